From an optimization exercise on the open Yosys and OpenROAD flow, aimed at small area and a short achievable clock period; shortcuts taken in it are not production practice. At most, simulation tests tie the RTL to the original design; equivalence was not proved. Runs are listed by start time; runs that overlapped did not see each other's results, and the first one shown may already differ from the original design. The series may have gaps, and a smaller design here may also do less where the tests do not look. The RTL of runs 1 to 4 was laid out without a check of its function.

--- flow/config.mk ---
export PLATFORM = sky130hd
export DESIGN_NAME = matrix_multiplication
export DESIGN_NICKNAME = matrix_multiplication
export VERILOG_FILES = /design/flow/design.v
export SDC_FILE = /design/flow/constraint.sdc
export NUM_CORES = 4
export LEC_CHECK = 0
export CAP_MARGIN = 20
export CORE_MARGIN = 2
export CORE_UTILIZATION = 40
export SLEW_MARGIN = 20
--- flow/constraint.sdc ---
create_clock -name core_clock -period 11.0 [get_ports {clk}]
set_input_delay 2.2000 -clock core_clock [delete_from_list [all_inputs] [get_ports {clk}]]
set_output_delay 2.2000 -clock core_clock [all_outputs]
set_load 0.01 [all_outputs]
--- flow/design.v ---
module matrix_multiplication #(
    parameter M = 2,  
    parameter N = 2,  
    parameter P = 2   
)(
    input clk,                    
    input reset,                  
    input start,                  
    input [M*N*32-1:0] A,         
    input [N*P*32-1:0] B,         
    output reg [M*P*32-1:0] C,    
    output reg done               
);
    reg [31:0] sum;
    integer i, j, k;
    always @(posedge clk or posedge reset) begin
        if (reset) begin
            done <= 0;
            for (i = 0; i < M; i = i + 1) begin
                for (j = 0; j < P; j = j + 1) begin
                    C[(i*P+j)*32 +: 32] <= 32'b0;
                end
            end
        end else if (start) begin
            done <= 0;   
            for (i = 0; i < M; i = i + 1) begin
                for (j = 0; j < P; j = j + 1) begin
                    sum = 32'b0;  
                    for (k = 0; k < N; k = k + 1) begin
                        sum = sum + A[(i*N+k)*32 +: 32] * B[(k*P+j)*32 +: 32];
                    end
                    C[(i*P+j)*32 +: 32] <= sum;   
                end
            end
            done <= 1;   
        end
    end
endmodule
--- flow/run.sh ---
#!/bin/bash
# synth_recipe.tcl (not shown) runs the flow's synth.tcl, then flattens the netlist and writes it again
# the make line also repeats each setting of config.mk as NAME=value (left out here)
make -C /OpenROAD-flow-scripts/flow DESIGN_CONFIG=/design/flow/config.mk WORK_HOME=/design/flow/orfs CLKGATE_MAP_FILE= SYNTH_SCRIPT=/design/flow/synth_recipe.tcl finish
==> results.cfg, run 1 <==
[logic_synthesis]
netlist_area_mm2 = 0.134
synthFlopType = dfrtp_1
synthesis.yosys.warnings = 1
yosysTopAreaCellShare_pct = 52.1
most_common_cell_in_the_netlist = inv_1
netlist_instances = 14700
synth_edf_count = 0
async_reset_ff_share_pct = 100
part_of_the_yosys_area_used_for_sequential_elements_pct = 2.41
synth_largest_area_cell = fa_1
cell_types_with_the_largest_area_share_after_synthesis = fa_1 (52%), inv_1 (11%), and2_1 (9.9%), ha_1 (9.5%), nand2_1 (6.1%)
synth_common_cells = inv_1 (3,789), fa_1 (3,480), nand2_1 (2,162), and2_1 (2,117), ha_1 (1,020)
synth.ff_latch_count = 129
syn_avg_cell_area_um2 = 9.07
synth.distinct_cells = 75

[clock_network]
cts_htree_levels = 4
cts_inserted_buffers = 17
worstSkewPairLatency_ns = 0.54
cts_tree = yes
cts_resized = 0
clockBufferDepth = 2
cts_hold_buffers_added = 0
tritoncts_num_sinks = 129
cts.clk_slew.worst_paths_ns = 0.08
postCtsSetupBuffers = 0
clock_root_buffer_master = clkbuf_16

[grt]
wire_length_of_the_first_global_routing_pass_um = 719000
first_global_vias = 107000
grt_start_max_net_pins = 52
gr-usage-all-layers_pct = 29.1
grt.overflow.total = 0
grt_antenna_before_repair = 78

[floorplan]
floorplan.die_area_mm2 = 0.339
floorplan.initialDensity_pct = 40.2
die_h_um = 582
fp.coreArea_mm2 = 0.333
num_io_pins = 388
rows = 212
die_w_um = 582

[setup_path]
critical-path-top-delay-family = adder cells
worstPathArrival_ns = 11.13
endpoint_required_time_on_the_critical_path_ns = 11.41
worst_path_most_repeated_cell = fa_1
startpoint_type = input pin
timing.setup.critical_path_class = input pin to flop
critical-path-slowest-cell = fa_1
endpoint_kind = flop
timing.critical_path.fanout_max = 12
critical-path-max-stage-delay_ns = 0.57
cp.buffers_inverters = 11

[detailed_routing]
viasPerCell = 5.11
top_signal_layer_used = met5
finalWirelength_um = 482000
wl_met2_um = 207000
avgRoutedWirePerCell_um = 24.8
drt-met1-wl_um = 200000
vias = 99400
number_of_drc_violations_after_detailed_routing_iteration_0 = 8201
drcViolationCount = 0
postRouteAntennaNets = 0
met3WireLength_um = 56300
drt_first_pass_iters = 9

[sta]
final_period_minus_worst_setup_slack_ns = 10.71
final.period_utilization_pct = 97.4
hold_violation_count_in_the_final_report = 0
relSlewSlack_pct = 23.0
final_max_slew_viol_count = 0
fmaxAchievable_ghz = 0.0934
finalSetupViolations = 0
whs_ns = 0.473
finalClockSkew_ns = 0
actual_slew_at_the_worst_max_slew_pin_ns = 1.15
setup_repair_after_global_routing_missed_its_margin = no
post-route-worst-setup-slack_ns = 0.289
tns_ns = 0

[min_path]
min-delay-path-class = flop to flop

[cells_and_area]
finish.net_count = 19800
fraction_of_layout_instances_using_a_drive_strength_above_1_pct = 6.73
stdcell_count = 19500
area.growth.synth_to_final_pct = 10.3

[placed_design]
gp_routability_congestion = 0.987
placement.io_buffers = 387
place_hpwl_um = 416000
dp.cells = 19400
dpl_worst_slack_ns = -0.412

[status]
run_status = no timing/DRC/antenna violations

[run]
maxCapViolations = 0
## per-stage QoR
| stage | util, % | area (um^2) |
|---|---|---|
| after floorplan | - | 134000 |
| after global placement | 44.1 | 147000 |
| after detailed placement | 44.1 | 147000 |
| after CTS | 44.3 | 148000 |
| after global routing | 44.3 | 148000 |
| final | 44.3 | 148000 |
## worst register-to-register path: stages, from the launching register on
cell and delay, ns:
dfrtp_1 0.49, nor2_1 0.15, a21oi_1 0.05, a211o_1 0.25
## cell usage in the layout, fill, tap and decap left out, drive strengths merged, types with 17 or more instances in the layout
cell type / netlist / layout
clkbuf: 857 / 17
nor2: 65 / 65
o21bai: 24 / 24
xnor2: 488 / 488
inv: 3789 / 3792
nand2: 2162 / 2162
nor3: 25 / 25
ha: 1020 / 1020
mux2: 92 / 92
a21o: 57 / 57
o21a: 19 / 19
a21oi: 104 / 104
buf: 10 / 867
fa: 3480 / 3480
xor2: 108 / 108
clkdlybuf4s50: 0 / 271
nand3: 17 / 17
dfrtp: 129 / 129
o21ai: 56 / 56
and2: 2117 / 2117
diode: 0 / 17
## path summary, 6_finish.rpt
kind,startpoint,to,slack (ns),cells past startpoint
min reg2reg,done,done,0.47,1
min in group asynchronous,reset,C[91],2.05,2
min,done,done,0.47,1
max in group asynchronous,reset,C[59],7.05,4
max,B[1],C[95],0.29,33
max reg2reg,C[62],C[62],9.94,3
## sequential cells by signal (all words and copies together), names as in the netlist
| signal | cells |
|---|---|
| C | 128 |
| done | 1 |
## per-layer routing
metal / global-route usage [%] / up-vias
met3: 8.91 / 747
met4: 9.33 / 56
met2: 43.8 / 4425
li1: - / 42000
met5: 0 / -
met1: 40.1 / 52200
## cell families (layout without fill, tap and decap cells)
| kind of cell | after synthesis | in the layout | share of synthesized area (%) |
|---|---|---|---|
| muxes | 94 | 94 | 0.792 |
| AOI/OAI and AO/OA | 335 | 335 | 1.66 |
| other | 0 | 17 | 0 |
| and+or+nand+nor | 4437 | 4437 | 16.6 |
| DFF | 129 | 129 | 2.41 |
| buffers and inverters | 4657 | 4959 | 13.1 |
| adders and majority gates | 4500 | 4500 | 61.6 |
| xor gates and xnor gates | 596 | 596 | 3.90 |
## layout make-up
| type | count | area [um^2] |
|---|---|---|
| Tap cell | 4387 | 5490 |
| Inverter | 3789 | 14200 |
| Timing Repair Buffer | 1138 | 10800 |
| Fill cell | 32800 | 186000 |
| Sequential cell | 129 | 3230 |
| Multi-Input combinational cell | 9962 | 113000 |
| Clock buffer | 17 | 425 |
| Clock inverter | 15 | 254 |
| Antenna cell | 17 | 42.5 |
Power of run 1 is left out: the tool's default activity adds up to more than one toggle a clock period on the data nets, which glitch-free logic cannot reach.
==> run 2: too many edits to list; what changed since run 1 <==
flow/design.v: 38 -> 8485 lines; modules unchanged: 0
  matrix_multiplication: edited, 38 -> 8475 lines, shown in part
  mm_fa: new, 4 lines
  mm_bpp: new, 3 lines
  mm_add32: new, 3 lines
==> module matrix_multiplication, changes in run 2, first 53 of 8507 lines <==
@@ -1,38 +1,8475 @@
-module matrix_multiplication #(
-    parameter M = 2,  
-    parameter N = 2,  
-    parameter P = 2   
-)(
-    input clk,                    
-    input reset,                  
-    input start,                  
-    input [M*N*32-1:0] A,         
-    input [N*P*32-1:0] B,         
-    output reg [M*P*32-1:0] C,    
-    output reg done               
+module matrix_multiplication (
+    input clk,
+    input reset,
+    input start,
+    input [127:0] A,
+    input [127:0] B,
+    output reg [127:0] C,
+    output reg done
 );
-    reg [31:0] sum;
-    integer i, j, k;
+    wire one1 = B[0];
+    wire two2 = B[1] & ~B[0];
+    wire one3 = B[2] ^ B[1];
+    wire two4 = (B[3] ^ B[2]) & ~(B[2] ^ B[1]);
+    wire one5 = B[4] ^ B[3];
+    wire two6 = (B[5] ^ B[4]) & ~(B[4] ^ B[3]);
+    wire one7 = B[6] ^ B[5];
+    wire two8 = (B[7] ^ B[6]) & ~(B[6] ^ B[5]);
+    wire one9 = B[8] ^ B[7];
+    wire two10 = (B[9] ^ B[8]) & ~(B[8] ^ B[7]);
+    wire one11 = B[10] ^ B[9];
+    wire two12 = (B[11] ^ B[10]) & ~(B[10] ^ B[9]);
+    wire one13 = B[12] ^ B[11];
+    wire two14 = (B[13] ^ B[12]) & ~(B[12] ^ B[11]);
+    wire one15 = B[14] ^ B[13];
+    wire two16 = (B[15] ^ B[14]) & ~(B[14] ^ B[13]);
+    wire one17 = B[16] ^ B[15];
+    wire two18 = (B[17] ^ B[16]) & ~(B[16] ^ B[15]);
+    wire one19 = B[18] ^ B[17];
+    wire two20 = (B[19] ^ B[18]) & ~(B[18] ^ B[17]);
+    wire one21 = B[20] ^ B[19];
+    wire two22 = (B[21] ^ B[20]) & ~(B[20] ^ B[19]);
+    wire one23 = B[22] ^ B[21];
+    wire two24 = (B[23] ^ B[22]) & ~(B[22] ^ B[21]);
+    wire one25 = B[24] ^ B[23];
+    wire two26 = (B[25] ^ B[24]) & ~(B[24] ^ B[23]);
+    wire one27 = B[26] ^ B[25];
+    wire two28 = (B[27] ^ B[26]) & ~(B[26] ^ B[25]);
+    wire one29 = B[28] ^ B[27];
==> module mm_fa as of run 2 <==
module mm_fa (input a, input b, input c, output s, output co);
    assign s = a ^ b ^ c;
    assign co = (a & b) | (a & c) | (b & c);
endmodule
==> module mm_bpp as of run 2 <==
module mm_bpp (input one, input two, input neg, input a1, input a0, output pp);
    assign pp = ((one & a1) | (two & a0)) ^ neg;
endmodule
==> module mm_add32 as of run 2 <==
module mm_add32 (input [31:0] x, input [31:0] y, output [31:0] s);
    assign s = x + y;
endmodule
--- a/flow/config.mk
+++ b/flow/config.mk
@@ -9,3 +9,4 @@
 export CORE_MARGIN = 2
 export CORE_UTILIZATION = 40
 export SLEW_MARGIN = 20
+export SYNTH_HIERARCHICAL = 1
==> run 2 against run 1 <==
Net effect:
- flip-flop and latch count is the same
- register-to-register slack improved by 0.22 ns
- worst setup slack better by 0.47 ns
- still clean
- cell count shrank 37%
- global-route usage rose by 9.5 points
- non-clock buffer count shrank 7
- largest cell class unchanged
- die area decreased by 26%
- core utilization grew 2.3 points
- clock-buffer cell count rose by 13
- clock skew stayed put
==> results.cfg, run 2 <==
[status]
run_status = no timing/DRC/antenna violations

[placed_design]
placement.io_buffers = 387
dp.cells = 12200
place_hpwl_um = 391000
gp_routability_congestion = 1.05

[setup_path]
worstSetupEndpoint = C[63]
worstPathArrival_ns = 10.69
r2r-end = C[31]
rrSetupSlack_ns = 10.16
timing.setup.critical_path_class = input pin to flop
worst_path_most_repeated_cell = fa_1
endpoint_required_time_on_the_critical_path_ns = 11.46
critical-path-max-stage-delay_ns = 0.91
cp_cell_sequence = clkdlybuf4s50_1 > nand2b_1 > o22ai_4 > buf_4 > a22oi_2 > xnor2_1 > fa_1 > fa_1 > fa_1 > fa_1 > fa_1 > fa_1 > fa_1 > fa_1 > fa_1 > fa_1 > ha_1 > a21oi_1 > inv_1 > o31ai_1 > o311ai_0 > mux2_2
rr_startpoint = C[31]
startpoint_type = input pin
cp-startpoint = B[102]
reg2regPathDepth = 1
timing.critical_path.fanout_max = 10
critical-path-slowest-cell = o22ai_4
endpoint_kind = flop

[logic_synthesis]
synth_common_cells = xnor2_1 (2,108), a22oi_2 (2,048), fa_1 (1,988), nand2_1 (155), a21oi_1 (136)
part_of_the_yosys_area_used_for_sequential_elements_pct = 3.28
syn_avg_cell_area_um2 = 12.5
cell_types_with_the_largest_area_share_after_synthesis = fa_1 (40%), a22oi_2 (26%), xnor2_1 (19%), dfrtp_1 (3.3%), ha_1 (1.6%)
synth_largest_area_cell = fa_1
synth.ff_latch_count = 129
synthFlopType = dfrtp_1
async_reset_ff_share_pct = 100
most_common_cell_in_the_netlist = xnor2_1
synth.distinct_cells = 57
synth_edf_count = 0
yosysTopAreaCellShare_pct = 40.4
netlist_instances = 7850
netlist_area_mm2 = 0.0985
synthesis.yosys.warnings = 7

[clock_network]
cts_tree = yes
clockBufferDepth = 3
tritoncts_num_sinks = 129
cts_htree_levels = 4
cts.clk_slew.worst_paths_ns = 0.06
cts_resized = 0
cts_hold_buffers_added = 0
postCtsSetupBuffers = 0
worstSkewPairLatency_ns = 0.56
cts_inserted_buffers = 25
clock_root_buffer_master = clkbuf_16

[cells_and_area]
multi_input_comb_area_mm2 = 0.0964
area.growth.synth_to_final_pct = 16.1
largest_register_ffs = 128
final_common_cell = xnor2_1
finish.net_count = 11400
commonest_cells_after_routing_fill_and_taps_aside = xnor2_1 (2,108), a22oi_2 (2,048), fa_1 (1,988), buf_4 (732), clkdlybuf4s50_1 (248)
top_register = C
stdcell_count = 12300
final.fill_count = 22300
utilization_pct = 46.6
fraction_of_layout_instances_using_a_drive_strength_above_1_pct = 35.9
biggestRegsByFlops = C x128, done x1
ff_latch_area_mm2 = 0.00323

[detailed_routing]
avgRoutedWirePerCell_um = 39.9
number_of_drc_violations_after_detailed_routing_iteration_0 = 9452
drcViolationCount = 0
drt_first_pass_iters = 6
postRouteAntennaNets = 0
viasPerCell = 6.63
finalWirelength_um = 489000
vias = 81300

[grt]
gr-usage-all-layers_pct = 38.7
grt_start_max_net_pins = 57
grt.overflow.total = 0
grt_antenna_before_repair = 39
first_global_vias = 85500
wire_length_of_the_first_global_routing_pass_um = 682000

[floorplan]
rows = 182
fp.coreArea_mm2 = 0.245
num_io_pins = 388
die_h_um = 500
die_w_um = 500
floorplan.initialDensity_pct = 40.1
floorplan.die_area_mm2 = 0.250

[sta]
finalClockSkew_ns = 0
final_max_slew_viol_count = 0
fmaxAchievable_ghz = 0.0977
final_period_minus_worst_setup_slack_ns = 10.24
relSlewSlack_pct = 19.9
whs_ns = 0.465
final.period_utilization_pct = 93.1
hold_violation_count_in_the_final_report = 0
finalSetupViolations = 0
actual_slew_at_the_worst_max_slew_pin_ns = 1.20
setup_repair_after_global_routing_missed_its_margin = no
tns_ns = 0

[min_path]
hold-path-cell-count = 1
min-delay-path-class = flop to flop

[run]
maxCapViolations = 0
==> run 2: cell count changes after synthesis, moves of 1492 or more <==
cell,before,now
nand2_1,2162,155
fa_1,3480,1988
inv_1,3789,21
a22oi_2,0,2048
xnor2_1,488,2108
and2_1,2117,128
==> run 2: layout make-up <==
type	count	share of cell area (%)
multi-input combinational	7697	84.3
timing repair buffer	1131	8.60
tap	3220	3.52
sequential	129	2.82
clock buffer	30	0.590
inverter	21	0.0733
antenna	21	0.0460
clock inverter	3	0.0131
==> run 2: kinds of logic (layout without fill, tap and decap cells) <==
kind of cell / count (synthesis) / count (layout) / share of synthesized area [%]
other: 1 / 81 / 0.00381
xor gates and xnor gates: 2220 / 2220 / 19.7
and+or+nand+nor: 545 / 545 / 2.88
DFF: 129 / 129 / 3.28
buffers and inverters: 83 / 1185 / 0.468
muxes: 128 / 128 / 1.46
adders and majority gates: 2112 / 2112 / 42.0
AOI/OAI and AO/OA: 2632 / 2632 / 30.2
==> run 2: layer usage <==
layer / share of wire (%) / up-vias / global-route usage, %
li1: - / 31000 / -
met1: 39 / 43400 / 50.5
met2: 42 / 5625 / 56.0
met3: 11 / 1291 / 9.78
met4: 8.4 / 12 / 26.8
met5: 0.016 / - / 0
==> run 2: per-stage QoR <==
stage,instance area (um^2),setup slack [ns]
after floorplan,99000,0.0355
after global routing,114000,0.604
final,114000,0.764
after global placement,114000,0.311
after detailed placement,114000,0.371
after CTS,114000,0.969
==> run 2: per-module statistics from Yosys (local to each module, per instance) <==
module	area, um^2	flip-flops and latches	copies in the design
matrix_multiplication	8210	129	1
mm_add32	1750	0	4
mm_bpp	21.3	0	2048
mm_fa	20.0	0	1984
==> run 2: how the worst min path moves through the flow <==
stage	from	endpoint	slack, ns
floorplan	done	done	0.51
global placement	done	done	0.45
detailed placement	done	done	0.45
CTS	done	done	0.47
global route	done	done	0.48
finish	done	done	0.47
==> run 2: worst max-delay path: cells and delay by family <==
kind                       cells  cell delay [ns]
adders and majority gates     11             5.14
AOI/OAI and AO/OA              5             1.62
buffers and inverters          3             0.97
muxes                          1             0.29
and+or+nand+nor                1             0.27
xor gates and xnor gates       1             0.17
Power of run 2 is left out for the same reason.
--- run 3: outline of the changes from run 2 ---
flow/design.v: 8485 -> 8485 lines; modules unchanged: 3
  matrix_multiplication: edited, 8475 -> 8475 lines, shown in part
==> module matrix_multiplication, changes in run 3, first 39 of 2468 lines <==
@@ -1252,7 +1252,7 @@
     wire s731, c732;
     mm_fa us731 (.a(c720), .b(s725), .c(s727), .s(s731), .co(c732));
     wire s733, c734;
-    mm_fa us733 (.a(c722), .b(s729), .c(s731), .s(s733), .co(c734));
+    mm_fa us733 (.a(s729), .b(c722), .c(s731), .s(s733), .co(c734));
     wire s735, c736;
     mm_fa us735 (.a(pp222), .b(pp510), .c(pp136), .s(s735), .co(c736));
     wire s737, c738;
@@ -1262,7 +1262,7 @@
     wire s741, c742;
     mm_fa us741 (.a(c728), .b(s735), .c(s737), .s(s741), .co(c742));
     wire s743, c744;
-    mm_fa us743 (.a(c730), .b(c732), .c(s739), .s(s743), .co(c744));
+    mm_fa us743 (.a(c730), .b(s739), .c(c732), .s(s743), .co(c744));
     wire s745, c746;
     mm_fa us745 (.a(s741), .b(c734), .c(s743), .s(s745), .co(c746));
     wire s747, c748;
@@ -1290,11 +1290,11 @@
     wire s769, c770;
     mm_fa us769 (.a(c752), .b(s761), .c(s763), .s(s769), .co(c770));
     wire s771, c772;
-    mm_fa us771 (.a(s765), .b(c754), .c(c756), .s(s771), .co(c772));
+    mm_fa us771 (.a(s765), .b(c754), .c(s767), .s(s771), .co(c772));
     wire s773, c774;
-    mm_fa us773 (.a(s767), .b(s769), .c(c758), .s(s773), .co(c774));
+    mm_fa us773 (.a(c756), .b(s769), .c(c758), .s(s773), .co(c774));
     wire s775, c776;
-    mm_fa us775 (.a(s771), .b(c760), .c(s773), .s(s775), .co(c776));
+    mm_fa us775 (.a(s771), .b(s773), .c(c760), .s(s775), .co(c776));
     wire s777, c778;
     mm_fa us777 (.a(pp139), .b(pp170), .c(pp199), .s(s777), .co(c778));
     wire s779, c780;
@@ -1330,9 +1330,9 @@
     wire s809, c810;
     mm_fa us809 (.a(c788), .b(s803), .c(s805), .s(s809), .co(c810));
     wire s811, c812;
-    mm_fa us811 (.a(c790), .b(s807), .c(c792), .s(s811), .co(c812));
+    mm_fa us811 (.a(c790), .b(s807), .c(s809), .s(s811), .co(c812));
removed: flow/run.sh
==> flow/flow/run.sh (new file) <==
#!/bin/bash
# Standard synthesis, then a drive-strength pass on the netlist, then the
# standard layout steps with small port buffers.
set -euo pipefail
HERE=$(pwd)
R=$HERE/orfs/results/sky130hd/matrix_multiplication/base
EXTRA=()
if [[ -f flow/extra.args ]]; then
  while read -r line; do [[ -n "$line" ]] && EXTRA+=("$line"); done < flow/extra.args
fi
bash standard.sh synth > "$HERE/log_1_synth.txt" 2>&1
cp "$R/1_2_yosys.v" "$HERE/synth_standard.v"
python3 flow/resize.py "$R/1_2_yosys.v" > "$HERE/log_1_resize.txt" 2>&1
rm -f "$R/1_synth.odb" "$R/1_synth.sdc"
bash standard.sh "${EXTRA[@]}" finish > "$HERE/log_2_layout.txt" 2>&1
==> flow/flow/extra.args (new file) <==
BUFFER_PORTS_ARGS=-buffer_cell sky130_fd_sc_hd__buf_2
==> flow/flow/resize.py (new file) <==
#!/usr/bin/env python3
"""Drive-strength pass on the synthesized netlist: cells that synthesis
picked at a larger drive than their loads need are set to the _1 size.
Only the cell's size changes; its function and pins stay the same."""
import re
import sys

SWAP = {
    'sky130_fd_sc_hd__a22oi_2': 'sky130_fd_sc_hd__a22oi_1',
    'sky130_fd_sc_hd__mux2_2': 'sky130_fd_sc_hd__mux2_1',
}
path = sys.argv[1]
text = open(path).read()
counts = {}


def sub(m):
    counts[m.group(1)] = counts.get(m.group(1), 0) + 1
    return SWAP[m.group(1)] + m.group(2)


pat = re.compile(r'\b(' + '|'.join(re.escape(k) for k in SWAP) + r')(\s+[^\s(]+\s*\()')
text = pat.sub(sub, text)
open(path, 'w').write(text)
for k, v in sorted(counts.items()):
    print(f'{k} -> {SWAP[k]}: {v}')
==> flow/standard.sh (new file) <==
#!/bin/bash
# synth_recipe.tcl (not shown) runs the flow's synth.tcl, then flattens the netlist and writes it again
# the make line also repeats each setting of config.mk as NAME=value (left out here)
make -C /OpenROAD-flow-scripts/flow DESIGN_CONFIG=/design/flow/config.mk WORK_HOME=/design/flow/orfs CLKGATE_MAP_FILE= SYNTH_SCRIPT=/design/flow/synth_recipe.tcl "${@:-finish}"
==> run 3 against run 2 <==
Net effect:
- worst hold slack improved by 0.010 ns
- core utilization is 0.78 points lower
- synthesized cell count is the same
- maximum frequency increased by 5.3%
- largest cell class unchanged
==> results.cfg, run 3 <==
[clock_network]
cts_tree = yes
cts.clk_slew.worst_paths_ns = 0.06
cts_htree_levels = 4
clock_root_buffer_master = clkbuf_16
cts_inserted_buffers = 17
postCtsSetupBuffers = 0
tritoncts_num_sinks = 129
clockBufferDepth = 2
worstSkewPairLatency_ns = 0.57
cts_hold_buffers_added = 0
cts_resized = 0

[setup_path]
timing.setup.critical_path_class = input pin to flop
r2r-end = C[127]
startpoint_type = input pin
endpoint_required_time_on_the_critical_path_ns = 11.44
reg2regPathDepth = 1
worst_path_most_repeated_cell = fa_1
rrSetupSlack_ns = 10.16
timing.critical_path.fanout_max = 17
critical-path-slowest-cell = buf_2
rr_startpoint = C[127]
worstPathArrival_ns = 10.16
endpoint_kind = flop
cp_cell_sequence = buf_2 > nand2_1 > o22ai_1 > buf_4 > a22oi_1 > xnor2_1 > fa_1 > fa_1 > fa_1 > fa_1 > fa_1 > fa_1 > fa_1 > fa_1 > ha_1 > a21o_1 > a21o_1 > a21oi_1 > inv_1 > o31ai_1 > o311ai_0 > mux2_1
critical-path-max-stage-delay_ns = 0.65

[cells_and_area]
top_register = C
final.fill_count = 20600
commonest_cells_after_routing_fill_and_taps_aside = xnor2_1 (2,108), a22oi_1 (2,048), fa_1 (1,988), buf_4 (545), buf_2 (358)
largest_register_ffs = 128
fraction_of_layout_instances_using_a_drive_strength_above_1_pct = 12.8
area.growth.synth_to_final_pct = 14.1
ff_latch_area_mm2 = 0.00323
finish.net_count = 11200
biggestRegsByFlops = C x128, done x1
final_common_cell = xnor2_1
multi_input_comb_area_mm2 = 0.0859

[floorplan]
floorplan.initialDensity_pct = 40.2
fp.coreArea_mm2 = 0.220
num_io_pins = 388
die_w_um = 474
rows = 172
floorplan.die_area_mm2 = 0.224
die_h_um = 474

[min_path]
min-delay-path-class = flop to flop
timing.hold.worst_endpoint = C[35]
hp-start = C[35]
hold-path-cell-count = 1

[grt]
grt.overflow.total = 0
grt_start_max_net_pins = 65
gr-usage-all-layers_pct = 40.8
wire_length_of_the_first_global_routing_pass_um = 651000
grt_antenna_before_repair = 61
first_global_vias = 85400

[sta]
final_period_minus_worst_setup_slack_ns = 9.72
actual_slew_at_the_worst_max_slew_pin_ns = 1.29
tns_ns = 0
hold_violation_count_in_the_final_report = 0
final.period_utilization_pct = 88.4
final_max_slew_viol_count = 0
setup_repair_after_global_routing_missed_its_margin = no
fmaxAchievable_ghz = 0.103
relSlewSlack_pct = 13.7
finalClockSkew_ns = 0
finalSetupViolations = 0

[detailed_routing]
drcViolationCount = 0
number_of_drc_violations_after_detailed_routing_iteration_0 = 12900
drt_first_pass_iters = 12
finalWirelength_um = 463000
viasPerCell = 7.01
vias = 82500
postRouteAntennaNets = 0
avgRoutedWirePerCell_um = 39.4

[placed_design]
gp_routability_congestion = 1.05
place_hpwl_um = 346000
placement.io_buffers = 387

[run]
maxCapViolations = 0

[status]
run_status = no timing/DRC/antenna violations

[logic_synthesis]
syn_avg_cell_area_um2 = 11.2
synthesis.yosys.warnings = 7
netlist_instances = 7850
netlist_area_mm2 = 0.0882
-- run 3: stage by stage --
step	hold slack [ns]	cells	utilization, %	instance area, um^2	setup WS [ns]
6_report	0.476	11800	45.8	101000	1.28
5_1_grt	0.487	11700	45.8	101000	1.04
4_1_cts	0.481	11700	45.8	101000	1.40
3_5_place_dp	0.455	11700	45.5	99900	0.810
3_3_place_gp	0.446	11700	45.5	99900	0.856
2_1_floorplan	0.509	7909	-	88400	0.512
-- run 3: worst max-delay path by stage --
stage                      from      to  slack [ns]
after global placement     B[5]   C[95]        0.86
after detailed placement   B[5]   C[91]        0.81
final                     B[55]   C[63]        1.28
after CTS                  B[5]   C[91]        1.40
after floorplan           B[34]  C[127]        0.51
after global routing       B[5]   C[91]        1.04
-- run 3: cell type report --
class                   instances  share of cell area [%]
flip-flops and latches        129                    3.21
clock inverters                11                   0.138
multi-input cells            7697                    85.4
repair buffers                966                    7.09
clock buffers                  20                   0.444
well taps                    2871                    3.57
diodes                         45                   0.112
inverters                      21                  0.0833
-- run 3: critical path: cells and delay by family --
| kind | cells | cell delay (ns) |
|---|---|---|
| multiplexers | 1 | 0.33 |
| AND/OR/NAND/NOR | 1 | 0.16 |
| adder cells (fa/ha/maj) | 9 | 4.50 |
| XOR/XNOR | 1 | 0.44 |
| buffers and inverters | 3 | 1.07 |
| AO/OA/AOI/OAI | 7 | 1.38 |
-- run 3: routing by layer --
metal	share of wire (%)	track usage, %	up-vias
met5	0.084	0.844	-
met4	8.8	29.5	27
met3	14	14.9	2029
met2	42	58.3	7655
met1	36	50.6	42100
li1	-	-	30700
Power of run 3 is left out for the same reason.
==> run 4: changes to the inputs <==
==> flow/flow/extra.args (replaced) <==
BUFFER_PORTS_ARGS=-buffer_cell sky130_fd_sc_hd__buf_2
SETUP_SLACK_MARGIN=2
==> run 4 against run 3 <==
Net effect:
- still clean
- die area did not move
- first-iteration DRC count grew 9.9%
- register-to-register slack lost 0.06 ns
- sequential share of layout area decreased by 0.068 points
- critical path depth is 1 lower
- wire length about the same
- cell count rose by 0.75%
- clock-buffer cell count unchanged
- core utilization is 0.99 points higher
- via count up 0.93%
- critical endpoint unchanged
==> results.cfg, run 4 <==
[sta]
relSlewSlack_pct = 28.1
setup_repair_after_global_routing_missed_its_margin = yes
finalClockSkew_ns = 0
actual_slew_at_the_worst_max_slew_pin_ns = 1.08
final.period_utilization_pct = 81.6
final_period_minus_worst_setup_slack_ns = 8.97
fmaxAchievable_ghz = 0.111
tns_ns = 0
final_max_slew_viol_count = 0
hold_violation_count_in_the_final_report = 0
finalSetupViolations = 0
whs_ns = 0.475

[placed_design]
placement.io_buffers = 387
place_hpwl_um = 332000
gp_routability_congestion = 1.04

[floorplan]
floorplan.initialDensity_pct = 40.2
num_io_pins = 388
rows = 172
fp.coreArea_mm2 = 0.220
die_h_um = 474
die_w_um = 474
floorplan.die_area_mm2 = 0.224

[grt]
wire_length_of_the_first_global_routing_pass_um = 641000
grt_start_max_net_pins = 73
first_global_vias = 85400
gr-usage-all-layers_pct = 40.0
grt.overflow.total = 0
grt_antenna_before_repair = 77

[setup_path]
reg2regPathDepth = 1
startpoint_type = input pin
cp-startpoint = A[45]
timing.setup.critical_path_class = input pin to flop
worstPathArrival_ns = 9.43
endpoint_required_time_on_the_critical_path_ns = 11.46
rr_startpoint = C[0]
timing.critical_path.fanout_max = 21
rrSetupSlack_ns = 10.10
endpoint_kind = flop
r2r-end = C[0]

[detailed_routing]
avgRoutedWirePerCell_um = 39.2
drcViolationCount = 0
postRouteAntennaNets = 0
vias = 83200
finalWirelength_um = 464000
drt_first_pass_iters = 9
number_of_drc_violations_after_detailed_routing_iteration_0 = 14200
viasPerCell = 7.02

[cells_and_area]
commonest_cells_after_routing_fill_and_taps_aside = xnor2_1 (2,103), a22oi_1 (2,047), fa_1 (1,982), buf_4 (537), buf_2 (307)
utilization_pct = 46.8
largest_register_ffs = 128
multi_input_comb_area_mm2 = 0.0862
biggestRegsByFlops = C x128, done x1
final_common_cell = xnor2_1
fraction_of_layout_instances_using_a_drive_strength_above_1_pct = 14.1
top_register = C
finish.net_count = 11300
final.fill_count = 20400
ff_latch_area_mm2 = 0.00323
area.growth.synth_to_final_pct = 16.5

[min_path]
hold-path-cell-count = 1
min-delay-path-class = flop to flop
hp-start = C[20]
timing.hold.worst_endpoint = C[20]

[clock_network]
cts_inserted_buffers = 17
cts_tree = yes
clock_root_buffer_master = clkbuf_16
cts_hold_buffers_added = 0
worstSkewPairLatency_ns = 0.57
cts_htree_levels = 4
clockBufferDepth = 2
cts.clk_slew.worst_paths_ns = 0.06
tritoncts_num_sinks = 129

[run]
maxCapViolations = 0

[status]
run_status = no timing/DRC/antenna violations

[logic_synthesis]
netlist_area_mm2 = 0.0882
synthesis.yosys.warnings = 7
syn_avg_cell_area_um2 = 11.2
netlist_instances = 7850
## run 4: cell count changes in the layout (fill, tap and decap cells not counted), sizes merged
cell	previous run	this run
buf	966	1008
bufbuf	0	1
clkbuf	20	62
clkinv	6	5
clkinvlp	2	3
diode	45	47
xor2	112	113
## run 4: through the flow
stage | cell area (um^2) | worst slack [ns] | std cells
final | 103000 | 2.03 | 11800
after global routing | 103000 | 1.94 | 11800
after CTS | 101000 | 1.98 | 11700
after detailed placement | 99400 | 0.285 | 11600
after global placement | 99400 | 0.355 | 11600
after floorplan | 89400 | 2.01 | 7909
## run 4: worst max-delay path, cell delays in order
cell and delay, ns:
buf_2 0.75, buf_12 0.32, a22oi_1 0.12, xnor2_1 0.22, fa_1 0.48, fa_1 0.46
fa_1 0.41, fa_1 0.45, fa_1 0.40, fa_1 0.46, fa_1 0.40, fa_1 0.39
fa_1 0.57, ha_1 0.40, a21o_1 0.19, a21o_1 0.20, a21oi_2 0.23, inv_1 0.06
o31ai_1 0.20, o311ai_0 0.16, mux2_1 0.31
## run 4: worst max path at each step
stage | to | cells past startpoint | slack, ns
5_1_grt | C[95] | 23 | 1.94
6_report | C[63] | 21 | 2.03
4_1_cts | C[95] | 24 | 1.98
2_1_floorplan | C[127] | 21 | 2.01
3_3_place_gp | C[91] | 22 | 0.36
3_5_place_dp | C[95] | 21 | 0.28
## run 4: area by class of cell
type	instances	area share, %
flip-flops and latches	129	3.14
multi-input cells	7698	83.9
clock buffers	20	0.444
repair buffers	1051	8.71
inverters	21	0.0816
well taps	2871	3.49
clock inverters	11	0.134
diodes	47	0.114
## run 4: layer usage
metal	wire length [um]	global-route usage [%]
met4	40700	29.0
met2	191000	56.6
met5	712	0.108
met1	163000	49.6
met3	68300	15.3
## run 4: timing repair
action                                  in CTS  in global routing
gates resized for setup                     79                156
endpoints found under the setup margin      28                 23
setup buffers                               83                 49
pin swaps                                   39                 42
cloned                                       4                 13
Power of run 4 is left out for the same reason.
==> run 5: too many edits to list; what changed since run 4 <==
flow/design.v: 8485 -> 11928 lines; modules unchanged: 2
  matrix_multiplication: edited, 8475 -> 11891 lines, shown in part
  mm_sel3: new, 3 lines
  mm_and2: new, 3 lines
  mm_or2: new, 3 lines
  mm_inv: new, 3 lines
  mm_nand2: new, 3 lines
  mm_nor2: new, 3 lines
  mm_xor2: new, 3 lines
  mm_xnor2: new, 3 lines
  mm_aoi21: new, 3 lines
  mm_oai21: new, 3 lines
  removed: mm_add32
==> module matrix_multiplication, changes in run 5, first 31 of 19593 lines <==
@@ -138,8331 +138,11747 @@
     wire pp129 = one1 & A[0];
     wire pp130 = B[1] & ~pp129;
     wire pp131;
-    mm_bpp upp131 (.one(one1), .two(two2), .neg(B[1]), .a1(A[1]), .a0(A[0]), .pp(pp131));
-    wire pp132;
-    mm_bpp upp132 (.one(one1), .two(two2), .neg(B[1]), .a1(A[2]), .a0(A[1]), .pp(pp132));
+    mm_bpp ui132 (.one(one1), .two(two2), .neg(B[1]), .a1(A[1]), .a0(A[0]), .pp(pp131));
     wire pp133;
-    mm_bpp upp133 (.one(one1), .two(two2), .neg(B[1]), .a1(A[3]), .a0(A[2]), .pp(pp133));
-    wire pp134;
-    mm_bpp upp134 (.one(one1), .two(two2), .neg(B[1]), .a1(A[4]), .a0(A[3]), .pp(pp134));
+    mm_bpp ui134 (.one(one1), .two(two2), .neg(B[1]), .a1(A[2]), .a0(A[1]), .pp(pp133));
     wire pp135;
-    mm_bpp upp135 (.one(one1), .two(two2), .neg(B[1]), .a1(A[5]), .a0(A[4]), .pp(pp135));
-    wire pp136;
-    mm_bpp upp136 (.one(one1), .two(two2), .neg(B[1]), .a1(A[6]), .a0(A[5]), .pp(pp136));
+    mm_bpp ui136 (.one(one1), .two(two2), .neg(B[1]), .a1(A[3]), .a0(A[2]), .pp(pp135));
     wire pp137;
-    mm_bpp upp137 (.one(one1), .two(two2), .neg(B[1]), .a1(A[7]), .a0(A[6]), .pp(pp137));
-    wire pp138;
-    mm_bpp upp138 (.one(one1), .two(two2), .neg(B[1]), .a1(A[8]), .a0(A[7]), .pp(pp138));
+    mm_bpp ui138 (.one(one1), .two(two2), .neg(B[1]), .a1(A[4]), .a0(A[3]), .pp(pp137));
     wire pp139;
-    mm_bpp upp139 (.one(one1), .two(two2), .neg(B[1]), .a1(A[9]), .a0(A[8]), .pp(pp139));
-    wire pp140;
-    mm_bpp upp140 (.one(one1), .two(two2), .neg(B[1]), .a1(A[10]), .a0(A[9]), .pp(pp140));
+    mm_bpp ui140 (.one(one1), .two(two2), .neg(B[1]), .a1(A[5]), .a0(A[4]), .pp(pp139));
     wire pp141;
-    mm_bpp upp141 (.one(one1), .two(two2), .neg(B[1]), .a1(A[11]), .a0(A[10]), .pp(pp141));
-    wire pp142;
==> module mm_sel3 as of run 5 <==
module mm_sel3 (input s1, input s2, input s3, input a1, input a0, input t, output y);
    assign y = ~((s1 & a1) | (s2 & a0) | (s3 & t));
endmodule
==> module mm_and2 as of run 5 <==
module mm_and2 (input a, input b, output y);
    assign y = a & b;
endmodule
==> module mm_or2 as of run 5 <==
module mm_or2 (input a, input b, output y);
    assign y = a | b;
endmodule
==> module mm_inv as of run 5 <==
module mm_inv (input a, output y);
    assign y = ~a;
endmodule
==> module mm_nand2 as of run 5 <==
module mm_nand2 (input a, input b, output y);
    assign y = ~(a & b);
endmodule
==> module mm_nor2 as of run 5 <==
module mm_nor2 (input a, input b, output y);
    assign y = ~(a | b);
endmodule
==> module mm_xor2 as of run 5 <==
module mm_xor2 (input a, input b, output y);
    assign y = a ^ b;
endmodule
==> module mm_xnor2 as of run 5 <==
module mm_xnor2 (input a, input b, output y);
    assign y = ~(a ^ b);
endmodule
==> module mm_aoi21 as of run 5 <==
module mm_aoi21 (input a, input b, input c, output y);
    assign y = ~(a | (b & c));
endmodule
==> module mm_oai21 as of run 5 <==
module mm_oai21 (input a, input b, input c, output y);
    assign y = ~(a & (b | c));
endmodule
==> flow/flow/extra.args (replaced) <==
BUFFER_PORTS_ARGS=-buffer_cell sky130_fd_sc_hd__buf_2
SETUP_SLACK_MARGIN=3
--- a/flow/flow/resize.py
+++ b/flow/flow/resize.py
@@ -8,6 +8,7 @@
 SWAP = {
     'sky130_fd_sc_hd__a22oi_2': 'sky130_fd_sc_hd__a22oi_1',
     'sky130_fd_sc_hd__mux2_2': 'sky130_fd_sc_hd__mux2_1',
+    'sky130_fd_sc_hd__a21oi_2': 'sky130_fd_sc_hd__a21oi_1',
 }
 path = sys.argv[1]
 text = open(path).read()
==> run 5 against run 4 <==
Net effect:
- die area fell by 4.2%
- synthesized cell count down 2.5%
- still clean
- register-to-register slack got worse by 0.13 ns
- via count rose by 0.69%
- worst hold slack got worse by 0.012 ns
- maximum frequency is 11% higher
- flip-flop and latch count stayed put
- clock skew unchanged
- final area up 2.3%
==> results.cfg, run 5 <==
[status]
run_status = no timing/DRC/antenna violations

[placed_design]
place_area_mm2 = 0.0941
placement.io_buffers = 387
place_hpwl_um = 295000
gp_routability_congestion = 1.03

[cells_and_area]
area.growth.synth_to_final_pct = 24.4
finish.net_count = 11000
final_common_cell = xnor2_1
final.fill_count = 19000
fraction_of_layout_instances_using_a_drive_strength_above_1_pct = 20.4
biggestRegsByFlops = C x128, done x1
largest_register_ffs = 128
utilization_pct = 50.1
top_register = C
commonest_cells_after_routing_fill_and_taps_aside = xnor2_1 (2,085), a22oi_1 (2,022), fa_1 (1,571), buf_4 (485), xor2_1 (389)
layout.cell_area.non_filler_mm2 = 0.105

[sta]
tns_ns = 0
final_period_minus_worst_setup_slack_ns = 8.12
relSlewSlack_pct = 24.7
final_max_slew_viol_count = 0
final.period_utilization_pct = 73.8
setup_repair_after_global_routing_missed_its_margin = yes
finalClockSkew_ns = 0
hold_violation_count_in_the_final_report = 0
fmaxAchievable_ghz = 0.123
actual_slew_at_the_worst_max_slew_pin_ns = 1.13
finalSetupViolations = 0

[floorplan]
floorplan.die_area_mm2 = 0.215
fp.coreArea_mm2 = 0.210
die_w_um = 464
floorplan.initialDensity_pct = 40.3
die_h_um = 464
num_io_pins = 388
rows = 168

[grt]
grt.overflow.total = 0
gr-usage-all-layers_pct = 41.5
first_global_vias = 85300
grt_start_max_net_pins = 80
grt_antenna_before_repair = 40
wire_length_of_the_first_global_routing_pass_um = 638000

[detailed_routing]
vias = 83800
drt_first_pass_iters = 15
number_of_drc_violations_after_detailed_routing_iteration_0 = 15900
avgRoutedWirePerCell_um = 40.6
finalWirelength_um = 474000
postRouteAntennaNets = 0
drcViolationCount = 0
viasPerCell = 7.17

[logic_synthesis]
netlist_instances = 7657
synthesis.yosys.warnings = 7
netlist_area_mm2 = 0.0845
syn_avg_cell_area_um2 = 11.0

[clock_network]
cts_inserted_buffers = 17
clockBufferDepth = 2
worstSkewPairLatency_ns = 0.53
cts.clk_slew.worst_paths_ns = 0.08
clock_root_buffer_master = clkbuf_16
cts_hold_buffers_added = 0
cts_htree_levels = 4
cts_tree = yes
tritoncts_num_sinks = 129

[setup_path]
timing.setup.critical_path_class = input pin to flop
worst_path_most_repeated_cell = fa_1
timing.critical_path.fanout_max = 29
endpoint_required_time_on_the_critical_path_ns = 11.44
cp.buffers_inverters = 4
startpoint_type = input pin
cp_cell_sequence = buf_16 > xor2_4 > buf_4 > a22oi_1 > xnor2_1 > fa_1 > fa_1 > fa_1 > fa_1 > fa_1 > fa_1 > fa_2 > fa_2 > nor2_1 > inv_1 > nand2_1 > inv_1 > a21oi_1 > o21ai_2 > xor2_1 > mux2_4
critical-path-max-stage-delay_ns = 0.58
worstPathArrival_ns = 8.56
critical-path-slowest-cell = fa_1
critical-path-top-delay-family = adder cells
endpoint_kind = flop

[min_path]
min-delay-path-class = flop to flop

[run]
maxCapViolations = 0
[run 5: timing repair]
action / CTS / global route
gates cloned: 53 / 31
endpoints found under the setup margin: 64 / 46
resized for setup: 534 / 552
pin swaps: 152 / 407
buffers inserted: 200 / 220
endpoints found under the hold margin: 0 / 0
[run 5: final cells by class]
| class | instances | area, um^2 | share of cell area (%) |
|---|---|---|---|
| Antenna cell | 16 | 40.0 | 0.0381 |
| Clock inverter | 14 | 141 | 0.134 |
| Sequential cell | 129 | 3230 | 3.07 |
| Inverter | 109 | 414 | 0.394 |
| Clock buffer | 18 | 429 | 0.408 |
| Timing Repair Buffer | 1192 | 13100 | 12.4 |
| Multi-Input combinational cell | 7403 | 84300 | 80.2 |
| Tap cell | 2805 | 3510 | 3.34 |
[run 5: path summary, 6_finish.rpt]
check | from | end | slack [ns] | depth (start not counted)
max | B[35] | C[127] | 2.88 | 21
min | done | done | 0.46 | 1
max reg2reg | C[31] | C[31] | 9.97 | 1
min reg2reg | done | done | 0.46 | 1
max in group asynchronous | reset | C[62] | 7.51 | 4
min in group asynchronous | reset | C[10] | 1.64 | 2
[run 5: through the flow]
stage / hold WS [ns] / worst slack, ns / cells
floorplan: 0.509 / 2.69 / 7657
global placement: 0.452 / 1.17 / 11100
detailed placement: 0.453 / 1.07 / 11100
CTS: 0.470 / 2.98 / 11400
global route: 0.490 / 2.81 / 11700
finish: 0.463 / 2.88 / 11700
[run 5: layer usage]
layer	global-route usage, %	vias up	routed length (um)
li1	-	30000	-
met5	1.07	-	806
met3	21.0	2411	88900
met4	24.8	40	39300
met1	52.7	42100	164000
met2	55.7	9239	181000
Power of run 5 is left out for the same reason.
==> run 6: changes to the inputs <==
--- a/flow/flow/run.sh
+++ b/flow/flow/run.sh
@@ -1,6 +1,6 @@
 #!/bin/bash
 # Standard synthesis, then a drive-strength pass on the netlist, then the
-# standard layout steps with small port buffers.
+# standard layout steps; flow/extra.args holds the make settings for them.
 set -euo pipefail
 HERE=$(pwd)
 R=$HERE/orfs/results/sky130hd/matrix_multiplication/base
==> run 6 against run 5 <==
Net effect:
- core utilization did not move
- worst hold slack is the same
- flip-flop and latch count unchanged
- largest cell class unchanged
- global-route usage unchanged
- still clean on timing, DRC and antenna
- critical path depth did not move
- critical path type unchanged
==> results.cfg, run 6 <==
[status]
run_status = no timing/DRC/antenna violations

[cells_and_area]
final.fill_count = 19000
multi_input_comb_area_mm2 = 0.0843
area.growth.synth_to_final_pct = 24.4
utilization_pct = 50.1
finish.net_count = 11000
fraction_of_layout_instances_using_a_drive_strength_above_1_pct = 20.4
final_common_cell = xnor2_1
top_register = C
commonest_cells_after_routing_fill_and_taps_aside = xnor2_1 (2,085), a22oi_1 (2,022), fa_1 (1,571), buf_4 (485), xor2_1 (389)
biggestRegsByFlops = C x128, done x1
largest_register_ffs = 128
ff_latch_area_mm2 = 0.00323

[clock_network]
tritoncts_num_sinks = 129
clockBufferDepth = 2
clock_root_buffer_master = clkbuf_16
cts_tree = yes
cts.clk_slew.worst_paths_ns = 0.08
cts_inserted_buffers = 17
cts_hold_buffers_added = 0
worstSkewPairLatency_ns = 0.53
cts_htree_levels = 4

[setup_path]
timing.setup.critical_path_class = input pin to flop
startpoint_type = input pin
worstPathArrival_ns = 8.56
rrSetupSlack_ns = 9.97
timing.critical_path.fanout_max = 29
endpoint_required_time_on_the_critical_path_ns = 11.44
endpoint_kind = flop

[grt]
first_global_vias = 85300
wire_length_of_the_first_global_routing_pass_um = 638000
grt_antenna_before_repair = 40
grt.overflow.total = 0
gr-usage-all-layers_pct = 41.5
grt_start_max_net_pins = 80

[floorplan]
floorplan.initialDensity_pct = 40.3
fp.coreArea_mm2 = 0.210
die_h_um = 464
floorplan.die_area_mm2 = 0.215
rows = 168
die_w_um = 464
num_io_pins = 388

[sta]
tns_ns = 0
final.period_utilization_pct = 73.8
hold_violation_count_in_the_final_report = 0
final_period_minus_worst_setup_slack_ns = 8.12
relSlewSlack_pct = 24.7
finalClockSkew_ns = 0
actual_slew_at_the_worst_max_slew_pin_ns = 1.13
setup_repair_after_global_routing_missed_its_margin = yes
final_max_slew_viol_count = 0
finalSetupViolations = 0
fmaxAchievable_ghz = 0.123

[placed_design]
gp_routability_congestion = 1.03
place_hpwl_um = 295000
placement.io_buffers = 387

[detailed_routing]
number_of_drc_violations_after_detailed_routing_iteration_0 = 15900
viasPerCell = 7.17
avgRoutedWirePerCell_um = 40.6
drcViolationCount = 0
drt_first_pass_iters = 15
vias = 83800
finalWirelength_um = 474000
postRouteAntennaNets = 0

[run]
maxCapViolations = 0

[min_path]
min-delay-path-class = flop to flop

[logic_synthesis]
netlist_area_mm2 = 0.0845
syn_avg_cell_area_um2 = 11.0
synthesis.yosys.warnings = 7
netlist_instances = 7657
## run 6: cell counts in the layout (fill, tap and decap cells not counted)
No cell type changed its count.
## run 6: through the flow
stage          instance area (um^2)  worst slack, ns  hold WS, ns  cells
3_3_place_gp                  94100             1.17        0.452  11100
5_1_grt                      105000             2.81        0.490  11700
3_5_place_dp                  94100             1.07        0.453  11100
4_1_cts                      100000             2.98        0.470  11400
2_1_floorplan                 85600             2.69        0.509   7657
6_report                     105000             2.88        0.463  11700
## run 6: repair_timing
| item | CTS | global route |
|---|---|---|
| resized for setup | 534 | 552 |
| pin swaps | 152 | 407 |
| gates cloned | 53 | 31 |
| endpoints found under the setup margin | 64 | 46 |
| buffers inserted | 200 | 220 |
## run 6: per-layer routing
metal,part of all wire [%],global-route usage [%],up-vias
li1,-,-,30000
met1,35,52.7,42100
met2,38,55.7,9239
met3,19,21.0,2411
met4,8.3,24.8,40
met5,0.17,1.07,-
## run 6: path summary, 6_finish.rpt
check | startpoint | to | depth (start not counted)
min in group asynchronous | reset | C[10] | 2
max reg2reg | C[31] | C[31] | 1
max | B[35] | C[127] | 21
min reg2reg | done | done | 1
min | done | done | 1
max in group asynchronous | reset | C[62] | 4
## run 6: area by class of cell
cell class                 count  area share [%]
multi-input combinational   7403            80.2
timing repair buffer        1192            12.4
tap                         2805            3.34
sequential                   129            3.07
clock buffer                  18           0.408
inverter                     109           0.394
clock inverter                14           0.134
antenna                       16          0.0381
## run 6: critical path, stage by stage
cell	delay, ns
buf_16	0.15
xor2_4	0.20
buf_4	0.45
a22oi_1	0.20
xnor2_1	0.30
fa_1	0.50
fa_1	0.56
fa_1	0.54
fa_1	0.58
fa_1	0.47
fa_1	0.51
fa_2	0.37
fa_2	0.42
nor2_1	0.11
inv_1	0.07
nand2_1	0.07
inv_1	0.07
a21oi_1	0.19
o21ai_2	0.08
xor2_1	0.16
mux2_4	0.27
Power of run 6 is left out for the same reason.
==> run 7: changes to the inputs <==
==> flow/flow/extra.args (replaced) <==
DONT_BUFFER_PORTS=1
PRE_GLOBAL_PLACE_TCL=@HERE@/flow/pre_gpl.tcl
POST_GLOBAL_PLACE_TCL=@HERE@/flow/post_gpl.tcl
REMOVE_ABC_BUFFERS=1
SETUP_SLACK_MARGIN=3
==> flow/flow/post_gpl.tcl (new file) <==
# Let the later steps size the port buffers like any other cell.
foreach inst $::my_port_bufs { unset_dont_touch $inst }
==> flow/flow/pre_gpl.tcl (new file) <==
# Port buffers: a strong one on each input (the inputs fan out widely) and
# a small one on each output. Synthesis buffers are removed first, as the
# standard step does before it buffers the ports; the port buffers are then
# kept through that step's remove_buffers and freed for sizing afterwards.
remove_buffers
buffer_ports -inputs -buffer_cell sky130_fd_sc_hd__buf_4
buffer_ports -outputs -buffer_cell sky130_fd_sc_hd__buf_1
set ::my_port_bufs {}
foreach inst [get_cells -quiet {input* output*}] {
  lappend ::my_port_bufs $inst
  set_dont_touch $inst
}
puts "port buffers kept: [llength $::my_port_bufs]"
--- a/flow/config.mk
+++ b/flow/config.mk
@@ -5,8 +5,8 @@
 export SDC_FILE = /design/flow/constraint.sdc
 export NUM_CORES = 4
 export LEC_CHECK = 0
-export CAP_MARGIN = 20
+export CAP_MARGIN = 0
 export CORE_MARGIN = 2
 export CORE_UTILIZATION = 40
-export SLEW_MARGIN = 20
+export SLEW_MARGIN = 0
 export SYNTH_HIERARCHICAL = 1
==> run 7 against run 6 <==
Net effect:
- the run now fails in global placement (3_3_place_gp)
- area after synthesis unchanged
- synthesized cell count stayed put
==> results.cfg, run 7 <==
[placed_design]
placement.io_buffers = 0

[floorplan]
floorplan.initialDensity_pct = 40.3
die_w_um = 464
die_h_um = 464
num_io_pins = 388
rows = 168

[logic_synthesis]
syn_avg_cell_area_um2 = 11.0
netlist_area_mm2 = 0.0845
netlist_instances = 7657
synthesis.yosys.warnings = 7

[status]
first-error = Error: global_place.tcl, 5 couldn't read file "@HERE@/flow/pre_gpl.tcl": no such file or directory
run_status = stopped before the end
failed_stage = global placement (3_3_place_gp)
==> run 8: changes to the inputs <==
==> flow/flow/run.sh (replaced) <==
#!/bin/bash
# Standard synthesis, then a drive-strength pass on the netlist, then the
# standard layout steps; flow/extra.args holds the make settings for them
# (@HERE@ stands for this work folder).
set -euo pipefail
HERE=$(pwd)
R=$HERE/orfs/results/sky130hd/matrix_multiplication/base
EXTRA=()
if [[ -f flow/extra.args ]]; then
  while read -r line; do [[ -n "$line" ]] && EXTRA+=("${line//@HERE@/$HERE}"); done < flow/extra.args
fi
bash standard.sh synth > "$HERE/log_1_synth.txt" 2>&1
cp "$R/1_2_yosys.v" "$HERE/synth_standard.v"
python3 flow/resize.py "$R/1_2_yosys.v" > "$HERE/log_1_resize.txt" 2>&1
rm -f "$R/1_synth.odb" "$R/1_synth.sdc"
bash standard.sh "${EXTRA[@]}" finish > "$HERE/log_2_layout.txt" 2>&1
==> run 8 against run 7 <==
Net effect:
- now clean on timing, DRC and antenna
- synthesized cell count unchanged
- area after synthesis unchanged
==> results.cfg, run 8 <==
[cells_and_area]
commonest_cells_after_routing_fill_and_taps_aside = xnor2_1 (2,090), a22oi_1 (2,031), fa_1 (1,647), buf_4 (606), xor2_1 (388)
layout.cell_area.non_filler_mm2 = 0.105
utilization_pct = 49.9
finish.net_count = 10900
final.fill_count = 18900
top_register = C
final_common_cell = xnor2_1
fraction_of_layout_instances_using_a_drive_strength_above_1_pct = 17.4
multi_input_comb_area_mm2 = 0.0840
area.growth.synth_to_final_pct = 23.9
largest_register_ffs = 128
ff_latch_area_mm2 = 0.00323
biggestRegsByFlops = C x128, done x1

[min_path]
hp-start = done
min-delay-path-class = flop to flop

[setup_path]
cp-startpoint = A[65]
timing.critical_path.fanout_max = 42
worstPathArrival_ns = 8.59
startpoint_type = input pin
endpoint_kind = flop
endpoint_required_time_on_the_critical_path_ns = 11.47
rr_startpoint = C[60]
timing.setup.critical_path_class = input pin to flop

[status]
run_status = no timing/DRC/antenna violations

[floorplan]
fp.coreArea_mm2 = 0.210
die_h_um = 464
rows = 168
floorplan.die_area_mm2 = 0.215
num_io_pins = 388
floorplan.initialDensity_pct = 40.3
die_w_um = 464

[grt]
grt_antenna_before_repair = 40
gr-usage-all-layers_pct = 41.1
grtUsageMet3_pct = 20.5
grt_util_met2_pct = 55.8
grt.overflow.total = 0
global_routing_usage_on_met1_pct = 51.4
wire_length_of_the_first_global_routing_pass_um = 632000
top_usage_layer = met2
grt_start_max_net_pins = 67
first_global_vias = 85500

[sta]
finalClockSkew_ns = 0
actual_slew_at_the_worst_max_slew_pin_ns = 1.08
tns_ns = 0
relSlewSlack_pct = 28.1
final_period_minus_worst_setup_slack_ns = 8.12
final_max_slew_viol_count = 0
whs_ns = 0.463
final.period_utilization_pct = 73.8
finalSetupViolations = 0
fmaxAchievable_ghz = 0.123
setup_repair_after_global_routing_missed_its_margin = yes
hold_violation_count_in_the_final_report = 0

[clock_network]
cts_tree = yes
cts.clk_slew.worst_paths_ns = 0.10
worstSkewPairLatency_ns = 0.56
cts_inserted_buffers = 17
cts_htree_levels = 4
clock_root_buffer_master = clkbuf_16
clockBufferDepth = 2
tritoncts_num_sinks = 129

[detailed_routing]
vias = 84200
number_of_drc_violations_after_detailed_routing_iteration_0 = 17100
drcViolationCount = 0
avgRoutedWirePerCell_um = 40.7
drt_first_pass_iters = 17
finalWirelength_um = 474000
postRouteAntennaNets = 0
viasPerCell = 7.22

[placed_design]
place_area_mm2 = 0.0940
place_hpwl_um = 294000
placement.io_buffers = 387

[logic_synthesis]
synthesis.yosys.warnings = 7
syn_avg_cell_area_um2 = 11.0
netlist_instances = 7657
netlist_area_mm2 = 0.0845

[run]
maxCapViolations = 0
==> run 8: critical path, stage by stage <==
cell     delay (ns)
buf_8          0.35
buf_6          0.41
a22oi_1        0.17
xnor2_1        0.18
fa_1           0.63
fa_1           0.47
fa_1           0.52
fa_1           0.52
fa_2           0.61
fa_1           0.45
fa_2           0.36
fa_2           0.65
nand2_4        0.09
o21ai_4        0.20
a21oi_1        0.09
o21ai_1        0.10
xor2_1         0.09
mux2_1         0.31
==> run 8: per-stage QoR <==
| step | cells | worst slack [ns] |
|---|---|---|
| 6_report | 11700 | 2.88 |
| 5_1_grt | 11600 | 2.78 |
| 4_1_cts | 11400 | 2.99 |
| 3_5_place_dp | 11100 | 1.05 |
| 3_3_place_gp | 11100 | 1.03 |
| 2_1_floorplan | 7619 | 1.10 |
==> run 8: timing repair <==
item / 4_1_cts / 5_1_grt
cloned: 46 / 43
endpoints found under the setup margin: 61 / 44
buffers inserted: 184 / 200
gates resized for setup: 460 / 548
hold buffers: 0 / 0
pin swaps: 104 / 299
==> run 8: final timing paths <==
kind | slack (ns) | cells past startpoint | endpoint
max | 2.88 | 18 | C[95]
min | 0.46 | 1 | done
max reg2reg | 9.89 | 1 | C[60]
min reg2reg | 0.46 | 1 | done
max in group asynchronous | 7.46 | 4 | C[116]
min in group asynchronous | 1.68 | 2 | C[12]
==> run 8: metal layers <==
layer  up-vias  part of all wire, %
met4        62                  8.6
met1     42300                   34
met2      9374                   39
li1      29900                    -
met5         -                 0.29
met3      2507                   18
==> run 8: cell type report <==
class / instances / share of cell area (%)
antenna: 20 / 0.0478
clock buffer: 18 / 0.419
clock inverter: 14 / 0.215
inverter: 109 / 0.395
multi-input combinational: 7404 / 80.2
sequential: 129 / 3.08
tap: 2805 / 3.35
timing repair buffer: 1154 / 12.3
Power of run 8 is left out for the same reason.
==> run 9: changes to the inputs <==
==> flow/flow/extra.args (replaced) <==
DONT_BUFFER_PORTS=1
PRE_GLOBAL_PLACE_TCL=@HERE@/flow/pre_gpl.tcl
POST_GLOBAL_PLACE_TCL=@HERE@/flow/post_gpl.tcl
REMOVE_ABC_BUFFERS=1
SETUP_SLACK_MARGIN=2.5
==> run 9 against run 8 <==
Net effect:
- largest cell class unchanged
- core utilization decreased by 2.9 points
- critical path depth is 1 higher
- sequential share of layout area increased by 0.19 points
- clock skew is the same
- highest routed layer unchanged
==> results.cfg, run 9 <==
[status]
run_status = no timing/DRC/antenna violations

[cells_and_area]
utilization_pct = 47.0
fraction_of_layout_instances_using_a_drive_strength_above_1_pct = 11.0
largest_register_ffs = 128
stdcell_count = 11400
final.fill_count = 19600
commonest_cells_after_routing_fill_and_taps_aside = xnor2_1 (2,104), a22oi_1 (2,048), fa_1 (1,856), buf_4 (534), xor2_1 (392)
final_common_cell = xnor2_1
biggestRegsByFlops = C x128, done x1
area.growth.synth_to_final_pct = 16.7
top_register = C
finish.net_count = 10700

[sta]
hold_violation_count_in_the_final_report = 0
post-route-worst-setup-slack_ns = 2.49
tns_ns = 0
final_max_slew_viol_count = 0
actual_slew_at_the_worst_max_slew_pin_ns = 1.23
final.period_utilization_pct = 77.4
relSlewSlack_pct = 18.2
setup_repair_after_global_routing_missed_its_margin = no
finalClockSkew_ns = 0
fmaxAchievable_ghz = 0.117
finalSetupViolations = 0
final_period_minus_worst_setup_slack_ns = 8.51

[floorplan]
fp.coreArea_mm2 = 0.210
rows = 168
die_w_um = 464
num_io_pins = 388
die_h_um = 464
floorplan.die_area_mm2 = 0.215
floorplan.initialDensity_pct = 40.3

[min_path]
min-delay-path-class = flop to flop

[setup_path]
timing.setup.critical_path_class = input pin to flop
worstPathArrival_ns = 9.03
endpoint_kind = flop
timing.critical_path.fanout_max = 65
startpoint_type = input pin
endpoint_required_time_on_the_critical_path_ns = 11.51

[clock_network]
cts_htree_levels = 4
worstSkewPairLatency_ns = 0.56
cts.clk_slew.worst_paths_ns = 0.08
clock_root_buffer_master = clkbuf_16
cts_hold_buffers_added = 0
cts_inserted_buffers = 17
clockBufferDepth = 2
tritoncts_num_sinks = 129
cts_tree = yes

[placed_design]
dpl_worst_slack_ns = 1.05
place_hpwl_um = 294000
placement.io_buffers = 387
dp.cells = 11100

[logic_synthesis]
netlist_area_mm2 = 0.0845
synthesis.yosys.warnings = 7
syn_avg_cell_area_um2 = 11.0
netlist_instances = 7657

[detailed_routing]
avgRoutedWirePerCell_um = 39.3
postRouteAntennaNets = 0
number_of_drc_violations_after_detailed_routing_iteration_0 = 15500
drcViolationCount = 0
finalWirelength_um = 446000
viasPerCell = 7.10
vias = 80700
drt_first_pass_iters = 14

[grt]
wire_length_of_the_first_global_routing_pass_um = 616000
gr-usage-all-layers_pct = 39.9
first_global_vias = 84000
grt.overflow.total = 0
grt_start_max_net_pins = 67
grt_antenna_before_repair = 36

[run]
maxCapViolations = 0
[run 9: changes by cell type in the layout (fill, tap and decap cells not counted), sizes merged]
cell,change
bufbuf,-15
clkbuf,-30
diode,-7
buf,-233
[run 9: area by class of cell]
type	instances	area [um^2]	area share, %
multi-input combinational	7404	82700	83.8
inverter	109	414	0.420
tap	2805	3510	3.56
clock inverter	14	225	0.228
clock buffer	18	439	0.445
sequential	129	3230	3.27
timing repair buffer	876	8100	8.21
antenna	13	32.5	0.0330
[run 9: what timing repair did]
item / in CTS / in global routing
pin swaps: 40 / 45
setup endpoints to repair: 46 / 40
cloned: 24 / 13
resized for setup: 82 / 261
setup buffers: 79 / 79
[run 9: worst paths after layout]
path / from / to / slack (ns) / cells past startpoint
worst max register to register: C[62] / C[62] / 9.97 / 1
max in group asynchronous: reset / C[116] / 7.47 / 4
worst min register to register: done / done / 0.46 / 1
worst min-delay path: done / done / 0.46 / 1
worst max-delay path: A[0] / C[57] / 2.49 / 19
min in group asynchronous: reset / C[12] / 1.67 / 2
[run 9: routing by layer]
layer | GRT usage, % | routed length (um) | vias to the layer above
li1 | - | - | 29300
met1 | 50.7 | 157000 | 40900
met2 | 54.6 | 177000 | 8360
met3 | 18.0 | 76500 | 2091
met4 | 24.9 | 35500 | 42
met5 | 2.07 | 582 | -
[run 9: stage by stage]
stage | cell area (um^2) | hold WS [ns]
after floorplan | 84300 | 0.509
after global placement | 94000 | 0.448
after detailed placement | 94000 | 0.449
after CTS | 96300 | 0.468
after global routing | 98600 | 0.499
final | 98700 | 0.462
[run 9: critical path, cell delays in order]
cell and delay (ns):
buf_8 0.44, buf_6 0.40, a22oi_1 0.14, xnor2_1 0.48
fa_1 0.55, fa_1 0.43, fa_1 0.48, fa_1 0.44
fa_1 0.48, fa_1 0.42, fa_1 0.43, fa_1 0.44
nor2_1 0.23, nor2_1 0.09, a21oi_1 0.20, o21ai_1 0.10
buf_4 0.19, xor2_1 0.53, mux2_1 0.23
Power of run 9 is left out for the same reason.
==> run 10: changes to the inputs <==
==> flow/flow/extra.args (replaced) <==
DONT_BUFFER_PORTS=1
PRE_GLOBAL_PLACE_TCL=@HERE@/flow/pre_gpl.tcl
POST_GLOBAL_PLACE_TCL=@HERE@/flow/post_gpl.tcl
REMOVE_ABC_BUFFERS=1
SETUP_SLACK_MARGIN=3
SKIP_INCREMENTAL_REPAIR=1
==> run 10 against run 9 <==
Net effect:
- still clean on timing, DRC and antenna
- global-route usage rose by 1.2 points
- maximum frequency increased by 2.6%
- first-iteration DRC count down 0.92%
- cell count is 0.32% higher
- critical path depth did not move
- area after synthesis unchanged
- non-clock buffer count rose by 35
- core utilization is 0.52 points higher
- final area rose by 1.1%
==> results.cfg, run 10 <==
[sta]
finalSetupViolations = 0
hold_violation_count_in_the_final_report = 0
final.period_utilization_pct = 75.4
tns_ns = 0
final_max_slew_viol_count = 0
final_period_minus_worst_setup_slack_ns = 8.30
actual_slew_at_the_worst_max_slew_pin_ns = 1.18
whs_ns = 0.466
relSlewSlack_pct = 21.3
fmaxAchievable_ghz = 0.121
finalClockSkew_ns = 0

[grt]
grt.overflow.total = 0
first_global_vias = 85500
wire_length_of_the_first_global_routing_pass_um = 632000
grt_antenna_before_repair = 46
grt_util_met2_pct = 55.8
grtUsageMet3_pct = 20.5
gr-usage-all-layers_pct = 41.1
grt_start_max_net_pins = 67
global_routing_usage_on_met1_pct = 51.4
top_usage_layer = met2

[logic_synthesis]
syn_avg_cell_area_um2 = 11.0
netlist_area_mm2 = 0.0845
netlist_instances = 7657
synthesis.yosys.warnings = 7

[min_path]
min-delay-path-class = flop to flop

[status]
run_status = no timing/DRC/antenna violations

[clock_network]
cts.clk_slew.worst_paths_ns = 0.09
clockBufferDepth = 2
clock_root_buffer_master = clkbuf_16
postCtsSetupBuffers = 184
tritoncts_num_sinks = 129
cts_inserted_buffers = 17
cts_hold_buffers_added = 0
worstSkewPairLatency_ns = 0.56
cts_resized = 460
cts_tree = yes
cts_htree_levels = 4

[detailed_routing]
drt_first_pass_iters = 13
postRouteAntennaNets = 0
viasPerCell = 7.11
vias = 81100
drcViolationCount = 0
avgRoutedWirePerCell_um = 39.6
finalWirelength_um = 452000
number_of_drc_violations_after_detailed_routing_iteration_0 = 15400

[cells_and_area]
layout.cell_area.non_filler_mm2 = 0.0997
top_register = C
fraction_of_layout_instances_using_a_drive_strength_above_1_pct = 11.9
biggestRegsByFlops = C x128, done x1
largest_register_ffs = 128
final_common_cell = xnor2_1
area.growth.synth_to_final_pct = 18.0
commonest_cells_after_routing_fill_and_taps_aside = xnor2_1 (2,105), a22oi_1 (2,047), fa_1 (1,832), buf_4 (530), xor2_1 (392)
finish.net_count = 10700

[setup_path]
endpoint_kind = flop
rrSetupSlack_ns = 9.88
timing.setup.critical_path_class = input pin to flop
startpoint_type = input pin
timing.critical_path.fanout_max = 43
endpoint_required_time_on_the_critical_path_ns = 11.51
worstPathArrival_ns = 8.81

[placed_design]
place_hpwl_um = 294000
placement.io_buffers = 387
place_area_mm2 = 0.0940

[floorplan]
die_h_um = 464
rows = 168
fp.coreArea_mm2 = 0.210
floorplan.initialDensity_pct = 40.3
num_io_pins = 388
die_w_um = 464
floorplan.die_area_mm2 = 0.215

[run]
maxCapViolations = 0
## run 10: worst paths after layout
check                           depth (start not counted)   from      to
worst max register to register                          1  C[60]   C[60]
min in group asynchronous                               2  reset   C[12]
worst min register to register                          1   done    done
worst max-delay path                                   19   A[3]   C[57]
max in group asynchronous                               4  reset  C[116]
worst min-delay path                                    1   done    done
## run 10: cell type report
class	count	area [um^2]
Fill cell	19500	110000
Multi-Input combinational cell	7404	82900
Timing Repair Buffer	911	9000
Tap cell	2805	3510
Sequential cell	129	3230
Clock buffer	18	439
Inverter	109	414
Clock inverter	14	225
Antenna cell	14	35.0
## run 10: worst max-delay path, stage by stage
cell and delay, ns:
buf_6 0.50, buf_4 0.51, a22oi_1 0.15, xnor2_1 0.19
fa_1 0.50, fa_1 0.47, fa_1 0.47, fa_1 0.58
fa_2 0.47, fa_2 0.36, fa_2 0.38, fa_2 0.62
inv_1 0.07, nor2_2 0.10, nand2_1 0.08, o21ai_1 0.14
buf_4 0.20, xor2_1 0.52, mux2_1 0.23
## run 10: stage by stage
stage          util, %  worst slack (ns)  std cells
2_1_floorplan        -              1.10       7619
3_3_place_gp      44.8              1.03      11100
3_5_place_dp      44.8              1.05      11100
4_1_cts           47.5              2.99      11400
5_1_grt           47.5              2.55      11400
6_report          47.5              2.70      11400
## run 10: routing by layer
metal	vias up	wire, um
met4	64	35600
met1	41000	158000
met3	2091	79800
met2	8505	178000
met5	-	765
li1	29400	-
Power of run 10 is left out for the same reason.
==> run 11: changes to the inputs <==
--- a/flow/config.mk
+++ b/flow/config.mk
@@ -7,6 +7,6 @@
 export LEC_CHECK = 0
 export CAP_MARGIN = 0
 export CORE_MARGIN = 2
-export CORE_UTILIZATION = 40
+export CORE_UTILIZATION = 50
 export SLEW_MARGIN = 0
 export SYNTH_HIERARCHICAL = 1
==> run 11 against run 10 <==
Net effect:
- register-to-register slack better by 0.20 ns
- first-iteration DRC count is 5.4% lower
- critical path depth is 1 higher
- cell count is 5.9% lower
- synthesized cell count stayed put
- wire length is 4.6% lower
- maximum frequency is 0.41% higher
- still clean
- flip-flop and latch count stayed put
- die area is 20% lower
==> results.cfg, run 11 <==
[cells_and_area]
utilization_pct = 58.3
stdcell_count = 10700
fraction_of_layout_instances_using_a_drive_strength_above_1_pct = 10.7
largest_register_ffs = 128
top_register = C
area.growth.synth_to_final_pct = 15.7
multi_input_comb_area_mm2 = 0.0825
finish.net_count = 10600
layout.cell_area.non_filler_mm2 = 0.0978
ff_latch_area_mm2 = 0.00323
final_common_cell = xnor2_1
biggestRegsByFlops = C x128, done x1
final.fill_count = 14300
commonest_cells_after_routing_fill_and_taps_aside = xnor2_1 (2,111), a22oi_1 (2,048), fa_1 (1,849), buf_4 (514), xor2_1 (391)

[setup_path]
reg2regPathDepth = 1
rr_startpoint = C[58]
startpoint_type = input pin
rrSetupSlack_ns = 10.08
endpoint_kind = flop
worstPathArrival_ns = 8.71
timing.setup.critical_path_class = input pin to flop
timing.critical_path.fanout_max = 54
cp-startpoint = A[5]
worstSetupEndpoint = C[31]
endpoint_required_time_on_the_critical_path_ns = 11.45
r2r-end = C[58]

[detailed_routing]
drt_first_pass_iters = 13
drcViolationCount = 0
finalWirelength_um = 431000
number_of_drc_violations_after_detailed_routing_iteration_0 = 14600
avgRoutedWirePerCell_um = 40.2
vias = 80100
postRouteAntennaNets = 0
viasPerCell = 7.46

[sta]
fmaxAchievable_ghz = 0.121
finalClockSkew_ns = 0
relSlewSlack_pct = 20.0
hold_violation_count_in_the_final_report = 0
final_max_slew_viol_count = 0
final.period_utilization_pct = 75.1
tns_ns = 0
final_period_minus_worst_setup_slack_ns = 8.26
finalSetupViolations = 0
actual_slew_at_the_worst_max_slew_pin_ns = 1.20

[floorplan]
num_io_pins = 388
fp.coreArea_mm2 = 0.168
rows = 150
floorplan.die_area_mm2 = 0.172
die_h_um = 415
die_w_um = 415
floorplan.initialDensity_pct = 50.4

[grt]
grt_antenna_before_repair = 20
grt.overflow.total = 0
wire_length_of_the_first_global_routing_pass_um = 609000
gr-usage-all-layers_pct = 49.4
first_global_vias = 84400
grt_start_max_net_pins = 76

[clock_network]
cts_htree_levels = 4
worstSkewPairLatency_ns = 0.54
tritoncts_num_sinks = 129
cts_tree = yes
cts_inserted_buffers = 17
postCtsSetupBuffers = 162
clockBufferDepth = 2
cts_resized = 349
cts_hold_buffers_added = 0
clock_root_buffer_master = clkbuf_16
cts.clk_slew.worst_paths_ns = 0.07

[logic_synthesis]
syn_avg_cell_area_um2 = 11.0
netlist_instances = 7657
netlist_area_mm2 = 0.0845
synthesis.yosys.warnings = 7

[min_path]
min-delay-path-class = flop to flop

[placed_design]
place_hpwl_um = 282000
placement.io_buffers = 387
dp.cells = 10500
place_area_mm2 = 0.0930

[status]
run_status = no timing/DRC/antenna violations

[run]
maxCapViolations = 0
## run 11: critical path, cell delays in order
cell and delay, ns:
buf_4 0.77, a22oi_1 0.25, xnor2_1 0.22, fa_1 0.49, fa_1 0.47, fa_1 0.49
fa_1 0.41, fa_1 0.41, fa_1 0.46, fa_1 0.41, fa_1 0.40, fa_1 0.45
nor2_2 0.18, inv_1 0.06, nand2_1 0.10, o21ai_2 0.08, a21oi_1 0.16, o21ai_1 0.11
xor2_1 0.17, mux2_1 0.30
## run 11: worst min path at each step
stage	end	from	slack (ns)	cells after the start
after floorplan	done	done	0.51	1
after global placement	done	done	0.45	1
after detailed placement	done	done	0.45	1
after CTS	done	done	0.47	1
after global routing	C[96]	C[96]	0.50	1
final	done	done	0.47	1
## run 11: cell type report
| cell class | instances | share of cell area [%] |
|---|---|---|
| repair buffers | 859 | 8.42 |
| multi-input cells | 7394 | 84.4 |
| clock buffers | 20 | 0.467 |
| well taps | 2204 | 2.82 |
| inverters | 109 | 0.424 |
| diodes | 6 | 0.0154 |
| flip-flops and latches | 129 | 3.30 |
| clock inverters | 12 | 0.160 |
## run 11: stage by stage
step | worst slack (ns) | hold WS (ns)
2_1_floorplan | 1.10 | 0.509
3_3_place_gp | 1.13 | 0.447
3_5_place_dp | 1.03 | 0.454
4_1_cts | 3.00 | 0.468
5_1_grt | 2.54 | 0.497
6_report | 2.74 | 0.468
## run 11: layer usage
| layer | vias to the layer above | share of wire (%) | global-route usage, % |
|---|---|---|---|
| met1 | 40400 | 34 | 62.2 |
| met5 | - | 0.17 | 1.94 |
| met4 | 39 | 8.5 | 33.7 |
| met3 | 1925 | 18 | 24.4 |
| met2 | 8511 | 39 | 65.8 |
| li1 | 29200 | - | - |
Power of run 11 is left out for the same reason.

[separate check: timing with driven ports]
In the flow no input, the clock included, has a driving cell. The finished layouts below were timed again as built, in two steps.
Step 1 sets driving cells, clkbuf_16 on the clock port and buf_2 on the other inputs (assumed; they add their load-dependent delay and slew).
Step 2 also shifts input and output timing later by t, the mid clock arrival at the registers, as if the neighbouring blocks saw the same clock.
Three values: no drivers, after step 1, after step 2; two values: the first two.
run | shift t [ns] | setup WS [ns] | clock arrival spread, ns | worst register clock-pin slew, ns | cell pins on the clock port's net
run 1 | 0.635 | 0.289 / 0.265 / -0.370 | 0.074 / 0.074 | 0.11 / 0.11 | 1
run 2 | 0.649 | 0.764 / 0.777 / 0.128 | 0.038 / 0.038 | 0.08 / 0.08 | 1
run 3 | 0.663 | 1.277 / 1.343 / 0.681 | 0.043 / 0.043 | 0.08 / 0.08 | 1
run 4 | 0.655 | 2.029 / 1.840 / 1.184 | 0.041 / 0.041 | 0.09 / 0.09 | 1
run 5 | 0.629 | 2.883 / 2.632 / 2.003 | 0.039 / 0.039 | 0.09 / 0.09 | 1
run 6 | 0.629 | 2.883 / 2.632 / 2.003 | 0.039 / 0.039 | 0.09 / 0.09 | 1
run 8 | 0.641 | 2.878 / 2.603 / 1.963 | 0.040 / 0.041 | 0.10 / 0.10 | 1
run 9 | 0.649 | 2.489 / 2.353 / 1.705 | 0.041 / 0.041 | 0.10 / 0.10 | 1
run 10 | 0.641 | 2.703 / 2.501 / 1.860 | 0.039 / 0.039 | 0.10 / 0.10 | 1
run 11 | 0.618 | 2.737 / 2.447 / 1.829 | 0.028 / 0.028 | 0.08 / 0.08 | 1
Met with ideal ports but missed after step 2: setup timing in run 1. For run 8, which loses most, drivers alone change the setup slack by -0.275 ns; drivers and shift together by -0.915 ns.
